Source: an optimization exercise on an open RTL-to-GDS flow (aim: small area and a short achievable clock period). Production flows keep margins and buffers that such runs may drop. In this exercise RTL edits were held to simulation tests only and were not proved equivalent to the original. Runs are listed by start time; runs that overlapped did not see each other's results, and the first one shown may already differ from the original design. Some runs may be left out. An edit can pass the tests and still lose a function that they never use. No activity file was given, so power comes from the tool's default toggle rates.

==> flow/design.v <==
module ALU_64_bit (
  input [63:0]a,
  input [63:0]b,
  input [3:0] ALUOp,
  output reg [63:0]  result,
  output zero
);
  always @ (a or b or ALUOp)
    begin
      case (ALUOp)
        4'b0000: result = a & b;    
        4'b0001: result = a | b;    
        4'b0010: result = a + b;    
        4'b0110: result = a - b;    
        4'b1100: result = ~(a | b); 
        default: result = 64'b0;
      endcase
    end
  	assign zero = result ? 1'b0 : 1'b1;  
endmodule
module ALU_Control(
  input [1:0] ALUOp,
  input [3:0] Funct,
  output reg [3:0] Operation
);
  always @(*)
    begin 
      case (ALUOp)
        2'b00 : Operation = 4'b0010;
      	2'b01 : Operation = 4'b0110;
      	2'b10 :
          begin 
          	case (Funct)
              4'b0000 : Operation = 4'b0010;
              4'b1000 : Operation = 4'b0110;
              4'b0111 : Operation = 4'b0000;
              4'b0110 : Operation = 4'b0001;
              default : Operation = 4'b0010;
          	endcase
          end
        default: Operation = 4'b0000;
      endcase
    end
endmodule
module Control_Unit(
  input [6:0] Opcode,
  output reg [1:0] ALUOp,
  output reg Branch, MemRead, MemtoReg, MemWrite, ALUSrc, RegWrite
);
  always @ (Opcode)
    begin
      case (Opcode)
        7'b0110011:   
          begin
            ALUSrc = 1'b0;
            MemtoReg = 1'b0;
            RegWrite = 1'b1;
            MemRead = 1'b0;
            MemWrite = 1'b0;
            Branch = 1'b0;
            ALUOp = 2'b10;
          end
        7'b0000011:  
          begin
            ALUSrc = 1'b1;
            MemtoReg = 1'b1;
            RegWrite = 1'b1;
            MemRead = 1'b1;
            MemWrite = 1'b0;
            Branch = 1'b0;
            ALUOp = 2'b00;
          end
        7'b0100011:  
          begin
            ALUSrc = 1'b1;
            MemtoReg = 1'b0;
            RegWrite = 1'b0;
            MemRead = 1'b0;
            MemWrite = 1'b1;
            Branch = 1'b0;
            ALUOp = 2'b00;
          end
        7'b1100011:  
          begin
            ALUSrc = 1'b0;
            MemtoReg = 1'b0;
            RegWrite = 1'b0;
            MemRead = 1'b0;
            MemWrite = 1'b0;
            Branch = 1'b1;
            ALUOp = 2'b01;
          end
        7'b0010011:    
          begin
            ALUSrc = 1'b1;
            MemtoReg = 1'b0;
            RegWrite = 1'b1;
            MemRead = 1'b0;
            MemWrite = 1'b0;
            Branch = 1'b0;
            ALUOp = 2'b00;
          end
        default: 
          begin
            ALUSrc = 1'b0;
            MemtoReg = 1'b0;
            RegWrite = 1'b0;
            MemRead = 1'b0;
            MemWrite = 1'b0;
            Branch = 1'b0;
            ALUOp = 2'b00;
          end
      endcase
    end
endmodule
module Adder(
  input [63:0] a,
  input [63:0] b,
  output reg [63:0] out);
  always @(*)
    begin 
      out = a + b;
    end
endmodule
module Program_Counter(
  input clk, 
  input reset,
  input [63:0] PC_In,
  output reg [63:0] PC_Out
);
  always@(posedge clk or posedge reset)
    begin 
      if (reset)
        begin
          PC_Out <= 0;
        end
      else
        begin
          PC_Out <= PC_In;
        end
    end
endmodule
module IF_ID(
  input clk, reset,
  input [31:0] Instruction,
  input [63:0] PC,
  output reg [31:0] IF_ID_Instruction,
  output reg [63:0] IF_ID_PC
);
  always @(posedge clk or posedge reset)
    begin
      if (reset)
        begin 
          IF_ID_Instruction <= 0;
          IF_ID_PC <= 0;
        end
      else
        begin 
          IF_ID_Instruction <= Instruction;
          IF_ID_PC <= PC;
        end
    end
endmodule
module ID_EX(
  input clk, reset,
  input [3:0] IF_ID_Instruction,
  input [4:0] rs1,
  input [4:0] rs2,
  input [4:0] rd,
  input [63:0] imm_data,
  input [63:0] ReadData1,
  input [63:0] ReadData2,
  input [63:0] PC,
  input [1:0] ALUOp,
  input Branch, MemRead, MemtoReg, MemWrite, ALUSrc, RegWrite,
  output reg [3:0] ID_EX_Instruction,
  output reg [4:0] ID_EX_rs1,
  output reg [4:0] ID_EX_rs2,
  output reg [4:0] ID_EX_rd,
  output reg [63:0] ID_EX_imm_data,
  output reg [63:0] ID_EX_ReadData1,
  output reg [63:0] ID_EX_ReadData2,
  output reg [63:0] ID_EX_PC,
  output reg [1:0] ID_EX__ALUOp,
  output reg ID_EX__ALUSrc,
  output reg ID_EX__Branch,
  output reg ID_EX__MemRead,
  output reg ID_EX__MemtoReg,
  output reg ID_EX__MemWrite,
  output reg ID_EX__RegWrite  
);
  always @(posedge clk or posedge reset)
    begin 
      if(reset)
        begin
          ID_EX_Instruction		<= 0;
          ID_EX_rs1 			<= 0;
          ID_EX_rs2				<= 0;
          ID_EX_rd 				<= 0;
          ID_EX_imm_data		<= 0;
          ID_EX_ReadData1		<= 0;
          ID_EX_ReadData2		<= 0;
          ID_EX_PC				<= 0;
          ID_EX__ALUOp			<= 0;
          ID_EX__Branch			<= 0;
          ID_EX__MemRead		<= 0;
          ID_EX__MemtoReg		<= 0;
          ID_EX__MemWrite		<= 0;
          ID_EX__ALUSrc			<= 0;
          ID_EX__RegWrite		<= 0;
        end
      else
        begin 
          ID_EX_Instruction		<= IF_ID_Instruction;
          ID_EX_rs1 			<= rs1;
          ID_EX_rs2				<= rs2;
          ID_EX_rd 				<= rd;
          ID_EX_imm_data		<= imm_data;
          ID_EX_ReadData1		<= ReadData1;
          ID_EX_ReadData2		<= ReadData2;
          ID_EX_PC				<= PC;
          ID_EX__ALUOp			<= ALUOp;
          ID_EX__Branch			<= Branch;
          ID_EX__MemRead		<= MemRead;
          ID_EX__MemtoReg		<= MemtoReg;
          ID_EX__MemWrite		<= MemWrite;
          ID_EX__ALUSrc			<= ALUSrc;
          ID_EX__RegWrite		<= RegWrite;
        end
    end
endmodule
module EX_Mem(
  input clk, reset,
  input ID_EX_Branch, 
  input ID_EX_MemRead,
  input ID_EX_MemtoReg, 
  input ID_EX_MemWrite, 
  input ID_EX_RegWrite,
  input	[63:0] Adder,
  input Zero,
  input	[63:0] ALU_Rslt,
  input [63:0] ForwardB_MUX,
  input [4:0] ID_EX_rd,
  output reg EX_Mem_Branch,
  output reg EX_Mem_MemRead,
  output reg EX_Mem_MemtoReg, 
  output reg EX_Mem_MemWrite,
  output reg EX_Mem_RegWrite,
  output reg[63:0] EX_Mem_Adder,
  output reg EX_Mem_Zero,
  output reg [63:0] EX_Mem_ALU_Rslt,
  output reg [63:0] EX_Mem_ForwardB_MUX,
  output reg [4:0] EX_Mem_rd  
);
  always @ (posedge clk or posedge reset)
    begin
      if (reset)
        begin
          EX_Mem_Branch   <= 0;
          EX_Mem_MemRead	<= 0;
          EX_Mem_MemtoReg 	<= 0;
          EX_Mem_MemWrite	<= 0;
          EX_Mem_RegWrite	<= 0;
          EX_Mem_Adder	<= 0;
          EX_Mem_Zero	<= 0;
          EX_Mem_ALU_Rslt	<= 0;
          EX_Mem_ForwardB_MUX	<= 0;
          EX_Mem_rd	<= 0;
        end
      else
        begin
          EX_Mem_Branch   		<= ID_EX_Branch;
          EX_Mem_MemRead		<= ID_EX_MemRead;
          EX_Mem_MemtoReg 		<= ID_EX_MemtoReg;
          EX_Mem_MemWrite		<= ID_EX_MemWrite;
          EX_Mem_RegWrite		<= ID_EX_RegWrite;
          EX_Mem_Adder			<= Adder;
          EX_Mem_Zero			<= Zero;
          EX_Mem_ALU_Rslt		<= ALU_Rslt;
          EX_Mem_ForwardB_MUX	<= ForwardB_MUX;
          EX_Mem_rd				<= ID_EX_rd;
        end
    end
endmodule
module Mem_WB(
  input clk, reset,
  input EX_Mem_MemtoReg,
  input EX_Mem_RegWrite,
  input [63:0] Read_Data, 
  input [63:0] EX_Mem_ALU_Rslt,
  input [4:0] EX_Mem_rd,
  output reg Mem_WB_MemtoReg,
  output reg Mem_WB_RegWrite,
  output reg [63:0] Mem_WB_Read_Data,
  output reg [63:0] Mem_WB_ALU_Result,
  output reg [4:0] Mem_WB_rd
);
  always @(posedge clk or posedge reset)
    begin
      if (reset)
        begin
          Mem_WB_MemtoReg <= 1'b0;
          Mem_WB_RegWrite <= 1'b0;
          Mem_WB_Read_Data <= 64'b0;
          Mem_WB_ALU_Result <= 64'b0;
          Mem_WB_rd <= 5'b0;
        end
      else
        begin
          Mem_WB_MemtoReg <= EX_Mem_MemtoReg;
          Mem_WB_RegWrite <= EX_Mem_RegWrite;
          Mem_WB_Read_Data <= Read_Data;
          Mem_WB_ALU_Result <= EX_Mem_ALU_Rslt;
          Mem_WB_rd <= EX_Mem_rd;
        end
    end
endmodule
module Forwarding_Unit(
  input [4:0] ID_EX_rs1,
  input [4:0] ID_EX_rs2,
  input [4:0] EX_Mem_rd,
  input EX_Mem_RegWrite,
  input [4:0] Mem_WB_rd,
  input Mem_WB_RegWrite,
  output reg [1:0] Forward_A,
  output reg [1:0] Forward_B  
);
  always @(*)
    begin 
      if(EX_Mem_rd == ID_EX_rs1 & EX_Mem_RegWrite ==1 & EX_Mem_rd != 0 )
        begin 
          Forward_A = 2'b10;
        end 
      else if (Mem_WB_rd == ID_EX_rs1 & Mem_WB_RegWrite == 1 & Mem_WB_rd != 0 &
               !(EX_Mem_RegWrite == 1 & EX_Mem_rd != 0 && EX_Mem_rd == ID_EX_rs1)
              )
        begin 
          Forward_A = 2'b01;
        end
      else
        begin 
          Forward_A = 2'b00;
        end
      if(EX_Mem_rd == ID_EX_rs2 & EX_Mem_RegWrite ==1 & EX_Mem_rd != 0 )
        begin 
          Forward_B = 2'b10;
        end 
      else if (Mem_WB_rd == ID_EX_rs2 & Mem_WB_RegWrite == 1 & Mem_WB_rd != 0 &
               !(EX_Mem_RegWrite == 1 && EX_Mem_rd != 0 && EX_Mem_rd == ID_EX_rs2)
              )
        begin 
          Forward_B = 2'b01;
        end
      else
        begin 
          Forward_B = 2'b00;
        end
    end
endmodule
module ImmGen(
  input [31:0] instruction,
  output reg [63:0] imm_data
);
  wire [6:5] field;
  assign field = instruction[6:5];
    always @ (*)
    begin
      case (field)
        2'b00: imm_data[11:0] = {instruction[31:20]};  
        2'b01:imm_data[11:0] = {instruction[31:25], instruction[11:7] };    
        2'b11: imm_data[11:0] = {instruction[31], instruction[7], instruction[30:25], instruction[11:8]};  
        default: imm_data[11:0] = 12'b0;
      endcase
     imm_data = { {52  {imm_data[11]}}, imm_data[11:0] } ;
    end  
endmodule
module mux(
  output [63:0] data_out,
  input S,
  input [63:0] A,
  input [63:0] B
);
  assign data_out = S ? B : A;
endmodule
module mux_3by1(
  output reg [63:0] data_out,
  input [1:0] S,
  input [63:0] A,
  input [63:0] B,
  input [63:0] C
);
  always @(*)
    begin
      case (S)
        2'b00: data_out = A; 
        2'b01: data_out = B;
        2'b10: data_out = C;
        default: data_out = A;
  endcase
    end
endmodule
module Parser(
  input [31:0] instruction,
  output [6:0] opcode,
  output [4:0] rd,
  output [2:0] funct3,
  output [4:0] rs1,
  output [4:0] rs2,
  output [6:0] funct7 
);
  assign opcode = instruction[6:0];
  assign rd = instruction[11:7];
  assign funct3 = instruction[14:12];
  assign rs1  = instruction[19:15];
  assign rs2  = instruction[24:20];
  assign funct7  = instruction[31:25];
endmodule
module registerFile(
  input [4:0] rs1,
  input [4:0] rs2,
  input [4:0] rd, 
  input clk,
  input reset,
  input regWrite,
  input [63:0] writeData,
  output reg [63:0] readData1,
  output reg [63:0] readData2
);
  reg [63:0] registers [31:1];
  integer x;
  always @ (*)
    begin
      if (reset == 1)
        begin
          readData1 = 64'b0;
          readData2 = 64'b0;
        end
      else
        begin
          if (rs1 == 0)
            readData1 = 64'b0;
          else if (regWrite && rd == rs1)
            readData1 = writeData;
          else
            readData1 = registers[rs1];
          if (rs2 == 0)
            readData2 = 64'b0;
          else if (regWrite && rd == rs2)
            readData2 = writeData;
          else
            readData2 = registers[rs2];
        end
    end
  always @ (posedge clk or posedge reset)
    begin
      if (reset)
        begin
          for (x = 1; x < 32; x = x + 1)
            registers[x] <= {59'b0, x[4:0]};
        end
      else if (regWrite && rd != 0)
        begin
          registers[rd] <= writeData;
        end
    end
endmodule
module PIPELINE_Processor(
  input clk,
  input reset,
  output [63:0] imem_addr,
  input  [31:0] imem_rdata,
  output [63:0] dmem_addr,
  output [63:0] dmem_wdata,
  output dmem_we,
  output dmem_re,
  input  [63:0] dmem_rdata,
  output wb_en,
  output [4:0] wb_rd,
  output [63:0] wb_data
);
  wire [63:0] mux1_out, mux2_out, mux3_out;
  wire [63:0] pc_out, add1_out, add2_out;
  wire [31:0] inst;
  wire [6:0] OPCODE, FUNCT7;
  wire [4:0] RD, RS1, RS2;
  wire [2:0] FUNCT3;
  wire [63:0] Read_Data_1, Read_Data_2, Imm_Data, ALU_Result, ReadData;
  wire [1:0] ALU_Op;
  wire [3:0] oper;
  wire branch, Mem_Read, Mem_to_Reg, Mem_Write, ALU_Src, Reg_Write, ZERO;
  wire [31:0] IF_ID_inst;
  wire [63:0] IF_ID_pc;
  wire [3:0] ID_EX_inst;
  wire [4:0] ID_EX_RS1, ID_EX_RS2, ID_EX_RD;
  wire [63:0] ID_EX_IMM, ID_EX_READ1, ID_EX_READ2, ID_EX_pc;
  wire [1:0] ID_EX_Op;
  wire ID_EX_Src, ID_EX_br, ID_EX_MemRd, ID_EX_MemtoRg, ID_EX_MemWr, ID_EX_RgWr;
  wire [4:0] EX_Mem_RD, Mem_WB_RD;
  wire Mem_WB_RgWr, Mem_WB_MemtoRg;
  wire [1:0] Fwd_A, Fwd_B;
  wire [63:0] MuxA_Out, MuxB_Out;
  wire [63:0] EX_Mem_ALU_Result, EX_Mem_Add, EX_Mem_FwdB;
  wire EX_Mem_br, EX_Mem_MemRd, EX_Mem_RgWr, EX_Mem_MemtoRg, EX_Mem_MemWr, EX_Mem_ZERO;
  wire [63:0] Mem_WB_ALU_Rslt, Mem_WB_RdDATA;
  Program_Counter pc(.clk(clk), .reset(reset), .PC_In(mux1_out), .PC_Out(pc_out));
  Adder add1(.a(pc_out), .b(64'd4), .out(add1_out));
  mux a(.data_out(mux1_out), .S(EX_Mem_br & EX_Mem_ZERO), .A(add1_out), .B(EX_Mem_Add));
  assign imem_addr = pc_out;
  assign inst = imem_rdata;
  IF_ID IF_ID1(.clk(clk), .reset(reset), .Instruction(inst), .PC(pc_out),
               .IF_ID_Instruction(IF_ID_inst), .IF_ID_PC(IF_ID_pc));
  Parser par(.instruction(IF_ID_inst), .opcode(OPCODE), .rd(RD), .funct3(FUNCT3),
             .rs1(RS1), .rs2(RS2), .funct7(FUNCT7));
  Control_Unit cu(.Opcode(OPCODE), .ALUOp(ALU_Op), .Branch(branch), .MemRead(Mem_Read),
                  .MemtoReg(Mem_to_Reg), .MemWrite(Mem_Write), .ALUSrc(ALU_Src),
                  .RegWrite(Reg_Write));
  registerFile rf(.rs1(RS1), .rs2(RS2), .rd(Mem_WB_RD), .clk(clk), .reset(reset),
                  .regWrite(Mem_WB_RgWr), .writeData(mux3_out),
                  .readData1(Read_Data_1), .readData2(Read_Data_2));
  ImmGen ig(.instruction(IF_ID_inst), .imm_data(Imm_Data));
  ID_EX ID_EX1(.clk(clk), .reset(reset),
               .IF_ID_Instruction({IF_ID_inst[30], IF_ID_inst[14:12]}),
               .rs1(RS1), .rs2(RS2), .rd(RD), .imm_data(Imm_Data),
               .ReadData1(Read_Data_1), .ReadData2(Read_Data_2), .PC(IF_ID_pc),
               .ALUOp(ALU_Op), .Branch(branch), .MemRead(Mem_Read), .MemtoReg(Mem_to_Reg),
               .MemWrite(Mem_Write), .ALUSrc(ALU_Src), .RegWrite(Reg_Write),
               .ID_EX_Instruction(ID_EX_inst), .ID_EX_rs1(ID_EX_RS1), .ID_EX_rs2(ID_EX_RS2),
               .ID_EX_rd(ID_EX_RD), .ID_EX_imm_data(ID_EX_IMM),
               .ID_EX_ReadData1(ID_EX_READ1), .ID_EX_ReadData2(ID_EX_READ2),
               .ID_EX_PC(ID_EX_pc), .ID_EX__ALUOp(ID_EX_Op), .ID_EX__ALUSrc(ID_EX_Src),
               .ID_EX__Branch(ID_EX_br), .ID_EX__MemRead(ID_EX_MemRd),
               .ID_EX__MemtoReg(ID_EX_MemtoRg), .ID_EX__MemWrite(ID_EX_MemWr),
               .ID_EX__RegWrite(ID_EX_RgWr));
  Adder add2(.a(ID_EX_pc), .b(ID_EX_IMM << 1), .out(add2_out));
  Forwarding_Unit FU(.ID_EX_rs1(ID_EX_RS1), .ID_EX_rs2(ID_EX_RS2), .EX_Mem_rd(EX_Mem_RD),
                     .EX_Mem_RegWrite(EX_Mem_RgWr), .Mem_WB_rd(Mem_WB_RD),
                     .Mem_WB_RegWrite(Mem_WB_RgWr), .Forward_A(Fwd_A), .Forward_B(Fwd_B));
  mux_3by1 muxA(.data_out(MuxA_Out), .S(Fwd_A), .A(ID_EX_READ1), .B(mux3_out),
                .C(EX_Mem_ALU_Result));
  mux_3by1 muxB(.data_out(MuxB_Out), .S(Fwd_B), .A(ID_EX_READ2), .B(mux3_out),
                .C(EX_Mem_ALU_Result));
  mux b(.data_out(mux2_out), .S(ID_EX_Src), .A(MuxB_Out), .B(ID_EX_IMM));
  ALU_Control alu_c(.ALUOp(ID_EX_Op), .Funct(ID_EX_inst), .Operation(oper));
  ALU_64_bit alu(.a(MuxA_Out), .b(mux2_out), .ALUOp(oper), .result(ALU_Result), .zero(ZERO));
  EX_Mem EX_Mem1(.clk(clk), .reset(reset),
                 .ID_EX_Branch(ID_EX_br), .ID_EX_MemRead(ID_EX_MemRd),
                 .ID_EX_MemtoReg(ID_EX_MemtoRg), .ID_EX_MemWrite(ID_EX_MemWr),
                 .ID_EX_RegWrite(ID_EX_RgWr), .Adder(add2_out), .Zero(ZERO),
                 .ALU_Rslt(ALU_Result), .ForwardB_MUX(MuxB_Out), .ID_EX_rd(ID_EX_RD),
                 .EX_Mem_Branch(EX_Mem_br), .EX_Mem_MemRead(EX_Mem_MemRd),
                 .EX_Mem_MemtoReg(EX_Mem_MemtoRg), .EX_Mem_MemWrite(EX_Mem_MemWr),
                 .EX_Mem_RegWrite(EX_Mem_RgWr), .EX_Mem_Adder(EX_Mem_Add),
                 .EX_Mem_Zero(EX_Mem_ZERO), .EX_Mem_ALU_Rslt(EX_Mem_ALU_Result),
                 .EX_Mem_ForwardB_MUX(EX_Mem_FwdB), .EX_Mem_rd(EX_Mem_RD));
  assign dmem_addr  = EX_Mem_ALU_Result;
  assign dmem_wdata = EX_Mem_FwdB;
  assign dmem_we    = EX_Mem_MemWr;
  assign dmem_re    = EX_Mem_MemRd;
  assign ReadData   = dmem_rdata;
  Mem_WB MemWB1(.clk(clk), .reset(reset), .EX_Mem_MemtoReg(EX_Mem_MemtoRg),
                .EX_Mem_RegWrite(EX_Mem_RgWr), .Read_Data(ReadData),
                .EX_Mem_ALU_Rslt(EX_Mem_ALU_Result), .EX_Mem_rd(EX_Mem_RD),
                .Mem_WB_MemtoReg(Mem_WB_MemtoRg), .Mem_WB_RegWrite(Mem_WB_RgWr),
                .Mem_WB_Read_Data(Mem_WB_RdDATA), .Mem_WB_ALU_Result(Mem_WB_ALU_Rslt),
                .Mem_WB_rd(Mem_WB_RD));
  mux c(.data_out(mux3_out), .S(Mem_WB_MemtoRg), .A(Mem_WB_ALU_Rslt), .B(Mem_WB_RdDATA));
  assign wb_en   = Mem_WB_RgWr;
  assign wb_rd   = Mem_WB_RD;
  assign wb_data = mux3_out;
endmodule
==> flow/run.sh <==
#!/bin/bash
# synth_recipe.tcl (not shown) runs the flow's synth.tcl, then flattens the netlist and writes it again
# the make line also repeats each setting of config.mk as NAME=value (left out here)
make -C /OpenROAD-flow-scripts/flow DESIGN_CONFIG=/design/flow/config.mk WORK_HOME=/design/flow/orfs CLKGATE_MAP_FILE= SYNTH_SCRIPT=/design/flow/synth_recipe.tcl finish
==> flow/config.mk <==
export PLATFORM = sky130hd
export DESIGN_NAME = PIPELINE_Processor
export DESIGN_NICKNAME = PIPELINE_Processor
export VERILOG_FILES = /design/flow/design.v
export SDC_FILE = /design/flow/constraint.sdc
export NUM_CORES = 4
export LEC_CHECK = 0
export CAP_MARGIN = 20
export CORE_MARGIN = 2
export CORE_UTILIZATION = 22
export PLACE_DENSITY = 0.35
export SLEW_MARGIN = 20
==> flow/constraint.sdc <==
create_clock -name core_clock -period 10.0 [get_ports {clk}]
set_input_delay 2.0000 -clock core_clock [delete_from_list [all_inputs] [get_ports {clk}]]
set_output_delay 2.0000 -clock core_clock [all_outputs]
set_load 0.01 [all_outputs]
==> impl_metrics.toml, run 1 <==
[outcome]
status = "complete, no violations"

[global_routing]
grt_pass1_wl_microns = 1100000
grt.met2_usage = 0.406
grt_pass1_vias = 117000
grt_use_met3 = 0.0479
antenna_found_initial = 61
use_met1 = 0.375
grt_overflow_total = 0
grt_usage = 0.270
top_usage_layer = "met2"
grt_max_degree = 149

[timing]
final_max_slew_viol_count = 0
fin_setup_tns_ns = 0
max_freq_mhz = 107
setup_violations = 0
hold_violations = 0
slew_headroom = 0.125
period_needed_ns = 9.34
rsz0062_at_grt = "no"
tightest_slew_ns = 1.30
finalCritPeriodShare = 0.934
skew_ns = 0.0431

[floorplanning]
dieHeight_microns = 767
row_count = 280
io_pins = 362
die_area_sq_um = 588000
fp.dieW_microns = 767
initial_utilization = 0.221
core_sq_um = 581000

[logic_synthesis]
ys_seq_area_frac = 0.530
syn_inst = 13700
ys_types = 91
synth_edf_count = 0
syn_area_sq_um = 128000
ys.flop_type = "dfrtp_1"
ys_async_sr_fraction = 1.00
yosysWarnings = 14
synth_fp_nets = 14000
syn_avg_cell_area_sq_um = 9.32
ys_seq_elements = 2710

[clocking]
htree_num_levels = 5
cts_root_buffer = "clkbuf_16"
clk_pin_slew_ns = 0.07
clk_latency_ns = 1.02
numCtsBuffers = 321
tritoncts_num_sinks = 2710
cts_tree = "done"
ctsHoldBuffers = 0
cts.path.max_buffers = 4
cts-resized-gates = 0
cts_setup_buffers = 0

[detailed_routing]
vias_per_cell = 5.65
firstDrtPassIters = 9
wire_per_inst_microns = 38.1
wirelength_microns = 825000
drcViolationCount = 0
dr.first_iter.drc_count = 17900
ant_nets = 0
num_vias = 122000

[finish]
syn_to_final_growth_pct = 20.0
drive_gt1_frac = 0.0942
finalNetCount = 13900
finalNonFillerCells = 21700

[place]
portBuffers = 361
gp_congestion = 0.914
dp_hpwl_microns = 491000
dp_cells = 21100

[power]
vdd_ir_drop_max_v = 0.000128
leakage_nw = 64.8
p_per_area_nw_per_um2 = 187

[run]
cap_violations = 0

[setup_path]
end_kind = "register"
arrival_ns = 10.22
slowest_delay_ns = 0.71
critPathSlowestCell = "a2111oi_2"
path_class = "reg -> reg"
path_common_cell = "a21oi_1"
path_max_fanout = 14
critPathTopFamily = "compound AO/OA/AOI/OAI gates"
crit_required_ns = 10.88
start_kind = "register"
cp_num_buf_inv = 0

[worst_hold_path]
hp-class = "reg -> reg"
## cells in the mapped netlist, types with 75 or more instances
library cell | count | area share
nand4_1 | 368 | 0.018
nor4_1 | 75 | 0.0037
dfstp_2 | 80 | 0.016
o21ai_0 | 1143 | 0.045
xor2_1 | 108 | 0.0074
clkbuf_1 | 1174 | 0.034
a222oi_1 | 129 | 0.010
dfrtp_1 | 2630 | 0.51
a21oi_1 | 1662 | 0.065
xnor2_1 | 150 | 0.010
a22o_1 | 324 | 0.022
nand2_1 | 1212 | 0.036
a221oi_1 | 336 | 0.023
nor2_1 | 1743 | 0.051
nand3_1 | 223 | 0.0087
a22oi_1 | 1025 | 0.060
mux2i_1 | 83 | 0.0065
ha_1 | 133 | 0.013
nor3_1 | 269 | 0.011
inv_1 | 129 | 0.0038
## final cells by class
class,count,area [sq um]
multi-input cells,9645,56700
inverters,129,488
repair buffers,820,8000
clock inverters,119,1480
fillers,62300,427000
clock buffers,460,9360
diodes,21,52.6
well taps,7755,9700
flip-flops and latches,2710,67900
## final timing paths
check	depth (start not counted)	slack [ns]	end	start
min in group asynchronous	3	1.72	rf.registers[22][9]	reset
setup reg to reg	26	0.66	EX_Mem1.EX_Mem_Zero	MemWB1.Mem_WB_rd[3]
hold reg to reg	0	0.33	ID_EX1.ID_EX_PC[46]	IF_ID1.IF_ID_PC[46]
setup / recovery	26	0.66	EX_Mem1.EX_Mem_Zero	MemWB1.Mem_WB_rd[3]
max in group asynchronous	6	5.44	MemWB1.Mem_WB_Read_Data[10]	reset
hold / removal	0	0.33	ID_EX1.ID_EX_PC[46]	IF_ID1.IF_ID_PC[46]
## layout by cell type, fill, tap and decap left out, types with 222 or more instances in the layout
cell             count
a21oi_1           1661
a221oi_1           336
a22o_1             324
a22oi_1           1025
buf_4              383
clkbuf_16          328
clkdlybuf4s50_1    361
dfrtp_1           2627
nand2_1           1202
nand3_1            222
nand4_1            368
nor2_1            1670
nor3_1             246
o21ai_0           1140
## per-layer routing
layer,routed length [microns],up-vias
li1,-,50000
met2,355000,6986
met4,46800,16
met3,64200,1710
met5,222,-
met1,359000,63600
## through the flow
stage / setup slack [ns] / instance area, sq um / hold slack, ns / utilization / power [mW]
floorplan: -40.74 / 128000 / 0.331 / - / 13.9
global placement: 0.700 / 143000 / 0.332 / 0.246 / 16.4
detailed placement: 0.803 / 143000 / 0.335 / 0.246 / 16.3
CTS: 0.771 / 154000 / 0.341 / 0.264 / 28.9
global route: 0.226 / 154000 / 0.347 / 0.264 / 29.6
finish: 0.659 / 154000 / 0.334 / 0.265 / 28.8
## kinds of logic after synthesis
family	synth area share
muxes	0.00719
AOI/OAI and AO/OA	0.251
and+or+nand+nor	0.139
buffers and inverters	0.0411
DFF	0.530
xor gates and xnor gates	0.0176
adders and majority gates	0.0140
## sequential cells by signal, indices dropped and copies added (netlist names), 4 cells and up
name                         count
ID_EX1.ID_EX_Instruction         4
EX_Mem1.EX_Mem_rd                5
MemWB1.Mem_WB_ALU_Result        64
ID_EX1.ID_EX_PC                 64
ID_EX1.ID_EX_ReadData1          64
MemWB1.Mem_WB_Read_Data         64
EX_Mem1.EX_Mem_ForwardB_MUX     64
EX_Mem1.EX_Mem_Adder            64
rf.registers                  1984
EX_Mem1.EX_Mem_ALU_Rslt         64
ID_EX1.ID_EX_imm_data           12
IF_ID1.IF_ID_Instruction        32
ID_EX1.ID_EX_ReadData2          64
IF_ID1.IF_ID_PC                 64
ID_EX1.ID_EX_rd                  5
MemWB1.Mem_WB_rd                 5
pc.PC_Out                       64
ID_EX1.ID_EX_rs1                 5
ID_EX1.ID_EX_rs2                 5
## power breakdown
group	internal [mW]	leakage, nW	switching (mW)
Clock	7.23	5.34	5.37
Combinational	1.08	22.8	3.03
Sequential	11.4	36.7	0.668
==> inputs of run 2 (changes only) <==
==> flow/design.v (replaced) <==
module PIPELINE_Processor(
  input clk,
  input reset,
  output [63:0] imem_addr,
  input  [31:0] imem_rdata,
  output [63:0] dmem_addr,
  output [63:0] dmem_wdata,
  output dmem_we,
  output dmem_re,
  input  [63:0] dmem_rdata,
  output wb_en,
  output [4:0] wb_rd,
  output [63:0] wb_data
);
  reg  [63:1] pc;
  reg         ifid_r, ifid_ld, ifid_sd, ifid_br, ifid_ai;    
  reg  [31:7] ifid_ins;
  reg  [63:1] ifid_pc;
  reg         idex_rw, idex_mr, idex_mw, idex_br;
  reg         idex_sub, idex_and, idex_or, idex_imm;
  reg         idex_fa, idex_fb;                           
  reg  [4:0]  idex_rd;
  reg  [11:0] idex_immv;
  reg  [63:0] idex_a, idex_b;
  reg  [63:1] idex_tgt;
  reg         exm_rw, exm_mr, exm_mw, exm_tk;
  reg  [4:0]  exm_rd;
  reg  [63:0] exm_alu, exm_wd;
  reg  [63:1] exm_tgt;
  reg         mwb_rw;
  reg  [4:0]  mwb_rd;
  reg  [63:0] mwb_d;
  wire [63:0] rf [1:31];
  reg  [31:1] rv;
  wire [6:0] op = imem_rdata[6:0];
  wire [63:1] pc_inc = pc + 63'd2;
  wire [63:1] pc_nx  = exm_tk ? exm_tgt : pc_inc;
  always @(posedge clk or posedge reset)
    if (reset) begin
      pc <= 63'd0;
      ifid_r <= 1'b0; ifid_ld <= 1'b0; ifid_sd <= 1'b0; ifid_br <= 1'b0; ifid_ai <= 1'b0;
    end else begin
      pc <= pc_nx;
      ifid_r  <= (op == 7'b0110011);
      ifid_ld <= (op == 7'b0000011);
      ifid_sd <= (op == 7'b0100011);
      ifid_br <= (op == 7'b1100011);
      ifid_ai <= (op == 7'b0010011);
    end
  always @(posedge clk) begin
    ifid_ins <= imem_rdata[31:7];
    ifid_pc  <= pc;
  end
  assign imem_addr = {pc, 1'b0};
  wire [4:0] rd  = ifid_ins[11:7];
  wire [4:0] rs1 = ifid_ins[19:15];
  wire [4:0] rs2 = ifid_ins[24:20];
  wire [3:0] fn  = {ifid_ins[30], ifid_ins[14:12]};
  wire [11:0] immI = ifid_ins[31:20];
  wire [11:0] immS = {ifid_ins[31:25], ifid_ins[11:7]};
  wire [12:1] immB = {ifid_ins[31], ifid_ins[7], ifid_ins[30:25], ifid_ins[11:8]};
  wire [63:1] tgt  = ifid_pc + {{51{immB[12]}}, immB};
  wire [63:0] mem_val = exm_mr ? dmem_rdata : exm_alu;
  reg [63:0] rf1, rf2;
  reg        v1, v2;
  integer i;
  always @(*) begin
    rf1 = 64'd0; rf2 = 64'd0; v1 = 1'b0; v2 = 1'b0;
    for (i = 1; i < 32; i = i + 1) begin
      if (rs1 == i && rv[i]) begin rf1 = rf1 | rf[i]; v1 = 1'b1; end
      if (rs2 == i && rv[i]) begin rf2 = rf2 | rf[i]; v2 = 1'b1; end
    end
  end
  wire [63:0] reg1 = v1 ? rf1 : {59'd0, rs1};
  wire [63:0] reg2 = v2 ? rf2 : {59'd0, rs2};
  wire exm_fw = exm_rw & (exm_rd != 5'd0);
  wire mwb_fw = mwb_rw & (mwb_rd != 5'd0);
  wire idex_fw = idex_rw & (idex_rd != 5'd0);
  wire [63:0] opa = (exm_fw && exm_rd == rs1) ? mem_val :
                    (mwb_fw && mwb_rd == rs1) ? mwb_d : reg1;
  wire [63:0] opb = (exm_fw && exm_rd == rs2) ? mem_val :
                    (mwb_fw && mwb_rd == rs2) ? mwb_d : reg2;
  always @(posedge clk or posedge reset)
    if (reset) begin
      idex_rw <= 1'b0; idex_mr <= 1'b0; idex_mw <= 1'b0; idex_br <= 1'b0;
    end else begin
      idex_rw <= ifid_r | ifid_ld | ifid_ai;
      idex_mr <= ifid_ld;
      idex_mw <= ifid_sd;
      idex_br <= ifid_br;
    end
  always @(posedge clk) begin
    idex_sub  <= ifid_r & (fn == 4'b1000);
    idex_and  <= ifid_r & (fn == 4'b0111);
    idex_or   <= ifid_r & (fn == 4'b0110);
    idex_imm  <= ifid_ld | ifid_sd | ifid_ai;
    idex_fa   <= idex_fw && idex_rd == rs1;
    idex_fb   <= idex_fw && idex_rd == rs2;
    idex_rd   <= rd;
    idex_immv <= ifid_sd ? immS : immI;
    idex_a    <= opa;
    idex_b    <= opb;
    idex_tgt  <= tgt;
  end
  wire [63:0] a  = idex_fa ? exm_alu : idex_a;
  wire [63:0] bf = idex_fb ? exm_alu : idex_b;
  wire [63:0] b  = idex_imm ? {{52{idex_immv[11]}}, idex_immv} : bf;
  wire [63:0] bx = b ^ {64{idex_sub}};
  wire [64:0] sum = {a, 1'b1} + {bx, idex_sub};
  wire [63:0] res = idex_and ? (a & b) : idex_or ? (a | b) : sum[64:1];
  wire        eq  = (a == bf);
  always @(posedge clk or posedge reset)
    if (reset) begin
      exm_rw <= 1'b0; exm_mr <= 1'b0; exm_mw <= 1'b0; exm_tk <= 1'b0;
    end else begin
      exm_rw <= idex_rw;
      exm_mr <= idex_mr;
      exm_mw <= idex_mw;
      exm_tk <= idex_br & eq;
    end
  always @(posedge clk) begin
    exm_rd  <= idex_rd;
    exm_alu <= res;
    exm_wd  <= bf;
    exm_tgt <= idex_tgt;
  end
  assign dmem_addr  = exm_alu;
  assign dmem_wdata = exm_wd;
  assign dmem_we    = exm_mw;
  assign dmem_re    = exm_mr;
  always @(posedge clk or posedge reset)
    if (reset) mwb_rw <= 1'b0;
    else       mwb_rw <= exm_rw;
  always @(posedge clk) begin
    mwb_rd <= exm_rd;
    mwb_d  <= mem_val;
  end
  assign wb_en   = mwb_rw;
  assign wb_rd   = mwb_rd;
  assign wb_data = mwb_d;
  genvar g;
  generate
    for (g = 1; g < 32; g = g + 1) begin : regs
      reg [63:0] x;
      always @(posedge clk)
        if (mwb_rw && mwb_rd == g) x <= mwb_d;
      assign rf[g] = x;
    end
  endgenerate
  always @(posedge clk or posedge reset)
    if (reset) rv <= 31'd0;
    else if (mwb_rw && mwb_rd != 5'd0) rv[mwb_rd] <= 1'b1;
endmodule
==> run 2 against run 1 <==
Largest power group is now registers. First-iteration DRC count grew 4.2%. Still clean on timing, DRC and antenna. Design area down 10%. Combinational power decreased by 73%. Flip-flop and latch count shrank 51. Critical endpoint is now idex_b[1]. Sequential share of layout area rose by 9.3 points.
==> impl_metrics.toml, run 2 <==
[floorplanning]
io_pins = 362
fp.dieW_microns = 723
row_count = 264
core_sq_um = 516000
initial_utilization = 0.220
die_area_sq_um = 523000
dieHeight_microns = 723

[detailed_routing]
wire_per_inst_microns = 43.7
firstDrtPassIters = 12
ant_nets = 0
wirelength_microns = 704000
vias_per_cell = 5.97
dr.first_iter.drc_count = 18700
num_vias = 96200
drcViolationCount = 0

[setup_path]
critPathSlowestCell = "and3_4"
reg2reg_slack_ns = 4.33
r2r_cells = 12
r2r-start = "ifid_ins[21]"
slowest_delay_ns = 1.06
r2r_end = "idex_b[1]"
critPathTopFamily = "simple AND/OR/NAND/NOR gates"
crit_path_cell_trace = "nand2_1, nor2_1, and3_4, buf_4, nor4_1, nand4_1, nor2_1, a2111oi_0, buf_4, nand2_1, o211ai_1, o21ai_0"
cp_num_buf_inv = 2
end_kind = "register"
path_max_fanout = 32
arrival_ns = 6.48
path_class = "reg -> reg"
start_kind = "register"
crit_required_ns = 10.81

[clocking]
numCtsBuffers = 312
cts_root_buffer = "clkbuf_16"
cts_setup_buffers = 0
ctsHoldBuffers = 0
cts-resized-gates = 0
cts.path.max_buffers = 4
clk_pin_slew_ns = 0.06
cts_tree = "done"
clk_latency_ns = 1.07
htree_num_levels = 5
tritoncts_num_sinks = 2659

[finish]
regArea_sq_um = 73700
finalNetCount = 9136
drive_gt1_frac = 0.113
layout_common_cells = "edfxtp_1 (1984), a22oi_1 (690), a221oi_1 (572)"
multi_input_area_sq_um = 37800
largest_register_ffs = 1984
layout_commonest_cell = "edfxtp_1"
largest_register = "regs.x"
syn_to_final_growth_pct = 21.2
n_fill_cell = 53000

[worst_hold_path]
hold_path_startpoint = "idex_tgt[51]"
hold-path-endpoint = "exm_tgt[51]"
hp-class = "reg -> reg"
whs_path_depth = 0

[place]
gp_congestion = 0.925
dp_hpwl_microns = 400000
portBuffers = 360

[power]
p_switching_mw = 6.15
combPwrFrac = 0.044
leakage_nw = 47.1
intPower_mw = 19.6
p_seq_frac = 0.478
p_clk_frac = 0.478
power_mw = 25.7
p_per_area_nw_per_um2 = 187
vdd_ir_drop_max_v = 0.000146
p_sw_frac = 0.239

[global_routing]
grt_pass1_wl_microns = 906000
grt_overflow_total = 0
grt_usage = 0.257
antenna_found_initial = 51
grt_pass1_vias = 91200
grt_max_degree = 82

[timing]
final_max_slew_viol_count = 0
fin_setup_tns_ns = 0
rsz0062_at_grt = "no"
slew_headroom = 0.0868
skew_ns = 0.137
hold_violations = 0
finalCritPeriodShare = 0.567
tightest_slew_ns = 1.37
period_needed_ns = 5.67
max_freq_mhz = 176
setup_violations = 0

[logic_synthesis]
ys_seq_elements = 2659
netlist.area_leader.share = 0.524
synth_edf_count = 1984
yosys-top-cells-count = "edfxtp_1 (1984), a22oi_1 (690), a221oi_1 (572), dfxtp_1 (567), a22o_1 (554)"
ys_async_sr_fraction = 0.0406
synth_fp_nets = 8824
yosysMostFrequentCell = "edfxtp_1"
yosys.area.top_type = "edfxtp_1"
yosysWarnings = 1
syn_inst = 8587
ys.flop_type = "edfxtp_1"
syn_area_sq_um = 114000
ys_seq_area_frac = 0.648
ys_types = 101
ys_top_cells_by_area = "edfxtp_1 (52%), dfxtp_1 (10%), a22oi_1 (4.6%)"
syn_avg_cell_area_sq_um = 13.2

[outcome]
status = "complete, no violations"

[run]
cap_violations = 0
## run 2: power by group through the flow
stage	Sequential, mW	Combinational (mW)	Clock (mW)
6_report	12.3	1.12	12.3
5_1_grt	12.3	1.19	12.8
4_1_cts	12.3	1.11	12.5
3_5_place_dp	12.5	1.10	0
3_3_place_gp	12.5	1.10	0
2_1_floorplan	12.5	0.421	0
## run 2: worst max-delay path by stage
| stage | start | to | slack, ns | cells after the start |
|---|---|---|---|---|
| after floorplan | reset | exm_mr | 5.15 | 1 |
| after global placement | idex_fb | exm_alu[62] | 4.38 | 16 |
| after detailed placement | idex_fb | exm_alu[58] | 4.42 | 15 |
| after CTS | idex_fb | exm_alu[58] | 4.40 | 15 |
| after global routing | idex_fb | exm_alu[61] | 4.13 | 16 |
| final | ifid_ins[21] | idex_b[1] | 4.33 | 12 |
## run 2: metrics by stage
step	hold WS, ns	setup slack [ns]	utilization	instance area, sq um	instances
after floorplan	0.310	5.15	-	114000	8587
after global routing	0.286	4.13	0.267	138000	16100
final	0.292	4.33	0.267	138000	16100
after CTS	0.272	4.40	0.267	138000	16100
after global placement	0.310	4.38	0.246	127000	15500
after detailed placement	0.312	4.42	0.246	127000	15500
## run 2: layout make-up
| cell class | count | share of cell area |
|---|---|---|
| Timing Repair Buffer | 629 | 0.0452 |
| Multi-Input combinational cell | 5121 | 0.274 |
| Inverter | 176 | 0.00483 |
| Tap cell | 6916 | 0.0628 |
| Clock inverter | 205 | 0.0190 |
| Antenna cell | 28 | 0.000509 |
| Clock buffer | 364 | 0.0590 |
| Sequential cell | 2659 | 0.535 |
## run 2: per-layer routing
metal  GRT usage  wire, microns  vias to the layer above
met5           0             54                        -
met4       0.115          35900                       10
met3      0.0763          84000                     1782
met2       0.376         295000                     8325
met1       0.350         289000                    50300
li1            -              -                    35700
## run 2: cell families after synthesis
family	count (synthesis)	share of synthesized area
AOI/OAI and AO/OA	2932	0.198
xor gates and xnor gates	311	0.0240
adders and majority gates	139	0.0154
buffers and inverters	807	0.0279
DFF	2659	0.648
muxes	212	0.0196
other	1	0.0000330
and+or+nand+nor	1526	0.0679
==> inputs of run 3 (changes only) <==
--- a/flow/config.mk
+++ b/flow/config.mk
@@ -8,5 +8,6 @@
 export CAP_MARGIN = 20
 export CORE_MARGIN = 2
-export CORE_UTILIZATION = 22
-export PLACE_DENSITY = 0.35
+export CORE_UTILIZATION = 50
+export PLACE_DENSITY = 0.6
+export SETUP_SLACK_MARGIN = 5
 export SLEW_MARGIN = 20
==> run 3 against run 2 <==
Flip-flop and latch count unchanged. Synthesized cell count unchanged. Cell count decreased by 24%. Global-route usage increased by 23 points. Clock power decreased by 9%. Die area decreased by 56%. Critical path depth decreased by 1. Fmax increased by 5.8%. First-iteration DRC count increased by 37%. Non-clock buffer count increased by 36. Setup slack improved by 0.31 ns. Critical path type unchanged. Largest cell class unchanged. Largest power group unchanged.
==> impl_metrics.toml, run 3 <==
[logic_synthesis]
ys_top_cells_by_area = "edfxtp_1 (52%), dfxtp_1 (10%), a22oi_1 (4.6%)"
syn_avg_cell_area_sq_um = 13.2
syn_inst = 8587
yosys.area.top_type = "edfxtp_1"
ys_seq_area_frac = 0.648
syn_area_sq_um = 114000
ys_seq_elements = 2659
yosysMostFrequentCell = "edfxtp_1"
synth_edf_count = 1984
ys.flop_type = "edfxtp_1"
ys_async_sr_fraction = 0.0406
ys_types = 101
synth_fp_nets = 8824
yosysWarnings = 1
netlist.area_leader.share = 0.524
yosys-top-cells-count = "edfxtp_1 (1984), a22oi_1 (690), a221oi_1 (572), dfxtp_1 (567), a22o_1 (554)"

[power]
vdd_ir_drop_max_v = 0.000160
power_mw = 24.5
leakage_nw = 46.7
p_per_area_nw_per_um2 = 186

[finish]
syn_to_final_growth_pct = 15.9
largest_register_ffs = 1984
layout_common_cells = "edfxtp_1 (1984), a22oi_1 (690), a221oi_1 (571)"
finalNonFillerCells = 12200
regArea_sq_um = 73700
n_fill_cell = 18100
postLayoutCellArea_sq_um = 132000
finalNetCount = 9155
drive_gt1_frac = 0.111
multi_input_area_sq_um = 37700
layout_commonest_cell = "edfxtp_1"
largest_register = "regs.x"

[detailed_routing]
ant_nets = 0
met1_length_microns = 197000
dr.first_iter.drc_count = 25500
drcViolationCount = 0
wirelength_microns = 579000
highest_layer = "met5"
wl_met3_microns = 109000
dr_wl_met2_microns = 226000
firstDrtPassIters = 13
num_vias = 97900
vias_per_cell = 8.04
wire_per_inst_microns = 47.6

[floorplanning]
io_pins = 362
die_area_sq_um = 231000
row_count = 175
dieHeight_microns = 481
fp.dieW_microns = 481
initial_utilization = 0.501
core_sq_um = 227000

[setup_path]
r2r_cells = 11
path_max_fanout = 35
crit_required_ns = 10.80
r2r_end = "idex_b[4]"
end_kind = "register"
reg2reg_slack_ns = 4.64
start_kind = "register"
arrival_ns = 6.16
endpoint = "idex_b[4]"
crit_start = "ifid_ins[20]"
r2r-start = "ifid_ins[20]"
path_class = "reg -> reg"

[timing]
fin_setup_tns_ns = 0
max_freq_mhz = 187
setup_violations = 0
rsz0062_at_grt = "no"
slew_headroom = 0.0891
skew_ns = 0.0650
hold_violations = 0
period_needed_ns = 5.36
finalCritPeriodShare = 0.536
final_max_slew_viol_count = 0
tightest_slew_ns = 1.36
worst_slack_ns = 4.64

[outcome]
status = "complete, no violations"

[clocking]
numCtsBuffers = 295
cts.path.max_buffers = 4
clk_pin_slew_ns = 0.06
htree_num_levels = 5
tritoncts_num_sinks = 2659
clk_latency_ns = 0.99
cts_tree = "done"
ctsHoldBuffers = 0
cts_root_buffer = "clkbuf_16"

[run]
cap_violations = 0

[place]
dp_cells = 11600
dpl_cell_area_sq_um = 122000
dp_hpwl_microns = 332000
gp_congestion = 1.01
dpl_worst_slack_ns = 4.71
portBuffers = 360

[global_routing]
grt_pass1_wl_microns = 767000
grt_max_degree = 124
grt_pass1_vias = 90000
antenna_found_initial = 40
grt_usage = 0.485
grt_overflow_total = 0

[worst_hold_path]
hp-class = "reg -> reg"
-- run 3: cell counts after synthesis --
Identical to the previous run, type by type.
-- run 3: how the worst min path moves through the flow --
stage | start | endpoint | cells past startpoint
2_1_floorplan | idex_tgt[10] | exm_tgt[10] | 0
3_3_place_gp | idex_tgt[60] | exm_tgt[60] | 0
3_5_place_dp | idex_tgt[10] | exm_tgt[10] | 0
4_1_cts | idex_tgt[23] | exm_tgt[23] | 0
5_1_grt | idex_tgt[23] | exm_tgt[23] | 0
6_report | idex_tgt[23] | exm_tgt[23] | 0
-- run 3: kinds of logic (layout without fill, tap and decap cells) --
logic type	after synthesis	after routing	synth area share
compound gates	2932	2932	0.198
flops	2659	2659	0.648
simple gates	1526	1526	0.0679
buf+inv	807	1356	0.0279
xor+xnor	311	311	0.0240
mux	212	212	0.0196
fa+ha+maj	139	139	0.0154
other cells	1	26	0.0000330
-- run 3: layer usage --
layer | track usage | vias to the layer above
met5 | 0.00539 | -
met2 | 0.657 | 11600
met1 | 0.620 | 47500
met3 | 0.239 | 3068
li1 | - | 35700
met4 | 0.286 | 30
-- run 3: report_power, final --
part | internal [mW] | leakage (nW) | total (mW) | switching (mW)
clock | 6.58 | 4.72 | 11.2 | 4.59
combinational | 0.369 | 17.2 | 1.11 | 0.737
sequential | 12.1 | 24.8 | 12.2 | 0.166
total | 19.0 | 46.7 | 24.5 | 5.50
-- run 3: metrics by stage --
step	utilization	hold WS, ns
floorplan	-	0.310
global placement	0.536	0.310
detailed placement	0.537	0.312
CTS	0.580	0.306
global route	0.581	0.305
finish	0.581	0.300
-- run 3: area by class of cell --
type,instances,share of cell area
Antenna cell,25,0.000475
Clock buffer,377,0.0611
Clock inverter,138,0.0124
Inverter,176,0.00505
Multi-Input combinational cell,5121,0.286
Sequential cell,2659,0.559
Tap cell,3009,0.0286
Timing Repair Buffer,665,0.0475
-- run 3: critical path: stages (launching register included) --
cell,delay (ns)
dfxtp_1,0.30
buf_4,0.26
nor2b_1,0.65
and3_4,0.79
buf_4,1.01
nor4_1,0.19
nand4_1,0.17
nor2_1,0.20
a2111oi_1,1.10
nand2_1,0.14
o211ai_1,0.15
o21ai_0,0.15
-- run 3: timing repair --
item | in CTS | in global routing
endpoints found under the setup margin | 23 | 15
buffers inserted | 1 | 13
gates resized for setup | 6 | 10
pin swaps | 0 | 0
==> inputs of run 4 (changes only) <==
--- a/flow/design.v
+++ b/flow/design.v
@@ -19,5 +19,4 @@
   reg         idex_rw, idex_mr, idex_mw, idex_br;
   reg         idex_sub, idex_and, idex_or, idex_imm;
-  reg         idex_fa, idex_fb;                           
   reg  [4:0]  idex_rd;
   reg  [11:0] idex_immv;
@@ -75,10 +74,10 @@
   wire [63:0] reg2 = v2 ? rf2 : {59'd0, rs2};
   wire exm_fw = exm_rw & (exm_rd != 5'd0);
-  wire mwb_fw = mwb_rw & (mwb_rd != 5'd0);
   wire idex_fw = idex_rw & (idex_rd != 5'd0);
-  wire [63:0] opa = (exm_fw && exm_rd == rs1) ? mem_val :
-                    (mwb_fw && mwb_rd == rs1) ? mwb_d : reg1;
-  wire [63:0] opb = (exm_fw && exm_rd == rs2) ? mem_val :
-                    (mwb_fw && mwb_rd == rs2) ? mwb_d : reg2;
+  wire [63:0] res;
+  wire [63:0] opa = (idex_fw && idex_rd == rs1) ? res :
+                    (exm_fw && exm_rd == rs1) ? mem_val : reg1;
+  wire [63:0] opb = (idex_fw && idex_rd == rs2) ? res :
+                    (exm_fw && exm_rd == rs2) ? mem_val : reg2;
   always @(posedge clk or posedge reset)
     if (reset) begin
@@ -95,6 +94,4 @@
     idex_or   <= ifid_r & (fn == 4'b0110);
     idex_imm  <= ifid_ld | ifid_sd | ifid_ai;
-    idex_fa   <= idex_fw && idex_rd == rs1;
-    idex_fb   <= idex_fw && idex_rd == rs2;
     idex_rd   <= rd;
     idex_immv <= ifid_sd ? immS : immI;
@@ -103,10 +100,11 @@
     idex_tgt  <= tgt;
   end
-  wire [63:0] a  = idex_fa ? exm_alu : idex_a;
-  wire [63:0] bf = idex_fb ? exm_alu : idex_b;
+  wire [63:0] a  = idex_a;
+  wire [63:0] bf = idex_b;
   wire [63:0] b  = idex_imm ? {{52{idex_immv[11]}}, idex_immv} : bf;
   wire [63:0] bx = b ^ {64{idex_sub}};
   wire [64:0] sum = {a, 1'b1} + {bx, idex_sub};
-  wire [63:0] res = idex_and ? (a & b) : idex_or ? (a | b) : sum[64:1];
+  wire [63:0] lg  = idex_and ? (a & b) : (a | b);
+  assign      res = (idex_and | idex_or) ? lg : sum[64:1];
   wire        eq  = (a == bf);
   always @(posedge clk or posedge reset)
@@ -144,5 +142,5 @@
       reg [63:0] x;
       always @(posedge clk)
-        if (mwb_rw && mwb_rd == g) x <= mwb_d;
+        if (exm_rw && exm_rd == g) x <= mem_val;
       assign rf[g] = x;
     end
@@ -150,4 +148,4 @@
   always @(posedge clk or posedge reset)
     if (reset) rv <= 31'd0;
-    else if (mwb_rw && mwb_rd != 5'd0) rv[mwb_rd] <= 1'b1;
+    else if (exm_fw) rv[exm_rd] <= 1'b1;
 endmodule
==> flow/flow/run.sh (new file) <==
#!/bin/bash
set -euo pipefail
export SETUP_SLACK_MARGIN=6.2
export BUFFER_PORTS_ARGS="-buffer_cell sky130_fd_sc_hd__buf_2"
bash standard.sh > standard_flow.log 2>&1
==> flow/standard.sh (new file) <==
#!/bin/bash
# synth_recipe.tcl (not shown) runs the flow's synth.tcl, then flattens the netlist and writes it again
# the make line also repeats each setting of config.mk as NAME=value (left out here)
make -C /OpenROAD-flow-scripts/flow DESIGN_CONFIG=/design/flow/config.mk WORK_HOME=/design/flow/orfs CLKGATE_MAP_FILE= SYNTH_SCRIPT=/design/flow/synth_recipe.tcl "${@:-finish}"
--- a/flow/config.mk
+++ b/flow/config.mk
@@ -8,6 +8,7 @@
 export CAP_MARGIN = 20
 export CORE_MARGIN = 2
-export CORE_UTILIZATION = 50
-export PLACE_DENSITY = 0.6
-export SETUP_SLACK_MARGIN = 5
+export CORE_UTILIZATION = 45
+export CTS_CLUSTER_DIAMETER = 60
+export CTS_CLUSTER_SIZE = 30
+export PLACE_DENSITY = 0.55
 export SLEW_MARGIN = 20
removed: flow/run.sh
==> run 4 against run 3 <==
Global-route usage fell by 0.83 points. Sequential power about the same. Critical path depth decreased by 2. Clock skew rose by 0.012 ns. Register-to-register slack better by 1.2 ns. Clock power fell by 21%. Via count rose by 0.82%. Power down 9.8%. Sequential share of layout area increased by 0.24 points.
==> impl_metrics.toml, run 4 <==
[outcome]
status = "complete, no violations"

[power]
p_per_area_nw_per_um2 = 169
vdd_ir_drop_max_v = 0.000214
leakage_nw = 46.7

[logic_synthesis]
syn_area_sq_um = 112000
synth_fp_nets = 8548
yosysMostFrequentCell = "edfxtp_1"
ys_types = 89
netlist.area_leader.share = 0.531
ys.flop_type = "edfxtp_1"
syn_avg_cell_area_sq_um = 13.5
ys_seq_area_frac = 0.656
ys_top_cells_by_area = "edfxtp_1 (53%), dfxtp_1 (10%), a221oi_1 (5.9%)"
yosys-top-cells-count = "edfxtp_1 (1984), a221oi_1 (759), a22o_1 (726), dfxtp_1 (565), clkbuf_1 (395)"
ys_seq_elements = 2657
syn_inst = 8311
synth_edf_count = 1984
yosys.area.top_type = "edfxtp_1"
ys_async_sr_fraction = 0.0406
yosysWarnings = 1

[clocking]
cts.path.max_buffers = 3
clk_pin_slew_ns = 0.09
cts_tree = "done"
cts_root_buffer = "clkbuf_16"
tritoncts_num_sinks = 2657
htree_num_levels = 4
numCtsBuffers = 185
clk_latency_ns = 0.96

[setup_path]
crit_path_cell_trace = "nor2_4, and3_4, buf_8, buf_8, a221oi_1, nand4_1, or3_1, o21ai_0, o21ai_0"
path_class = "reg -> reg"
end_kind = "register"
start_kind = "register"
slowest_delay_ns = 0.60
path_max_fanout = 29
cp_num_buf_inv = 2
reg2reg_slack_ns = 5.89
crit_required_ns = 10.80
critPathTopFamily = "simple AND/OR/NAND/NOR gates"
critPathSlowestCell = "and3_4"
arrival_ns = 4.91

[finish]
layout_commonest_cell = "edfxtp_1"
largest_register = "regs.x"
n_fill_cell = 20800
syn_to_final_growth_pct = 16.9
largest_register_ffs = 1984
final_util = 0.529
postLayoutCellArea_sq_um = 131000
layout_common_cells = "edfxtp_1 (1984), a221oi_1 (741), a22o_1 (726)"
finalNetCount = 8957
drive_gt1_frac = 0.194

[floorplanning]
core_sq_um = 248000
initial_utilization = 0.452
fp.dieW_microns = 503
die_area_sq_um = 253000
io_pins = 362
dieHeight_microns = 503
row_count = 183

[global_routing]
antenna_found_initial = 91
grt_max_degree = 73
grt_pass1_wl_microns = 809000
grt_usage = 0.476
grt_pass1_vias = 88300
grt_overflow_total = 0

[detailed_routing]
vias_per_cell = 8.01
firstDrtPassIters = 13
dr.first_iter.drc_count = 24500
wire_per_inst_microns = 50.8
ant_nets = 0
num_vias = 98700
wirelength_microns = 625000
drcViolationCount = 0

[timing]
final_max_slew_viol_count = 0
slew_headroom = 0.0788
skew_ns = 0.0767
max_freq_mhz = 243
timing.hold.ws_ns = 0.322
rsz0062_at_grt = "yes"
hold_violations = 0
setup_violations = 0
worst_slack_ns = 5.89
fin_setup_tns_ns = 0
tightest_slew_ns = 1.37
finalCritPeriodShare = 0.411
period_needed_ns = 4.11

[place]
dpl_cell_area_sq_um = 119000
portBuffers = 360
dpl_worst_slack_ns = 4.34
dp_hpwl_microns = 332000
gp_congestion = 0.944

[run]
cap_violations = 0

[worst_hold_path]
hp-class = "reg -> reg"
run 4: area by class of cell:
| cell class | count | area (sq um) | share of cell area |
|---|---|---|---|
| repair buffers | 836 | 6770 | 0.0516 |
| inverters | 111 | 423 | 0.00322 |
| diodes | 99 | 248 | 0.00189 |
| flip-flops and latches | 2657 | 73700 | 0.561 |
| clock inverters | 150 | 2200 | 0.0168 |
| clock buffers | 202 | 4870 | 0.0371 |
| well taps | 3330 | 4170 | 0.0318 |
| multi-input cells | 4929 | 38900 | 0.296 |
run 4: layer usage:
| metal | routed length (microns) | up-vias | GRT usage | part of all wire |
|---|---|---|---|---|
| met4 | 57200 | 66 | 0.325 | 0.092 |
| met2 | 239000 | 11600 | 0.632 | 0.38 |
| met3 | 115000 | 3353 | 0.260 | 0.18 |
| li1 | - | 35300 | - | - |
| met5 | 2300 | - | 0.0463 | 0.0037 |
| met1 | 211000 | 48400 | 0.583 | 0.34 |
run 4: stage by stage:
step / std cells / power [mW]
2_1_floorplan: 8311 / 12.8
3_3_place_gp: 11600 / 13.3
3_5_place_dp: 11600 / 13.3
4_1_cts: 12100 / 22.0
5_1_grt: 12200 / 22.5
6_report: 12300 / 22.1
run 4: worst register-to-register path, cell delays in order, from the launching register on:
cell and delay [ns]:
dfxtp_2 0.44, nor2_4 0.51, and3_4 0.60, buf_8 0.44
buf_8 0.49, a221oi_1 0.32, nand4_1 0.15, or3_1 0.38
o21ai_0 0.39, o21ai_0 0.29
run 4: path summary, 6_finish.rpt:
path | startpoint | end | depth (start not counted)
max | ifid_ins[18] | idex_a[31] | 9
min | idex_tgt[32] | exm_tgt[32] | 0
max reg2reg | ifid_ins[18] | idex_a[31] | 9
min reg2reg | idex_tgt[32] | exm_tgt[32] | 0
max in group asynchronous | reset | exm_tk | 4
min in group asynchronous | reset | pc[32] | 3
run 4: timing repair:
action,in CTS,in global routing
setup endpoints to repair,410,267
resized for setup,321,254
cloned,32,4
setup buffers,146,70
hold buffers,0,0
pin swaps,86,90
run 4: cell families (layout without fill, tap and decap cells):
logic type / Yosys count / in the layout / share of synthesized area
buf+inv: 745 / 1299 / 0.0257
fa+ha+maj: 140 / 140 / 0.0157
xor+xnor: 300 / 300 / 0.0234
mux: 95 / 95 / 0.00906
compound gates: 2951 / 2951 / 0.205
other cells: 1 / 100 / 0.0000334
flops: 2657 / 2657 / 0.656
simple gates: 1422 / 1442 / 0.0651
run 4: report_power, final:
part / switching (mW) / total (mW) / internal, mW / leakage, nW
clock: 4.80 / 8.89 / 4.10 / 3.37
sequential: 0.159 / 12.2 / 12.0 / 25.1
combinational: 0.739 / 1.05 / 0.314 / 18.3
==> inputs of run 5 (changes only) <==
--- a/flow/design.v
+++ b/flow/design.v
@@ -16,4 +16,5 @@
   reg         ifid_r, ifid_ld, ifid_sd, ifid_br, ifid_ai;    
   reg  [31:7] ifid_ins;
+  reg  [31:1] ifid_s1, ifid_s2;                             
   reg  [63:1] ifid_pc;
   reg         idex_rw, idex_mr, idex_mw, idex_br;
@@ -33,4 +34,8 @@
   reg  [31:1] rv;
   wire [6:0] op = imem_rdata[6:0];
+  function [31:1] dec5(input [4:0] r);
+    integer j;
+    for (j = 1; j < 32; j = j + 1) dec5[j] = (r == j);
+  endfunction
   wire [63:1] pc_inc = pc + 63'd2;
   wire [63:1] pc_nx  = exm_tk ? exm_tgt : pc_inc;
@@ -49,4 +54,6 @@
   always @(posedge clk) begin
     ifid_ins <= imem_rdata[31:7];
+    ifid_s1  <= dec5(imem_rdata[19:15]);
+    ifid_s2  <= dec5(imem_rdata[24:20]);
     ifid_pc  <= pc;
   end
@@ -67,6 +74,8 @@
     rf1 = 64'd0; rf2 = 64'd0; v1 = 1'b0; v2 = 1'b0;
     for (i = 1; i < 32; i = i + 1) begin
-      if (rs1 == i && rv[i]) begin rf1 = rf1 | rf[i]; v1 = 1'b1; end
-      if (rs2 == i && rv[i]) begin rf2 = rf2 | rf[i]; v2 = 1'b1; end
+      if (ifid_s1[i]) rf1 = rf1 | rf[i];
+      if (ifid_s2[i]) rf2 = rf2 | rf[i];
+      v1 = v1 | (ifid_s1[i] & rv[i]);
+      v2 = v2 | (ifid_s2[i] & rv[i]);
     end
   end
==> flow/flow/run.sh (replaced) <==
#!/bin/bash
set -euo pipefail
export SETUP_SLACK_MARGIN=6.3
export BUFFER_PORTS_ARGS="-buffer_cell sky130_fd_sc_hd__buf_2"
bash standard.sh > standard_flow.log 2>&1
--- a/flow/config.mk
+++ b/flow/config.mk
@@ -8,7 +8,7 @@
 export CAP_MARGIN = 20
 export CORE_MARGIN = 2
-export CORE_UTILIZATION = 45
+export CORE_UTILIZATION = 35
 export CTS_CLUSTER_DIAMETER = 60
 export CTS_CLUSTER_SIZE = 30
-export PLACE_DENSITY = 0.55
+export PLACE_DENSITY = 0.5
 export SLEW_MARGIN = 20
==> run 5 against run 4 <==
Fmax is 0.66% higher. Via count fell by 2.0%. Worst hold slack worse by 0.018 ns. Area after synthesis rose by 1.1%. Critical path depth unchanged. Cell count is 9.6% higher. Clock power up 15%. Sequential share of layout area is 0.083 points higher. Clock skew is 0.0074 ns higher. Routed wire length shrank 0.56%. Count of clock-buffer cells in the layout rose by 41. Critical path type unchanged. Largest cell class unchanged.
==> impl_metrics.toml, run 5 <==
[detailed_routing]
dr.first_iter.drc_count = 21400
num_vias = 96700
wirelength_microns = 622000
wire_per_inst_microns = 46.0
vias_per_cell = 7.17
ant_nets = 0
drcViolationCount = 0
firstDrtPassIters = 11

[global_routing]
antenna_found_initial = 81
grt_usage = 0.360
grt_pass1_wl_microns = 812000
grt_pass1_vias = 89200
grt_max_degree = 84
grt_overflow_total = 0

[timing]
hold_violations = 0
tightest_slew_ns = 1.34
worst_slack_ns = 5.92
max_freq_mhz = 245
slew_headroom = 0.103
final_max_slew_viol_count = 0
fin_setup_tns_ns = 0
finalCritPeriodShare = 0.408
rsz0062_at_grt = "yes"
skew_ns = 0.0842
setup_violations = 0
period_needed_ns = 4.08

[logic_synthesis]
ys_async_sr_fraction = 0.0397
synth_top_family_by_area = "compound AO/OA/AOI/OAI gates"
synth_fp_nets = 8819
yosys-top-cells-count = "edfxtp_1 (1984), a22oi_1 (891), dfxtp_1 (627), a221oi_1 (512), a22o_1 (466)"
netlist.area_leader.share = 0.525
synth_fa_ha_area_frac = 0.0157
ys_seq_area_frac = 0.660
synth-simple-area-share = 0.0659
synthMuxAreaShare = 0.00835
ys_top_cells_by_area = "edfxtp_1 (53%), dfxtp_1 (11%), a22oi_1 (5.9%)"
yosysWarnings = 1
ys_seq_elements = 2719
ys_types = 85
yosysMostFrequentCell = "edfxtp_1"
synth_xor_area_frac = 0.0243
syn_area_sq_um = 113000
synth_edf_count = 1984
yosys.area.top_type = "edfxtp_1"
ys.flop_type = "edfxtp_1"
syn_avg_cell_area_sq_um = 13.2
synth_compound_area_frac = 0.200
syn_inst = 8582

[clocking]
tritoncts_num_sinks = 2719
htree_num_levels = 4
clk_latency_ns = 1.03
clk_pin_slew_ns = 0.08
numCtsBuffers = 229
cts_tree = "done"
cts_root_buffer = "clkbuf_16"
cts.path.max_buffers = 4

[power]
vdd_ir_drop_max_v = 0.000168
leakage_nw = 46.2
p_per_area_nw_per_um2 = 182

[floorplanning]
die_area_sq_um = 329000
initial_utilization = 0.351
dieHeight_microns = 573
fp.dieW_microns = 573
core_sq_um = 323000
row_count = 209
io_pins = 362

[finish]
layout_commonest_cell = "edfxtp_1"
largest_register = "regs.x"
largest_register_ffs = 1984
finalNetCount = 9177
syn_to_final_growth_pct = 17.8
drive_gt1_frac = 0.189
layout_common_cells = "edfxtp_1 (1984), a22oi_1 (891), dfxtp_1 (520)"
n_fill_cell = 29800

[setup_path]
arrival_ns = 5.00
path_class = "reg -> reg"
r2r-start = "ifid_s2[4]"
crit_required_ns = 10.92
path_common_cell = "buf_4"
end_kind = "register"
crit_start = "ifid_s2[4]"
critPathSlowestCell = "dfxtp_4"
start_kind = "register"
crit_path_cell_trace = "buf_4, buf_4, a22o_1, a221oi_1, nand4_1, o211ai_1, o21ai_1, nor2_1, a21oi_1"
slowest_delay_ns = 0.93
path_max_fanout = 25

[place]
dp_hpwl_microns = 355000
portBuffers = 360
gp_congestion = 0.991
dpl_worst_slack_ns = 4.24

[worst_hold_path]
hold_path_startpoint = "idex_tgt[5]"
hp-class = "reg -> reg"

[outcome]
status = "complete, no violations"

[run]
cap_violations = 0
==> run 5: cell count changes in the layout (fill, tap and decap cells not counted), sizes merged, moves of 62 or more <==
| cell | before | now |
|---|---|---|
| dfxtp | 565 | 627 |
| diode | 99 | 35 |
| nor2 | 202 | 356 |
| a221oi | 761 | 515 |
| a22oi | 348 | 891 |
| nand3 | 144 | 393 |
| buf | 822 | 759 |
| or4 | 9 | 97 |
| a22o | 726 | 466 |
| and3 | 110 | 28 |
| nand4 | 311 | 166 |
| a31oi | 24 | 94 |
==> run 5: critical path, delay by kind of cell, from the launching register on <==
kind                   cells  cell delay (ns)
buffers and inverters      2             1.33
AO/OA/AOI/OAI              5             1.32
flip-flops                 1             0.93
AND/OR/NAND/NOR            2             0.31
==> run 5: kinds of logic after synthesis <==
group           Yosys count
fa+ha+maj               142
buf+inv                 792
compound gates         3001
simple gates           1520
flops                  2719
other cells               1
xor+xnor                315
mux                      92
==> run 5: final cells by class <==
cell class	instances	area, sq um	area share
multi-input cells	5075	38100	0.285
well taps	4325	5410	0.0405
repair inverters	2	16.3	0.000122
flip-flops and latches	2719	75200	0.562
repair buffers	761	5780	0.0432
inverters	152	598	0.00447
clock inverters	187	2640	0.0197
clock buffers	243	5890	0.0440
diodes	35	87.6	0.000655
==> run 5: repair_timing <==
| action | CTS | global route |
|---|---|---|
| hold buffers | 0 | 0 |
| pin swaps | 89 | 92 |
| cloned | 7 | 2 |
| gates resized for setup | 354 | 181 |
| setup endpoints to repair | 712 | 304 |
| buffers inserted | 100 | 60 |
==> run 5: final timing paths <==
check,end,slack [ns],cells after the start
max,idex_b[36],5.92,9
max in group asynchronous,exm_tk,7.40,4
min in group asynchronous,pc[6],1.32,3
min reg2reg,exm_tgt[5],0.30,0
max reg2reg,idex_b[36],5.92,9
min,exm_tgt[5],0.30,0
==> run 5: where the power goes <==
part / total [mW] / switching (mW) / leakage (nW) / internal (mW)
sequential: 12.5 / 0.226 / 24.7 / 12.3
clock: 10.2 / 5.24 / 4.10 / 4.96
combinational: 1.69 / 1.22 / 17.4 / 0.469
==> run 5: routing by layer <==
metal	GRT usage	share of wire	up-vias
li1	-	-	35600
met1	0.451	0.35	48400
met2	0.511	0.41	9996
met3	0.157	0.16	2697
met4	0.218	0.076	60
met5	0.00160	0.0013	-
==> run 5: metrics by stage <==
step	util	cell area [sq um]	total power [mW]	hold slack (ns)	instances
3_5_place_dp	0.374	121000	14.2	0.312	12900
5_1_grt	0.413	134000	24.9	0.300	13500
4_1_cts	0.408	132000	24.2	0.290	13400
3_3_place_gp	0.374	121000	14.2	0.311	12900
6_report	0.413	134000	24.4	0.303	13500
2_1_floorplan	-	114000	13.3	0.310	8582
==> inputs of run 6 (changes only) <==
--- a/flow/design.v
+++ b/flow/design.v
@@ -16,11 +16,9 @@
   reg         ifid_r, ifid_ld, ifid_sd, ifid_br, ifid_ai;    
   reg  [31:7] ifid_ins;
-  reg  [31:1] ifid_s1, ifid_s2;                             
   reg  [63:1] ifid_pc;
   reg         idex_rw, idex_mr, idex_mw, idex_br;
-  reg         idex_sub, idex_and, idex_or, idex_imm;
+  reg         idex_add, idex_sub, idex_and, idex_or;       
   reg  [4:0]  idex_rd;
-  reg  [11:0] idex_immv;
-  reg  [63:0] idex_a, idex_b;
+  reg  [63:0] idex_a, idex_b, idex_sd;
   reg  [63:1] idex_tgt;
   reg         exm_rw, exm_mr, exm_mw, exm_tk;
@@ -34,8 +32,4 @@
   reg  [31:1] rv;
   wire [6:0] op = imem_rdata[6:0];
-  function [31:1] dec5(input [4:0] r);
-    integer j;
-    for (j = 1; j < 32; j = j + 1) dec5[j] = (r == j);
-  endfunction
   wire [63:1] pc_inc = pc + 63'd2;
   wire [63:1] pc_nx  = exm_tk ? exm_tgt : pc_inc;
@@ -54,6 +48,4 @@
   always @(posedge clk) begin
     ifid_ins <= imem_rdata[31:7];
-    ifid_s1  <= dec5(imem_rdata[19:15]);
-    ifid_s2  <= dec5(imem_rdata[24:20]);
     ifid_pc  <= pc;
   end
@@ -65,4 +57,5 @@
   wire [11:0] immI = ifid_ins[31:20];
   wire [11:0] immS = {ifid_ins[31:25], ifid_ins[11:7]};
+  wire [11:0] immX = ifid_sd ? immS : immI;
   wire [12:1] immB = {ifid_ins[31], ifid_ins[7], ifid_ins[30:25], ifid_ins[11:8]};
   wire [63:1] tgt  = ifid_pc + {{51{immB[12]}}, immB};
@@ -74,8 +67,6 @@
     rf1 = 64'd0; rf2 = 64'd0; v1 = 1'b0; v2 = 1'b0;
     for (i = 1; i < 32; i = i + 1) begin
-      if (ifid_s1[i]) rf1 = rf1 | rf[i];
-      if (ifid_s2[i]) rf2 = rf2 | rf[i];
-      v1 = v1 | (ifid_s1[i] & rv[i]);
-      v2 = v2 | (ifid_s2[i] & rv[i]);
+      if (rs1 == i && rv[i]) begin rf1 = rf1 | rf[i]; v1 = 1'b1; end
+      if (rs2 == i && rv[i]) begin rf2 = rf2 | rf[i]; v2 = 1'b1; end
     end
   end
@@ -99,22 +90,21 @@
     end
   always @(posedge clk) begin
+    idex_add  <= ~(ifid_r & (fn == 4'b1000 || fn == 4'b0111 || fn == 4'b0110));
     idex_sub  <= ifid_r & (fn == 4'b1000);
     idex_and  <= ifid_r & (fn == 4'b0111);
     idex_or   <= ifid_r & (fn == 4'b0110);
-    idex_imm  <= ifid_ld | ifid_sd | ifid_ai;
     idex_rd   <= rd;
-    idex_immv <= ifid_sd ? immS : immI;
     idex_a    <= opa;
-    idex_b    <= opb;
+    idex_b    <= (ifid_ld | ifid_sd | ifid_ai) ? {{52{immX[11]}}, immX} :
+                 opb ^ {64{ifid_r & (fn == 4'b1000)}};
+    idex_sd   <= opb;
     idex_tgt  <= tgt;
   end
-  wire [63:0] a  = idex_a;
-  wire [63:0] bf = idex_b;
-  wire [63:0] b  = idex_imm ? {{52{idex_immv[11]}}, idex_immv} : bf;
-  wire [63:0] bx = b ^ {64{idex_sub}};
-  wire [64:0] sum = {a, 1'b1} + {bx, idex_sub};
-  wire [63:0] lg  = idex_and ? (a & b) : (a | b);
-  assign      res = (idex_and | idex_or) ? lg : sum[64:1];
-  wire        eq  = (a == bf);
+  wire [63:0] a   = idex_a;
+  wire [63:0] b   = idex_b;
+  wire [64:0] sum = {a, 1'b1} + {b, idex_sub};       
+  assign      res = ({64{idex_add | idex_sub}} & sum[64:1]) |
+                    ({64{idex_and}} & (a & b)) | ({64{idex_or}} & (a | b));
+  wire        eq  = (a == b);
   always @(posedge clk or posedge reset)
     if (reset) begin
@@ -129,5 +119,5 @@
     exm_rd  <= idex_rd;
     exm_alu <= res;
-    exm_wd  <= bf;
+    exm_wd  <= idex_sd;
     exm_tgt <= idex_tgt;
   end
==> flow/flow/run.sh (replaced) <==
#!/bin/bash
set -euo pipefail
export SETUP_SLACK_MARGIN=6.5
export BUFFER_PORTS_ARGS="-buffer_cell sky130_fd_sc_hd__buf_2"
export CTS_ARGS="-sink_clustering_enable -repair_clock_nets -sink_clustering_size 30 -sink_clustering_max_diameter 60 -dont_use_dummy_load"
bash standard.sh > standard_flow.log 2>&1
==> run 6 against run 5 <==
Count of clock-buffer cells in the layout down 39. Sequential power about the same. Utilization up 1.1 points. Flip-flop and latch count down 10. Design area up 2.7%. Via count up 6.1%. Register-to-register slack worse by 0.04 ns. Routed wire length up 8.8%. Still clean. Combinational power down 27%. Setup slack worse by 0.037 ns. Power down 13%. First-iteration DRC count up 18%. Highest routed layer unchanged.
==> impl_metrics.toml, run 6 <==
[outcome]
status = "complete, no violations"

[floorplanning]
die_area_sq_um = 329000
dieHeight_microns = 574
core_sq_um = 323000
initial_utilization = 0.351
fp.dieW_microns = 574
row_count = 209
io_pins = 362

[worst_hold_path]
hold-path-endpoint = "exm_tgt[15]"
whs_path_depth = 0
hold_path_startpoint = "idex_tgt[15]"
hp-class = "reg -> reg"

[clocking]
ctsHoldBuffers = 0
tritoncts_num_sinks = 2709
numCtsBuffers = 204
clk_latency_ns = 1.00
htree_num_levels = 4
cts_root_buffer = "clkbuf_16"
cts.path.max_buffers = 4
cts_tree = "done"
clk_pin_slew_ns = 0.08

[setup_path]
start_kind = "register"
end_kind = "register"
path_max_fanout = 26
reg2reg_slack_ns = 5.88
path_class = "reg -> reg"
r2r_end = "idex_a[2]"
r2r-start = "ifid_ins[18]"
r2r_cells = 8
arrival_ns = 4.88
crit_required_ns = 10.76

[detailed_routing]
dr.first_iter.drc_count = 25400
vias_per_cell = 7.50
wirelength_microns = 676000
num_vias = 103000
firstDrtPassIters = 14
ant_nets = 0
wire_per_inst_microns = 49.4
drcViolationCount = 0

[finish]
largest_register_ffs = 1984
layout_common_cells = "edfxtp_1 (1984), a22oi_1 (663), a22o_1 (563)"
syn_to_final_growth_pct = 20.9
layout_commonest_cell = "edfxtp_1"
largest_register = "regs.x"
finalNetCount = 9545
drive_gt1_frac = 0.235

[logic_synthesis]
syn_area_sq_um = 114000
netlist.area_leader.share = 0.525
synth_edf_count = 1984
yosys.area.top_type = "edfxtp_1"
ys_top_cells_by_area = "edfxtp_1 (52%), dfxtp_1 (11%), a221oi_1 (4.4%)"
yosysMostFrequentCell = "edfxtp_1"
syn_inst = 8493
syn_avg_cell_area_sq_um = 13.4
ys_async_sr_fraction = 0.0399
ys.flop_type = "edfxtp_1"
yosys-top-cells-count = "edfxtp_1 (1984), a22oi_1 (666), dfxtp_1 (617), a221oi_1 (573), a22o_1 (563)"
synth_fp_nets = 8796
ys_types = 91
ys_seq_elements = 2709
yosysWarnings = 1
ys_seq_area_frac = 0.657

[timing]
final_max_slew_viol_count = 0
hold_violations = 0
setup_violations = 0
finalCritPeriodShare = 0.412
skew_ns = 0.0973
tightest_slew_ns = 1.32
slew_headroom = 0.121
period_needed_ns = 4.12
timing.hold.ws_ns = 0.311
rsz0062_at_grt = "yes"
max_freq_mhz = 243
fin_setup_tns_ns = 0

[place]
dp_hpwl_microns = 353000
portBuffers = 360
gp_congestion = 0.970

[global_routing]
antenna_found_initial = 118
grt_max_degree = 70
grt_overflow_total = 0
grt_pass1_vias = 90700
grt_pass1_wl_microns = 859000
grt_usage = 0.387

[power]
leakage_nw = 49.0
vdd_ir_drop_max_v = 0.000133
p_per_area_nw_per_um2 = 154

[run]
cap_violations = 0
## run 6: cell types whose count changed after synthesis, moves of 72 or more
cell / before / now
a22oi_1: 891 / 666
nor2_1: 356 / 184
nand3_1: 391 / 264
clkbuf_1: 440 / 325
a21oi_1: 331 / 219
buf_2: 9 / 116
a22o_1: 466 / 563
nor3_1: 58 / 151
or4_1: 96 / 14
nand4_1: 166 / 240
o211ai_1: 33 / 106
and3_1: 28 / 100
## run 6: worst max-delay path by stage
stage                 startpoint             to  slack [ns]
finish              ifid_ins[18]      idex_a[2]        5.88
global route        ifid_ins[24]      idex_b[1]        6.15
CTS                       exm_mr        dmem_re        6.31
detailed placement  ifid_ins[20]      idex_b[4]        4.58
global placement    ifid_ins[20]      idex_b[0]        4.57
floorplan              exm_rd[2]  regs[21].x[0]        5.87
## run 6: logic make-up (layout without fill, tap and decap cells)
family          count (synthesis)  in the layout  synth area share
flops                        2709           2709             0.657
compound gates               2881           2881             0.195
buf+inv                       852           1570            0.0295
xor+xnor                      262            262            0.0202
other cells                     1            123         0.0000330
fa+ha+maj                     205            205            0.0227
mux                            94             94           0.00918
simple gates                 1489           1518            0.0662
## run 6: worst max-delay path: stages (launching register included)
cell	delay, ns
dfxtp_4	0.44
nor2b_4	0.64
and3_4	0.89
buf_6	0.59
a221oi_1	0.18
nand4_1	0.14
or4_1	0.23
a31oi_1	0.16
a21oi_1	0.65
## run 6: area by class of cell
type / count / area [sq um]
Fill cell: 29600 / 186000
Sequential cell: 2709 / 74900
Multi-Input combinational cell: 4961 / 39700
Timing Repair Buffer: 1145 / 11000
Tap cell: 4325 / 5410
Clock buffer: 204 / 5100
Inverter: 221 / 858
Antenna cell: 122 / 305
## run 6: timing repair
| action | 4_1_cts | 5_1_grt |
|---|---|---|
| endpoints found under the setup margin | 909 | 305 |
| gates resized for setup | 798 | 431 |
| buffers inserted | 329 | 182 |
| cloned | 49 | 16 |
| pin swaps | 154 | 227 |
## run 6: metrics by stage
step / area [sq um] / cells / power, mW / setup WS, ns / util
floorplan: 114000 / 8493 / 13.0 / 5.87 / -
global placement: 121000 / 12800 / 13.5 / 4.57 / 0.374
detailed placement: 121000 / 12800 / 13.6 / 4.58 / 0.374
CTS: 133000 / 13400 / 21.0 / 6.31 / 0.412
global route: 137000 / 13600 / 21.6 / 6.15 / 0.424
finish: 137000 / 13700 / 21.2 / 5.88 / 0.424
## run 6: report_power, final
part	total (mW)	internal, mW	switching (mW)
registers	12.4	12.2	0.129
clock network	7.59	3.58	4.01
logic	1.24	0.387	0.848
## run 6: metal layers
metal  up-vias  track usage  wire, microns
met4        77        0.265          64000
met3      3501        0.196         119000
li1      35900            -              -
met1     50700        0.485         237000
met2     12400        0.508         254000
met5         -       0.0312           1790
==> inputs of run 7 (changes only) <==
--- a/flow/design.v
+++ b/flow/design.v
@@ -16,4 +16,5 @@
   reg         ifid_r, ifid_ld, ifid_sd, ifid_br, ifid_ai;    
   reg  [31:7] ifid_ins;
+  reg  [31:1] ifid_s1, ifid_s2;                             
   reg  [63:1] ifid_pc;
   reg         idex_rw, idex_mr, idex_mw, idex_br;
@@ -32,4 +33,8 @@
   reg  [31:1] rv;
   wire [6:0] op = imem_rdata[6:0];
+  function [31:1] dec5(input [4:0] r);
+    integer j;
+    for (j = 1; j < 32; j = j + 1) dec5[j] = (r == j);
+  endfunction
   wire [63:1] pc_inc = pc + 63'd2;
   wire [63:1] pc_nx  = exm_tk ? exm_tgt : pc_inc;
@@ -48,4 +53,6 @@
   always @(posedge clk) begin
     ifid_ins <= imem_rdata[31:7];
+    ifid_s1  <= dec5(imem_rdata[19:15]);
+    ifid_s2  <= dec5(imem_rdata[24:20]);
     ifid_pc  <= pc;
   end
@@ -61,16 +68,17 @@
   wire [63:1] tgt  = ifid_pc + {{51{immB[12]}}, immB};
   wire [63:0] mem_val = exm_mr ? dmem_rdata : exm_alu;
-  reg [63:0] rf1, rf2;
-  reg        v1, v2;
+  wire [31:1] e1 = ifid_s1 & rv;
+  wire [31:1] e2 = ifid_s2 & rv;
+  reg  [63:0] rf1, rf2;
   integer i;
   always @(*) begin
-    rf1 = 64'd0; rf2 = 64'd0; v1 = 1'b0; v2 = 1'b0;
+    rf1 = 64'd0; rf2 = 64'd0;
     for (i = 1; i < 32; i = i + 1) begin
-      if (rs1 == i && rv[i]) begin rf1 = rf1 | rf[i]; v1 = 1'b1; end
-      if (rs2 == i && rv[i]) begin rf2 = rf2 | rf[i]; v2 = 1'b1; end
+      rf1 = rf1 | ({64{e1[i]}} & rf[i]);
+      rf2 = rf2 | ({64{e2[i]}} & rf[i]);
     end
   end
-  wire [63:0] reg1 = v1 ? rf1 : {59'd0, rs1};
-  wire [63:0] reg2 = v2 ? rf2 : {59'd0, rs2};
+  wire [63:0] reg1 = rf1 | {59'd0, rs1 & {5{~|e1}}};
+  wire [63:0] reg2 = rf2 | {59'd0, rs2 & {5{~|e2}}};
   wire exm_fw = exm_rw & (exm_rd != 5'd0);
   wire idex_fw = idex_rw & (idex_rd != 5'd0);
==> flow/flow/run.sh (replaced) <==
#!/bin/bash
set -euo pipefail
export SETUP_SLACK_MARGIN=6.3
export BUFFER_PORTS_ARGS="-buffer_cell sky130_fd_sc_hd__buf_2"
export CTS_ARGS="-sink_clustering_enable -repair_clock_nets -sink_clustering_size 30 -sink_clustering_max_diameter 60 -dont_use_dummy_load"
bash standard.sh > standard_flow.log 2>&1
==> run 7 against run 6 <==
Non-clock buffer count decreased by 401. Cell count decreased by 3.0%. Sequential share of layout area increased by 3.2 points. Utilization decreased by 2.2 points. Clock power increased by 7.0%.
==> impl_metrics.toml, run 7 <==
[worst_hold_path]
hp-class = "reg -> reg"

[timing]
fin_setup_tns_ns = 0
tightest_slew_ns = 1.28
timing.hold.ws_ns = 0.272
skew_ns = 0.164
rsz0062_at_grt = "yes"
final_max_slew_viol_count = 0
period_needed_ns = 3.92
max_freq_mhz = 255
worst_slack_ns = 6.08
slew_headroom = 0.145
finalCritPeriodShare = 0.392
hold_violations = 0
setup_violations = 0

[floorplanning]
initial_utilization = 0.352
fp.dieW_microns = 577
die_area_sq_um = 333000
dieHeight_microns = 577
core_sq_um = 327000
io_pins = 362
row_count = 210

[place]
gp_congestion = 0.974
dp_hpwl_microns = 352000
dpl_worst_slack_ns = 4.60
dpl_cell_area_sq_um = 123000
portBuffers = 360

[setup_path]
path_class = "reg -> reg"
cp_num_buf_inv = 3
slowest_delay_ns = 0.71
start_kind = "register"
critPathSlowestCell = "a2111oi_0"
end_kind = "register"
path_max_fanout = 16
arrival_ns = 4.69
crit_required_ns = 10.77
crit_path_cell_trace = "and2_4, buf_4, buf_6, nor4_1, nand4_1, nor2_1, buf_4, a2111oi_0, a21oi_1, nor2_1, a21oi_1"
critPathTopFamily = "compound AO/OA/AOI/OAI gates"

[logic_synthesis]
ys_seq_area_frac = 0.659
ys_top_cells_by_area = "edfxtp_1 (52%), dfxtp_1 (12%), a221oi_1 (5.0%)"
yosysWarnings = 1
syn_area_sq_um = 115000
synth_fp_nets = 8836
ys_async_sr_fraction = 0.0390
netlist.area_leader.share = 0.518
synth_edf_count = 1984
ys_seq_elements = 2771
syn_inst = 8533
syn_avg_cell_area_sq_um = 13.5
ys.flop_type = "edfxtp_1"
yosys-top-cells-count = "edfxtp_1 (1984), dfxtp_1 (679), a221oi_1 (660), a22o_1 (657), a22oi_1 (481)"
yosys.area.top_type = "edfxtp_1"
ys_types = 89
yosysMostFrequentCell = "edfxtp_1"

[clocking]
htree_num_levels = 4
clk_pin_slew_ns = 0.09
clk_latency_ns = 1.00
numCtsBuffers = 229
tritoncts_num_sinks = 2771
cts_tree = "done"
cts.path.max_buffers = 4
cts_root_buffer = "clkbuf_16"
ctsHoldBuffers = 0

[finish]
largest_register_ffs = 1984
drive_gt1_frac = 0.158
layout_common_cells = "edfxtp_1 (1984), a221oi_1 (657), a22o_1 (657)"
finalNetCount = 9192
layout_commonest_cell = "edfxtp_1"
syn_to_final_growth_pct = 14.2
largest_register = "regs.x"
n_fill_cell = 30300
multi_input_area_sq_um = 37900
final_util = 0.402
postLayoutCellArea_sq_um = 131000
regArea_sq_um = 75900

[power]
intPower_mw = 16.8
p_sw_frac = 0.228
p_per_area_nw_per_um2 = 165
vdd_ir_drop_max_v = 0.000142
combPwrFrac = 0.045
p_clk_frac = 0.374
p_seq_frac = 0.581
leakage_nw = 46.2
p_switching_mw = 4.95

[detailed_routing]
num_vias = 97000
drcViolationCount = 0
vias_per_cell = 7.31
firstDrtPassIters = 10
ant_nets = 0
dr.first_iter.drc_count = 22000
wirelength_microns = 631000
wire_per_inst_microns = 47.5

[outcome]
status = "complete, no violations"

[global_routing]
antenna_found_initial = 60
grt_pass1_vias = 88800
grt_pass1_wl_microns = 810000
grt_max_degree = 105
grt_usage = 0.358
grt_overflow_total = 0

[run]
cap_violations = 0
run 7: final timing paths:
check	cells after the start	to	start	slack (ns)
min in group asynchronous	2	rv[25]	reset	1.18
max in group asynchronous	4	pc[30]	reset	7.06
max	11	idex_a[1]	ifid_s1[21]	6.08
min	0	exm_tgt[21]	idex_tgt[21]	0.27
max reg2reg	11	idex_a[1]	ifid_s1[21]	6.08
min reg2reg	0	exm_tgt[21]	idex_tgt[21]	0.27
run 7: area by class of cell:
type | instances | area share
flip-flops and latches | 2771 | 0.578
repair buffers | 744 | 0.0426
clock buffers | 229 | 0.0436
diodes | 40 | 0.000761
multi-input cells | 4932 | 0.288
well taps | 4346 | 0.0414
inverters | 211 | 0.00609
run 7: routing by layer:
| layer | global-route usage | routed length [microns] | up-vias | share of wire |
|---|---|---|---|---|
| li1 | - | - | 35200 | - |
| met1 | 0.452 | 223000 | 48200 | 0.35 |
| met4 | 0.209 | 50100 | 43 | 0.079 |
| met3 | 0.166 | 109000 | 2849 | 0.17 |
| met2 | 0.498 | 248000 | 10700 | 0.39 |
| met5 | 0.00539 | 795 | - | 0.0013 |
run 7: through the flow:
| stage | std cells | power (mW) |
|---|---|---|
| floorplan | 8533 | 13.3 |
| global placement | 12900 | 13.7 |
| detailed placement | 12900 | 13.7 |
| CTS | 13100 | 21.7 |
| global route | 13200 | 22.2 |
| finish | 13300 | 21.7 |
run 7: power by group through the flow:
stage,clock [mW],sequential [mW],combinational (mW)
after floorplan,0,12.8,0.440
final,8.12,12.6,0.980
after detailed placement,0,12.9,0.881
after global placement,0,12.9,0.871
after global routing,8.52,12.6,1.02
after CTS,8.13,12.6,0.920
run 7: repair_timing:
item                       in CTS  in global routing
setup endpoints to repair     566                155
resized for setup             189                167
buffers inserted               46                 71
gates cloned                    8                 11
pin swaps                      35                 47
run 7: logic make-up (layout without fill, tap and decap cells):
family | count (synthesis) | in the layout | synth area share
AOI/OAI and AO/OA | 2879 | 2879 | 0.195
xor gates and xnor gates | 265 | 265 | 0.0202
adders and majority gates | 205 | 205 | 0.0224
buffers and inverters | 846 | 1184 | 0.0281
DFF | 2771 | 2771 | 0.659
muxes | 111 | 111 | 0.0103
other | 1 | 41 | 0.0000326
and+or+nand+nor | 1455 | 1471 | 0.0647
==> inputs of run 8 (changes only) <==
==> flow/flow/run.sh (replaced) <==
#!/bin/bash
set -euo pipefail
export SETUP_SLACK_MARGIN=6.3
export BUFFER_PORTS_ARGS="-buffer_cell sky130_fd_sc_hd__buf_2"
export CTS_ARGS="-sink_clustering_enable -repair_clock_nets -sink_clustering_size 24 -sink_clustering_max_diameter 50 -dont_use_dummy_load"
bash standard.sh > standard_flow.log 2>&1
--- a/flow/config.mk
+++ b/flow/config.mk
@@ -8,7 +8,7 @@
 export CAP_MARGIN = 20
 export CORE_MARGIN = 2
-export CORE_UTILIZATION = 35
-export CTS_CLUSTER_DIAMETER = 60
-export CTS_CLUSTER_SIZE = 30
-export PLACE_DENSITY = 0.5
+export CORE_UTILIZATION = 25
+export CTS_CLUSTER_DIAMETER = 50
+export CTS_CLUSTER_SIZE = 24
+export PLACE_DENSITY = 0.4
 export SLEW_MARGIN = 20
==> run 8 against run 7 <==
Sequential power hardly changed. Critical path type unchanged. Die area is 40% higher. Sequential share of layout area is 2.9 points lower. Largest power group unchanged. Via count is 0.45% lower.
==> impl_metrics.toml, run 8 <==
[detailed_routing]
firstDrtPassIters = 13
vias_per_cell = 6.32
drcViolationCount = 0
dr.first_iter.drc_count = 19600
wire_per_inst_microns = 45.8
wirelength_microns = 700000
num_vias = 96600
ant_nets = 0

[clocking]
cts_root_buffer = "clkbuf_16"
ctsHoldBuffers = 0
clk_pin_slew_ns = 0.07
cts.path.max_buffers = 4
tritoncts_num_sinks = 2771
numCtsBuffers = 384
cts_tree = "done"
clk_latency_ns = 1.05
htree_num_levels = 5

[timing]
period_needed_ns = 3.91
max_freq_mhz = 256
fin_setup_tns_ns = 0
rsz0062_at_grt = "yes"
finalCritPeriodShare = 0.391
slew_headroom = 0.111
final_max_slew_viol_count = 0
skew_ns = 0.122
setup_violations = 0
tightest_slew_ns = 1.33
hold_violations = 0

[run]
cap_violations = 0

[floorplanning]
core_sq_um = 459000
initial_utilization = 0.251
dieHeight_microns = 683
io_pins = 362
die_area_sq_um = 466000
row_count = 249
fp.dieW_microns = 683

[logic_synthesis]
ys_seq_area_frac = 0.659
yosys-top-cells-count = "edfxtp_1 (1984), dfxtp_1 (679), a221oi_1 (660), a22o_1 (657), a22oi_1 (481)"
synth_fp_nets = 8836
netlist.area_leader.share = 0.518
ys_async_sr_fraction = 0.0390
yosysWarnings = 1
ys_top_cells_by_area = "edfxtp_1 (52%), dfxtp_1 (12%), a221oi_1 (5.0%)"
ys_types = 89
ys_seq_elements = 2771
yosysMostFrequentCell = "edfxtp_1"
ys.flop_type = "edfxtp_1"
syn_area_sq_um = 115000
syn_inst = 8533
synth_edf_count = 1984
yosys.area.top_type = "edfxtp_1"
syn_avg_cell_area_sq_um = 13.5

[setup_path]
reg2reg_slack_ns = 6.09
r2r_cells = 10
end_kind = "register"
path_max_fanout = 64
path_class = "reg -> reg"
crit_required_ns = 10.88
start_kind = "register"
r2r_end = "idex_a[13]"
arrival_ns = 4.78
r2r-start = "exm_rd[0]"

[worst_hold_path]
hp-class = "reg -> reg"
whs_path_depth = 0
hold-path-endpoint = "exm_tgt[6]"
hold_path_startpoint = "idex_tgt[6]"

[finish]
drive_gt1_frac = 0.186
layout_commonest_cell = "edfxtp_1"
final_util = 0.302
largest_register = "regs.x"
largest_register_ffs = 1984
syn_to_final_growth_pct = 20.4
finalNetCount = 9395
layout_common_cells = "edfxtp_1 (1984), a22o_1 (657), a221oi_1 (657)"

[global_routing]
grt_overflow_total = 0
antenna_found_initial = 88
grt_pass1_vias = 91100
grt_max_degree = 86
grt_pass1_wl_microns = 896000
grt_usage = 0.287

[place]
dp_hpwl_microns = 388000
portBuffers = 360
gp_congestion = 0.924

[power]
power_mw = 25.1
p_per_area_nw_per_um2 = 181
vdd_ir_drop_max_v = 0.000152
leakage_nw = 48.6

[outcome]
status = "complete, no violations"
## run 8: how the worst max path moves through the flow
stage	start	endpoint	slack [ns]	cells after the start
3_3_place_gp	idex_b[7]	idex_b[22]	4.60	13
4_1_cts	rv[27]	idex_b[0]	6.10	13
6_report	exm_rd[0]	idex_a[13]	6.09	10
5_1_grt	idex_a[32]	idex_b[63]	6.07	14
3_5_place_dp	idex_b[7]	idex_b[22]	4.63	13
2_1_floorplan	exm_rd[0]	regs[16].x[0]	5.78	5
## run 8: critical path: stages, from the launching register on
cell and delay (ns):
dfxtp_4 0.39, clkinvlp_4 0.17, ha_1 0.28, nand2_1 0.09, nand2_2 0.15, nor4_2 0.44, nand3_4 0.37, buf_12 0.32
nand2_1 0.74, o211ai_1 0.32, o21ai_0 0.17
## run 8: area by class of cell
cell class                 instances  area, sq um
multi-input combinational       4927        38200
timing repair buffer             797         6190
antenna                           43          108
tap                             6149         7690
clock buffer                     384         9610
fill                           46000       321000
inverter                         211          807
sequential                      2771        76000
## run 8: stage by stage
step           cell area, sq um  instances  worst slack [ns]  hold WS [ns]
3_3_place_gp             125000      14700              4.60         0.310
5_1_grt                  139000      15200              6.07         0.298
3_5_place_dp             125000      14700              4.63         0.312
2_1_floorplan            115000       8533              5.78         0.310
4_1_cts                  137000      15200              6.10         0.299
6_report                 139000      15300              6.09         0.294
## run 8: what timing repair did
item,CTS,global route
endpoints found under the hold margin,0,0
pin swaps,64,68
gates cloned,11,5
setup endpoints to repair,628,155
buffers inserted,71,75
resized for setup,339,155
## run 8: cells by family after synthesis
group,share of synthesized area
AO/OA/AOI/OAI,0.195
buffers and inverters,0.0281
XOR/XNOR,0.0202
multiplexers,0.0103
AND/OR/NAND/NOR,0.0647
flip-flops,0.659
adder cells (fa/ha/maj),0.0224
other,0.0000326
## run 8: metal layers
| metal | track usage | up-vias | share of wire |
|---|---|---|---|
| met5 | 0.00237 | - | 0.0012 |
| met4 | 0.171 | 56 | 0.076 |
| met3 | 0.104 | 2499 | 0.14 |
| met2 | 0.427 | 9234 | 0.42 |
| met1 | 0.355 | 49200 | 0.36 |
| li1 | - | 35600 | - |
## run 8: where the power goes
| group | internal [mW] | leakage [nW] | switching (mW) | total [mW] |
|---|---|---|---|---|
| sequential | 12.5 | 25.8 | 0.151 | 12.7 |
| clock | 6.63 | 4.73 | 4.83 | 11.5 |
| combinational | 0.289 | 18.1 | 0.716 | 1.00 |
==> inputs of run 9 (changes only) <==
--- a/flow/design.v
+++ b/flow/design.v
@@ -16,5 +16,6 @@
   reg         ifid_r, ifid_ld, ifid_sd, ifid_br, ifid_ai;    
   reg  [31:7] ifid_ins;
-  reg  [31:1] ifid_s1, ifid_s2;                             
+  reg  [31:1] ifid_s1, ifid_s2;       
+  reg         ifid_n1, ifid_n2;       
   reg  [63:1] ifid_pc;
   reg         idex_rw, idex_mr, idex_mw, idex_br;
@@ -32,4 +33,5 @@
   wire [63:0] rf [1:31];
   reg  [31:1] rv;
+  wire [31:1] rv_nx;                  
   wire [6:0] op = imem_rdata[6:0];
   function [31:1] dec5(input [4:0] r);
@@ -53,6 +55,8 @@
   always @(posedge clk) begin
     ifid_ins <= imem_rdata[31:7];
-    ifid_s1  <= dec5(imem_rdata[19:15]);
-    ifid_s2  <= dec5(imem_rdata[24:20]);
+    ifid_s1  <= dec5(imem_rdata[19:15]) & rv_nx;
+    ifid_s2  <= dec5(imem_rdata[24:20]) & rv_nx;
+    ifid_n1  <= ~|(dec5(imem_rdata[19:15]) & rv_nx);
+    ifid_n2  <= ~|(dec5(imem_rdata[24:20]) & rv_nx);
     ifid_pc  <= pc;
   end
@@ -68,6 +72,6 @@
   wire [63:1] tgt  = ifid_pc + {{51{immB[12]}}, immB};
   wire [63:0] mem_val = exm_mr ? dmem_rdata : exm_alu;
-  wire [31:1] e1 = ifid_s1 & rv;
-  wire [31:1] e2 = ifid_s2 & rv;
+  wire [31:1] e1 = ifid_s1;
+  wire [31:1] e2 = ifid_s2;
   reg  [63:0] rf1, rf2;
   integer i;
@@ -79,6 +83,6 @@
     end
   end
-  wire [63:0] reg1 = rf1 | {59'd0, rs1 & {5{~|e1}}};
-  wire [63:0] reg2 = rf2 | {59'd0, rs2 & {5{~|e2}}};
+  wire [63:0] reg1 = rf1 | {59'd0, rs1 & {5{ifid_n1}}};
+  wire [63:0] reg2 = rf2 | {59'd0, rs2 & {5{ifid_n2}}};
   wire exm_fw = exm_rw & (exm_rd != 5'd0);
   wire idex_fw = idex_rw & (idex_rd != 5'd0);
@@ -155,4 +159,5 @@
   always @(posedge clk or posedge reset)
     if (reset) rv <= 31'd0;
-    else if (exm_fw) rv[exm_rd] <= 1'b1;
+    else       rv <= rv_nx;
+  assign rv_nx = rv | (dec5(exm_rd) & {31{exm_fw}});
 endmodule
==> flow/flow/run.sh (replaced) <==
#!/bin/bash
set -euo pipefail
export SETUP_SLACK_MARGIN=6.3
export BUFFER_PORTS_ARGS="-buffer_cell sky130_fd_sc_hd__buf_2"
export CTS_ARGS="-sink_clustering_enable -repair_clock_nets -sink_clustering_size 30 -sink_clustering_max_diameter 60 -dont_use_dummy_load"
bash standard.sh > standard_flow.log 2>&1
--- a/flow/config.mk
+++ b/flow/config.mk
@@ -8,7 +8,7 @@
 export CAP_MARGIN = 20
 export CORE_MARGIN = 2
-export CORE_UTILIZATION = 25
-export CTS_CLUSTER_DIAMETER = 50
-export CTS_CLUSTER_SIZE = 24
-export PLACE_DENSITY = 0.4
+export CORE_UTILIZATION = 35
+export CTS_CLUSTER_DIAMETER = 60
+export CTS_CLUSTER_SIZE = 30
+export PLACE_DENSITY = 0.5
 export SLEW_MARGIN = 20
==> run 9 against run 8 <==
Worst hold slack worse by 0.0063 ns. Routed wire length is 13% lower. Flip-flop and latch count is 2 higher. Global-route usage is 6.6 points higher. Critical path type unchanged. Highest routed layer unchanged.
==> impl_metrics.toml, run 9 <==
[clocking]
ctsHoldBuffers = 0
clk_latency_ns = 0.98
cts_tree = "done"
clk_pin_slew_ns = 0.08
cts_root_buffer = "clkbuf_16"
tritoncts_num_sinks = 2773
numCtsBuffers = 227
cts.path.max_buffers = 4
htree_num_levels = 4

[power]
leakage_nw = 44.5
p_per_area_nw_per_um2 = 170
vdd_ir_drop_max_v = 0.000163

[finish]
regArea_sq_um = 76200
n_fill_cell = 30100
postLayoutCellArea_sq_um = 129000
finalNetCount = 9049
drive_gt1_frac = 0.144
layout_common_cells = "edfxtp_1 (1984), a22oi_1 (781), dfxtp_1 (613)"
syn_to_final_growth_pct = 12.8
multi_input_area_sq_um = 36300
layout_commonest_cell = "edfxtp_1"
largest_register_ffs = 1984
largest_register = "regs.x"

[floorplanning]
initial_utilization = 0.352
core_sq_um = 324000
fp.dieW_microns = 575
io_pins = 362
die_area_sq_um = 331000
dieHeight_microns = 575
row_count = 209

[setup_path]
path_class = "reg -> reg"
start_kind = "register"
path_common_cell = "buf_4"
end_kind = "register"
arrival_ns = 4.71
cp_num_buf_inv = 2
critPathTopFamily = "simple AND/OR/NAND/NOR gates"
critPathSlowestCell = "nor3_1"
crit_required_ns = 10.77
path_max_fanout = 29
slowest_delay_ns = 0.88
crit_path_cell_trace = "buf_4, buf_4, a221oi_1, nand4_1, nor3_1, nand2_1, o211ai_1, o21ai_0"

[global_routing]
grt_max_degree = 101
antenna_found_initial = 58
grt_usage = 0.352
grt_overflow_total = 0
grt_pass1_vias = 88100
grt_pass1_wl_microns = 796000

[timing]
finalCritPeriodShare = 0.394
max_freq_mhz = 254
skew_ns = 0.127
tightest_slew_ns = 1.31
final_max_slew_viol_count = 0
slew_headroom = 0.124
period_needed_ns = 3.94
timing.hold.ws_ns = 0.287
fin_setup_tns_ns = 0
hold_violations = 0
rsz0062_at_grt = "yes"
setup_violations = 0

[worst_hold_path]
hp-class = "reg -> reg"

[logic_synthesis]
ys_types = 75
syn_area_sq_um = 114000
syn_inst = 8530
netlist.area_leader.share = 0.522
synth_edf_count = 1984
ys_seq_elements = 2773
synth_fp_nets = 8821
yosys-top-cells-count = "edfxtp_1 (1984), a22oi_1 (781), dfxtp_1 (681), a221oi_1 (521), a22o_1 (517)"
ys_async_sr_fraction = 0.0389
yosysWarnings = 1
yosys.area.top_type = "edfxtp_1"
yosysMostFrequentCell = "edfxtp_1"
ys.flop_type = "edfxtp_1"
ys_seq_area_frac = 0.665
ys_top_cells_by_area = "edfxtp_1 (52%), dfxtp_1 (12%), a22oi_1 (5.1%)"
syn_avg_cell_area_sq_um = 13.4

[run]
cap_violations = 0

[detailed_routing]
ant_nets = 0
num_vias = 95300
wirelength_microns = 609000
vias_per_cell = 7.26
drcViolationCount = 0
firstDrtPassIters = 14
dr.first_iter.drc_count = 20900
wire_per_inst_microns = 46.4

[place]
portBuffers = 360
gp_congestion = 0.979
dp_hpwl_microns = 346000
dpl_cell_area_sq_um = 121000

[outcome]
status = "complete, no violations"
-- run 9: layout make-up --
class / instances / area share
sequential: 2773 / 0.592
antenna: 40 / 0.000777
timing repair buffer: 629 / 0.0329
clock buffer: 227 / 0.0441
multi-input combinational: 4898 / 0.282
tap: 4325 / 0.0420
inverter: 229 / 0.00673
-- run 9: worst reg2reg max path, delay by kind of cell (launching register included) --
| family | cells | cell delay (ns) |
|---|---|---|
| compound gates | 3 | 0.99 |
| buf+inv | 2 | 1.08 |
| flops | 1 | 0.47 |
| simple gates | 3 | 1.23 |
-- run 9: cell families (layout without fill, tap and decap cells) --
logic type / after synthesis / after routing / synth area share
AOI/OAI and AO/OA: 2856 / 2856 / 0.190
DFF: 2773 / 2773 / 0.665
and+or+nand+nor: 1480 / 1485 / 0.0644
buffers and inverters: 864 / 1085 / 0.0285
xor gates and xnor gates: 260 / 260 / 0.0200
adders and majority gates: 193 / 193 / 0.0213
muxes: 103 / 103 / 0.0101
other: 1 / 41 / 0.0000329
-- run 9: what timing repair did --
action,CTS,global route
buffers inserted,13,20
endpoints found under the setup margin,564,184
pin swaps,18,18
gates cloned,5,2
gates resized for setup,113,124
-- run 9: final timing paths --
path	slack [ns]	start	endpoint	cells past startpoint
setup / recovery	6.06	ifid_s1[17]	idex_a[4]	8
hold / removal	0.29	idex_tgt[14]	exm_tgt[14]	0
setup reg to reg	6.06	ifid_s1[17]	idex_a[4]	8
hold reg to reg	0.29	idex_tgt[14]	exm_tgt[14]	0
max in group asynchronous	6.86	reset	pc[56]	4
min in group asynchronous	1.29	reset	rv[8]	2
-- run 9: through the flow --
step / instances / total power [mW] / setup slack (ns) / utilization
after floorplan: 8530 / 13.4 / 6.33 / -
after global placement: 12800 / 14.0 / 5.53 / 0.374
after detailed placement: 12800 / 14.0 / 5.53 / 0.375
after CTS: 13100 / 21.8 / 6.08 / 0.394
after global routing: 13100 / 22.3 / 6.18 / 0.397
final: 13100 / 21.9 / 6.06 / 0.397
-- run 9: power breakdown --
part	total [mW]	internal (mW)	switching [mW]
clock	8.04	3.96	4.08
combinational	1.13	0.290	0.837
sequential	12.7	12.6	0.139
-- run 9: metal layers --
layer  GRT usage  up-vias  routed length, microns
li1            -    34700                       -
met3       0.165     2612                  104000
met5     0.00430        -                     801
met4       0.177       44                   41300
met1       0.452    47500                  220000
met2       0.494    10400                  243000

[re-timing with driven ports]
In the flow no input, the clock included, has a driving cell. The finished layouts below were timed again as built, in two steps.
Step 1 assumes that a clkbuf_16 drives the clock port and a buf_2 every other input.
Step 2 adds t to the input delays and takes it off the output delays; t is the mean of the earliest and latest rising clock arrival at the registers after step 1. Input paths then give back, and output paths get back, about the clock's delay inside the block.
Three values: ideal, step 1, step 2; two values: the first two.
| run | t (ns) | setup WS [ns] | hold WS [ns] | worst slew at a driven data input, ns | pins driven straight from the clock port |
|---|---|---|---|---|---|
| run 1 | 1.131 | 0.659 / 0.659 / 0.659 | 0.334 / 0.334 / 0.334 | 0.18 | 1 |
| run 2 | 1.115 | 4.332 / 4.332 / 4.332 | 0.292 / 0.292 / 0.292 | 0.10 | 1 |
| run 3 | 1.060 | 4.645 / 4.645 / 4.645 | 0.300 / 0.300 / 0.300 | 0.09 | 1 |
| run 4 | 1.023 | 5.890 / 5.890 / 5.478 | 0.322 / 0.322 / 0.322 | 0.13 | 1 |
| run 5 | 1.085 | 5.917 / 5.917 / 5.526 | 0.303 / 0.303 / 0.303 | 0.16 | 1 |
| run 6 | 1.044 | 5.880 / 5.880 / 5.727 | 0.311 / 0.311 / 0.311 | 0.10 | 1 |
| run 7 | 1.024 | 6.078 / 6.078 / 5.592 | 0.272 / 0.272 / 0.272 | 0.11 | 1 |
| run 8 | 1.096 | 6.093 / 6.093 / 5.670 | 0.294 / 0.294 / 0.294 | 0.16 | 1 |
| run 9 | 1.026 | 6.060 / 6.060 / 5.858 | 0.287 / 0.287 / 0.287 | 0.12 | 1 |
After both steps every run listed still meets setup and hold. The setup slack of run 7, which loses most, moves by 0.000 ns with the drivers and by -0.486 ns with both steps.
